From an optimization exercise on the open Yosys and OpenROAD flow, aimed at small area; shortcuts taken in it are not production practice.
The RTL was checked by simulation tests, not by an equivalence proof against the original design.
Order is by start time. A run may have started before the one above it ended, and the first run may already hold edits.
The series may have gaps, and a smaller design here may also do less where the tests do not look.

==> run.sh <==
#!/bin/bash
# synth_recipe.tcl (not shown) runs the flow's synth.tcl, then flattens the netlist and writes it again
# the make line also repeats each setting of config.mk as NAME=value (left out here)
make -C /OpenROAD-flow-scripts/flow DESIGN_CONFIG=/design/flow/config.mk WORK_HOME=/design/flow/orfs CLKGATE_MAP_FILE= SYNTH_SCRIPT=/design/flow/synth_recipe.tcl finish
==> design.v <==
`timescale 1ns/1ps
module BAUD_GEN #(
    parameter PARA_CLK_FREQ  = 50    
)
(
    input       I_CLK,
    input       I_RESET_N,
    input [3:0] I_BAUD_RATE,
    input       I_BCLK_MODE,      
    input       I_CNT_EN,
    input       I_CNT_LOAD,
    output logic O_BCLK      
);
localparam PARA_BD_9600   = 4'h0;
localparam PARA_BD_19200  = 4'h1;
localparam PARA_BD_38400  = 4'h2;
localparam PARA_BD_115200 = 4'h3;
localparam PARA_CLK_HZ = PARA_CLK_FREQ * 1000000;     
localparam PARA_DIV_9600_X16 = PARA_CLK_HZ / (9600 * 16) -1;
localparam PARA_DIV_19200_X16 = PARA_CLK_HZ / (19200 * 16) -1;
localparam PARA_DIV_38400_X16 = PARA_CLK_HZ / (38400 * 16) -1;
localparam PARA_DIV_115200_X16 = PARA_CLK_HZ / (115200 * 16) -1;
localparam PARA_DIV_9600_X13 = PARA_CLK_HZ / (9600 * 13) -1;
localparam PARA_DIV_19200_X13 = PARA_CLK_HZ / (19200 * 13) -1;
localparam PARA_DIV_38400_X13 = PARA_CLK_HZ / (38400 * 13) -1;
localparam PARA_DIV_115200_X13 = PARA_CLK_HZ / (115200 * 13) -1;
logic [8:0] divisor_x16;
logic [8:0] divisor_x13;
logic [8:0] divisor;
logic [8:0] cnt_reg;
always_comb begin
    casez(I_BAUD_RATE)
        PARA_BD_9600: divisor_x16   = PARA_DIV_9600_X16;
        PARA_BD_19200: divisor_x16  = PARA_DIV_19200_X16;
        PARA_BD_38400: divisor_x16  = PARA_DIV_38400_X16;
        PARA_BD_115200: divisor_x16 = PARA_DIV_115200_X16;
        default: divisor_x16   = 9'dx;
    endcase
end
always_comb begin
    casez(I_BAUD_RATE)
        PARA_BD_9600: divisor_x13   = PARA_DIV_9600_X13;
        PARA_BD_19200: divisor_x13  = PARA_DIV_19200_X13;
        PARA_BD_38400: divisor_x13  = PARA_DIV_38400_X13;
        PARA_BD_115200: divisor_x13 = PARA_DIV_115200_X13;
        default: divisor_x13   = 9'dx;
    endcase
end
always_ff@(posedge I_CLK or negedge I_RESET_N) begin
    if(!I_RESET_N)
       cnt_reg <= '0; 
    else if((I_CNT_LOAD || ~|cnt_reg) && I_CNT_EN)
        cnt_reg <= divisor;
    else if(I_CNT_EN) 
        cnt_reg <= cnt_reg -'d1;
end
assign divisor = (I_BCLK_MODE) ? divisor_x13 : divisor_x16;
assign O_BCLK  = ~|cnt_reg & I_CNT_EN; 
endmodule
`timescale 1ns/1ps
module FIFO_SYNC #(
    parameter PARA_FIFO_DEPTH = 16,
    parameter PARA_DATA_WIDTH = 8                
)
(
    input                              I_CLK,
    input                              I_RESET_N,
    input                              I_WR_EN,
    input                              I_RD_EN,
    input [PARA_DATA_WIDTH-1:0]        I_FIFO_WDATA,
    output logic [PARA_DATA_WIDTH-1:0] O_FIFO_RDATA,
    output logic                       O_FIFO_FULL,
    output logic                       O_FIFO_EMPTY 
); 
localparam PARA_ADDR_WIDTH = $clog2(PARA_FIFO_DEPTH);
logic [PARA_DATA_WIDTH-1:0] mem [0:PARA_FIFO_DEPTH-1];
logic [PARA_ADDR_WIDTH:0] wpointer_reg;
logic [PARA_ADDR_WIDTH:0] rpointer_reg;
always_ff@(posedge I_CLK) begin
    if(I_WR_EN && !O_FIFO_FULL)
      mem[wpointer_reg[PARA_ADDR_WIDTH-1:0]] <= I_FIFO_WDATA;
end
always_ff@(posedge I_CLK or negedge I_RESET_N) begin
    if(!I_RESET_N)
        wpointer_reg <= '0;       
    else if(!O_FIFO_FULL && I_WR_EN)
        wpointer_reg <= wpointer_reg + 'h1;
end
always_ff@(posedge I_CLK or negedge I_RESET_N) begin
    if(!I_RESET_N)
        rpointer_reg <= '0;        
    else if(!O_FIFO_EMPTY && I_RD_EN)
        rpointer_reg <= rpointer_reg + 'h1;
end
always_comb begin
    O_FIFO_EMPTY = ~(wpointer_reg[PARA_ADDR_WIDTH] ^ rpointer_reg[PARA_ADDR_WIDTH]) & (wpointer_reg[PARA_ADDR_WIDTH-1:0] == rpointer_reg[PARA_ADDR_WIDTH-1:0]);
    O_FIFO_FULL = (wpointer_reg[PARA_ADDR_WIDTH] ^ rpointer_reg[PARA_ADDR_WIDTH]) & (wpointer_reg[PARA_ADDR_WIDTH-1:0] == rpointer_reg[PARA_ADDR_WIDTH-1:0]);
    O_FIFO_RDATA = mem[rpointer_reg[PARA_ADDR_WIDTH-1:0]];
end
endmodule
`timescale 1ns/1ps
module HEX_7_SEG(
    input [3:0] I_HEX_IN,
    output logic [7:0] O_SEG_OUT
);
always@(*) begin
    case(I_HEX_IN)
        4'h0: O_SEG_OUT = 8'b1100_0000;  
        4'h1: O_SEG_OUT = 8'b1111_1001;  
        4'h2: O_SEG_OUT = 8'b1010_0100;  
        4'h3: O_SEG_OUT = 8'b1011_0000;  
        4'h4: O_SEG_OUT = 8'b1001_1001;  
        4'h5: O_SEG_OUT = 8'b1001_0010;  
        4'h6: O_SEG_OUT = 8'b1000_0010;  
        4'h7: O_SEG_OUT = 8'b1111_1000;  
        4'h8: O_SEG_OUT = 8'b1000_0000;  
        4'h9: O_SEG_OUT = 8'b1001_0000;  
        4'hA: O_SEG_OUT = 8'b1000_1000;  
        4'hB: O_SEG_OUT = 8'b1000_0011;  
        4'hC: O_SEG_OUT = 8'b1100_0110;  
        4'hD: O_SEG_OUT = 8'b1010_0001;  
        4'hE: O_SEG_OUT = 8'b1000_0110;  
        4'hF: O_SEG_OUT = 8'b1000_1110;  
        default: O_SEG_OUT = 8'b1111_1111;
    endcase
end
endmodule
`timescale 1ns/1ps
module RECEIVER_SHIFT_REG(
    input              I_CLK,
    input              I_RESET_N,
    input              I_BCLK,
    input              I_FIFO_NFULL,
    input              I_RX_IN,
    input              I_PARITY_EN,
    input              I_PARITY_TYPE,  
    output logic       O_PARITY_ERR,
    output logic       O_FIFO_WRITE,
    output logic [7:0] O_RDATA
);
localparam IDLE_STATE       = 3'b000;
localparam START_STATE      = 3'b001;
localparam DATA_STATE       = 3'b010;
localparam PARITY_STATE     = 3'b011;
localparam STOP_STATE       = 3'b100;
localparam WRITE_STATE      = 3'b101;
logic       falling_edge;
logic       falling_edge_reg;
logic [1:0] rx_in_sync;
logic [8:0] shift_reg;
logic       shift_clr;
logic       shift_en;
logic [3:0] baud_cnt_reg;
logic       baud_cnt_clr;
logic [2:0] bit_cnt_reg;
logic       bit_cnt_clr;
logic [2:0] current_state;
logic [2:0] next_state;
always_ff@(posedge I_CLK or negedge I_RESET_N) begin
    if(!I_RESET_N)
        rx_in_sync <= 2'b11;
    else
        rx_in_sync <= {rx_in_sync[0], I_RX_IN};
end
always_ff @(posedge I_CLK or negedge I_RESET_N ) begin 
   if(!I_RESET_N)
        falling_edge_reg <= 1'b1;
    else
        falling_edge_reg <= rx_in_sync[1];
end
always_ff@(posedge I_CLK or negedge I_RESET_N) begin
    if(!I_RESET_N)
        shift_reg <= '0;
    else if(shift_clr || ((current_state == START_STATE) && I_BCLK && ~rx_in_sync[1]))
        shift_reg <= '0;
   else if(shift_en && (baud_cnt_reg == 4'd7) && I_BCLK)
        shift_reg <= {rx_in_sync[1], shift_reg[8:1]};
end
always_ff@(posedge I_CLK or negedge I_RESET_N) begin
    if(!I_RESET_N)
        baud_cnt_reg <= '0;
    else if(baud_cnt_clr)
        baud_cnt_reg <= '0;
    else if(I_BCLK)
        baud_cnt_reg <= baud_cnt_reg + 1'b1;
end
always_ff@(posedge I_CLK or negedge I_RESET_N) begin
    if(!I_RESET_N)
        bit_cnt_reg <= '0;
    else if(bit_cnt_clr)
        bit_cnt_reg <= '0;
    else if(I_BCLK && (baud_cnt_reg == 4'd7))
        bit_cnt_reg <= bit_cnt_reg + 1'b1;
end
always_ff@(posedge I_CLK or negedge I_RESET_N) begin
    if (!I_RESET_N)
        O_PARITY_ERR <= '0;
    else if ((!I_PARITY_EN) | (current_state == IDLE_STATE))
        O_PARITY_ERR <= '0;
    else begin
        if ((I_PARITY_EN) && (current_state == STOP_STATE) && (baud_cnt_reg == 4'd7) && I_BCLK) begin
            if(I_PARITY_TYPE)
                O_PARITY_ERR <= ~(^shift_reg);
            else
                O_PARITY_ERR <= ^shift_reg;
        end
    end
end
always_ff@(posedge I_CLK or negedge I_RESET_N) begin
    if(!I_RESET_N)
        current_state <= IDLE_STATE;
    else
        current_state <= next_state;
end
always_comb begin
    casez(current_state)
        IDLE_STATE:  next_state = (falling_edge && I_FIFO_NFULL) ? START_STATE : current_state;
        START_STATE: begin
            if((baud_cnt_reg == 4'd7) && I_BCLK) begin
                if(~rx_in_sync[1])  
                    next_state = DATA_STATE;
                else
                    next_state = IDLE_STATE;  
            end  
            else
                next_state = current_state;
        end 
        DATA_STATE:  begin
            if ((bit_cnt_reg == 7) && (baud_cnt_reg == 4'd7) && I_BCLK) 
                next_state = I_PARITY_EN ? PARITY_STATE : STOP_STATE; 
            else
                next_state = current_state;
                     end
        PARITY_STATE: next_state = ((baud_cnt_reg == 4'd7) && I_BCLK) ? STOP_STATE : current_state; 
        STOP_STATE: begin
            if((baud_cnt_reg == 4'd7) && I_BCLK) begin
                if(rx_in_sync[1])
                    next_state = WRITE_STATE;
                else
                    next_state = IDLE_STATE;  
            end  
            else
                next_state = current_state;
        end 
        WRITE_STATE: next_state = IDLE_STATE;
        default: next_state = 3'bxx;
    endcase
end
always_comb begin
    casez(current_state)
        IDLE_STATE: begin
            shift_en        = 1'b0;
            bit_cnt_clr     = 1'b1; 
            baud_cnt_clr    = 1'b1; 
            shift_clr       = 1'b1;
            O_FIFO_WRITE    = 1'b0;
        end 
        START_STATE: begin         
            shift_en        = 1'b0;
            bit_cnt_clr     = 1'b1; 
            baud_cnt_clr    = 1'b0; 
            shift_clr       = 1'b0;
            O_FIFO_WRITE    = 1'b0;
        end
        DATA_STATE: begin
            shift_en        = 1'b1;
            bit_cnt_clr     = 1'b0; 
            baud_cnt_clr    = 1'b0; 
            shift_clr       = 1'b0;
            O_FIFO_WRITE    = 1'b0;
        end
        PARITY_STATE: begin
            shift_en        = 1'b1;
            bit_cnt_clr     = 1'b0; 
            baud_cnt_clr    = 1'b0; 
            shift_clr       = 1'b0;
            O_FIFO_WRITE    = 1'b0;
        end
        STOP_STATE: begin
            shift_en        = 1'b0;
            bit_cnt_clr     = 1'b1; 
            baud_cnt_clr    = 1'b0; 
            shift_clr       = 1'b0;
            O_FIFO_WRITE    = 1'b0;
        end
        WRITE_STATE: begin
            shift_en        = 1'b0;
            bit_cnt_clr     = 1'b1; 
            baud_cnt_clr    = 1'b1; 
            shift_clr       = 1'b0;
            O_FIFO_WRITE    = ~O_PARITY_ERR;
        end
        default: begin
            shift_en        = 1'bx;
            bit_cnt_clr     = 1'bx; 
            baud_cnt_clr    = 1'bx; 
            shift_clr       = 1'bx;
            O_FIFO_WRITE    = 1'bx;
        end
    endcase
end
assign falling_edge = ~rx_in_sync[1] & falling_edge_reg;
assign O_RDATA      = I_PARITY_EN ? shift_reg[7:0] : shift_reg[8:1];
endmodule
`timescale 1ns/1ps
module TRANS_SHIFT_REG(
    input        I_CLK,
    input        I_BCLK,
    input        I_RESET_N,
    input [7:0]  I_TDATA,  
    input        I_FIFO_NEMPTY,
    input        I_PARITY_TYPE,  
    input        I_PARITY_EN,
    output logic O_FIFO_READ,        
    output logic O_TX_OUT
);
localparam IDLE_STATE    = 3'b000;
localparam LOAD_STATE    = 3'b001;
localparam START_STATE   = 3'b010;
localparam DATA_STATE    = 3'b011;
localparam PARITY_STATE  = 3'b100;
localparam STOP_STATE    = 3'b101;
logic [7:0] shift_reg;
logic       shift_clr;
logic       shift_en;
logic       shift_load;
logic [3:0] baud_cnt_reg;
logic       baud_cnt_clr;
logic [2:0] bit_cnt_reg;
logic       bit_cnt_clr;
logic [2:0] current_state;
logic [2:0] next_state;
logic       parity_bit;
logic [7:0] parity_data;
always_ff@(posedge I_CLK or negedge I_RESET_N) begin
    if(!I_RESET_N)
        shift_reg <= '0;
    else if(shift_clr)
        shift_reg <= '0;
    else if(shift_load)
        shift_reg <= I_TDATA;
    else if(shift_en && (baud_cnt_reg == 4'd15) && I_BCLK)
        shift_reg <= {1'b1, shift_reg[7:1]};
end
always_ff@(posedge I_CLK or negedge I_RESET_N) begin
    if(!I_RESET_N)
        baud_cnt_reg <= '0;
    else if(baud_cnt_clr)
        baud_cnt_reg <= '0;
    else if(I_BCLK)
        baud_cnt_reg <= baud_cnt_reg + 1'b1;
end
always_ff@(posedge I_CLK or negedge I_RESET_N) begin
    if(!I_RESET_N)
        bit_cnt_reg <= '0;
    else if(bit_cnt_clr)
        bit_cnt_reg <= '0;
    else if(I_BCLK && (baud_cnt_reg == 4'd15))
        bit_cnt_reg <= bit_cnt_reg + 1'b1;
end
always_ff@(posedge I_CLK or negedge I_RESET_N) begin
    if(!I_RESET_N)
        parity_data <= '0;
    else if(shift_load)
        parity_data <= I_TDATA;
end
always_comb begin
    if(I_PARITY_EN) begin
        if(I_PARITY_TYPE)  
            parity_bit = ~(^parity_data);
        else  
            parity_bit = ^parity_data;
    end
    else
        parity_bit = 1'b1;  
end
always_ff@(posedge I_CLK or negedge I_RESET_N) begin
    if(!I_RESET_N)
        current_state <= IDLE_STATE;
    else
        current_state <= next_state;
end
always_comb begin
    casez(current_state)
        IDLE_STATE:  next_state = I_FIFO_NEMPTY ? LOAD_STATE : current_state;
        LOAD_STATE:  next_state = START_STATE;
        START_STATE: next_state = (I_BCLK && (baud_cnt_reg == 4'd15)) ? DATA_STATE : current_state;
        DATA_STATE:  begin 
                        if (I_BCLK && (baud_cnt_reg == 4'd15) && (bit_cnt_reg == 3'd7))
                            next_state = I_PARITY_EN ? PARITY_STATE : STOP_STATE;
                        else
                            next_state = current_state;
                     end
        PARITY_STATE: next_state = (I_BCLK && (baud_cnt_reg == 4'd15)) ? STOP_STATE : current_state;
        STOP_STATE:   next_state = (I_BCLK && (baud_cnt_reg == 4'd15)) ? IDLE_STATE : current_state;
        default: next_state = 3'bxx;
    endcase
end
always_comb begin
    casez(current_state)
        IDLE_STATE: begin
            shift_en        = 1'b0;
            bit_cnt_clr     = 1'b1; 
            baud_cnt_clr    = 1'b1; 
            shift_load      = 1'b0; 
            shift_clr       = 1'b1;
            O_FIFO_READ     = 1'b0;
            O_TX_OUT        = 1'b1; 
        end 
        LOAD_STATE: begin         
            shift_en        = 1'b0;
            bit_cnt_clr     = 1'b1; 
            baud_cnt_clr    = 1'b0; 
            shift_load      = 1'b1; 
            shift_clr       = 1'b0;
            O_FIFO_READ     = 1'b1;
            O_TX_OUT        = 1'b1;
        end
        START_STATE: begin         
            shift_en        = 1'b0;
            bit_cnt_clr     = 1'b1; 
            baud_cnt_clr    = 1'b0; 
            shift_load      = 1'b0; 
            shift_clr       = 1'b0;
            O_FIFO_READ     = 1'b0;
            O_TX_OUT        = 1'b0;
        end
        DATA_STATE: begin
            shift_en        = 1'b1;
            bit_cnt_clr     = 1'b0; 
            baud_cnt_clr    = 1'b0; 
            shift_load      = 1'b0; 
            shift_clr       = 1'b0;
            O_FIFO_READ     = 1'b0;
            O_TX_OUT        = shift_reg[0];
        end
        PARITY_STATE: begin
            shift_en        = 1'b0;
            bit_cnt_clr     = 1'b0; 
            baud_cnt_clr    = 1'b0; 
            shift_load      = 1'b0; 
            shift_clr       = 1'b0;
            O_FIFO_READ     = 1'b0;
            O_TX_OUT        = parity_bit;
        end
        STOP_STATE: begin
            shift_en        = 1'b0;
            bit_cnt_clr     = 1'b1; 
            baud_cnt_clr    = 1'b0; 
            shift_load      = 1'b0;
            shift_clr       = 1'b0;
            O_FIFO_READ     = 1'b0;
            O_TX_OUT        = 1'b1; 
        end
        default: begin
            shift_en        = 1'bx;
            bit_cnt_clr     = 1'bx; 
            baud_cnt_clr    = 1'bx; 
            shift_load      = 1'bx; 
            shift_clr       = 1'bx;
            O_FIFO_READ     = 1'bx;
            O_TX_OUT        = 1'bx;
        end
    endcase
end
endmodule
`timescale 1ns/1ps
module UART_TOP(
    input                I_CLK,
    input                I_RESET_N,
    input [3:0]          I_BAUD_RATE,
    input                I_BCLK_MODE,  
    input                I_CNT_EN,   
    input                I_CNT_LOAD,   
    input                I_PARITY_TYPE, 
    input                I_PARITY_EN,
    input                I_WR_EN,       
    input                I_RD_EN,       
    input [7:0]          I_WDATA,
    input                I_RX_IN,
    output logic        O_TX_OUT,
    output logic        O_RX_FULL,
    output logic        O_TX_EMPTY,
    output logic [15:0] O_RDATA,
    output logic        O_PARITY_ERR,
    output logic        O_RX_EMPTY
);
    logic [7:0] rdata_out;
    logic       bclk;
    logic       rsr_fifo_nfull;
    logic       rsr_write;
    logic [7:0] rsr_data;
    logic       tsr_fifo_nempty;
    logic       tsr_read;
    logic [7:0] tsr_data;
    logic       parity_error;
    logic       rsr_fifo_empty;
BAUD_GEN baud_gen(
    .I_CLK       ( I_CLK),
    .I_RESET_N   ( I_RESET_N),
    .I_BAUD_RATE ( I_BAUD_RATE),
    .I_BCLK_MODE ( I_BCLK_MODE),
    .I_CNT_EN    ( I_CNT_EN),
    .I_CNT_LOAD  ( I_CNT_LOAD),
    .O_BCLK      ( bclk)
);
RECEIVER_SHIFT_REG receiver_shift_reg(
    .I_CLK         ( I_CLK),
    .I_RESET_N     ( I_RESET_N),
    .I_BCLK        ( bclk),
    .I_FIFO_NFULL  ( ~rsr_fifo_nfull),
    .I_RX_IN       ( I_RX_IN),
    .I_PARITY_EN   ( I_PARITY_EN),
    .I_PARITY_TYPE ( I_PARITY_TYPE),
    .O_PARITY_ERR  ( parity_error),
    .O_FIFO_WRITE  ( rsr_write),
    .O_RDATA       ( rsr_data)
);
FIFO_SYNC fifo_sync_rsr(
    .I_CLK        ( I_CLK),
    .I_RESET_N    ( I_RESET_N),
    .I_WR_EN      ( rsr_write),
    .I_RD_EN      ( I_RD_EN),
    .I_FIFO_WDATA ( rsr_data),
    .O_FIFO_RDATA ( rdata_out),
    .O_FIFO_FULL  ( rsr_fifo_nfull),
    .O_FIFO_EMPTY ( rsr_fifo_empty)
);
TRANS_SHIFT_REG trans_shift_reg(
    .I_CLK         ( I_CLK),
    .I_BCLK        ( bclk),
    .I_RESET_N     ( I_RESET_N),
    .I_TDATA       ( tsr_data),
    .I_FIFO_NEMPTY ( ~tsr_fifo_nempty),
    .I_PARITY_EN   ( I_PARITY_EN),
    .I_PARITY_TYPE ( I_PARITY_TYPE),
    .O_FIFO_READ   ( tsr_read),
    .O_TX_OUT      ( O_TX_OUT)
);
FIFO_SYNC fifo_sync_tsr(
    .I_CLK        ( I_CLK),
    .I_RESET_N    ( I_RESET_N),
    .I_WR_EN      ( I_WR_EN),
    .I_RD_EN      ( tsr_read),
    .I_FIFO_WDATA ( I_WDATA),
    .O_FIFO_RDATA ( tsr_data),
    .O_FIFO_FULL  ( ),
    .O_FIFO_EMPTY ( tsr_fifo_nempty)
);
HEX_7_SEG hex_7_seg_0(
    .I_HEX_IN  ( rdata_out[3:0]),
    .O_SEG_OUT ( O_RDATA[7:0])  
);
HEX_7_SEG hex_7_seg_1(
    .I_HEX_IN  ( rdata_out[7:4]),
    .O_SEG_OUT ( O_RDATA[15:8])  
);
assign O_TX_EMPTY   = tsr_fifo_nempty;
assign O_RX_FULL    = rsr_fifo_nfull;
assign O_PARITY_ERR = parity_error;
assign O_RX_EMPTY   = rsr_fifo_empty;
endmodule
==> constraint.sdc <==
create_clock -name core_clock -period 20.0 [get_ports {I_CLK}]
set_input_delay 4.0000 -clock core_clock [delete_from_list [all_inputs] [get_ports {I_CLK}]]
set_output_delay 4.0000 -clock core_clock [all_outputs]
set_load 0.01 [all_outputs]
==> config.mk <==
export PLATFORM = sky130hd
export DESIGN_NAME = UART_TOP
export DESIGN_NICKNAME = UART_TOP
export VERILOG_FILES = /design/flow/design.v
export SDC_FILE = /design/flow/constraint.sdc
export NUM_CORES = 4
export LEC_CHECK = 0
export CAP_MARGIN = 20
export CORE_MARGIN = 2
export CORE_UTILIZATION = 40
export SLEW_MARGIN = 20
==> notes.md, run 1 <==
Route
The count of vias placed by the detailed router is 7780. The final routed DRC violation total is 0. The final antenna-violating net count is 0. In the final routed layout, each cell accounts on average for 19.42 µm. Before antenna repair, the detailed router went through 6 iterations.

The total wire length is 28220 µm. The first-iteration detailed-routing DRC count is 534. The detailed-route vias per instance is 5.354.

STA
Setup repair after global routing left no endpoint under its margin. The number of max-slew violations in the final report was 0. The actual transition at the worst max-transition pin is 1.021 ns. Setup violations remaining at the end of the flow were counted as 0.

Based on the critical path, the design can be clocked at up to 101.7 MHz. Measured against its own limit, the worst slew margin works out to 0.3161. Dividing the final minimum period by the clock period gives 0.4917. After routing, the total negative slack on setup checks comes to 0 ns.

The number of hold violations in the final report is 0. The routed design could run at a clock period as short as 9.834 ns. Clock skew on the completed layout was measured at 0.02053 ns.

Clock tree
The depth of the CTS H-tree is 2. Buffers inserted during clock tree synthesis total 36. The CTS tree is built. The number of buffers added for setup after CTS is 0.

The tree built by TritonCTS fans out to 334 sinks. The library cell used as clock root buffer is sky130_fd_sc_hd__clkbuf_16. Gates resized during post-CTS repair numbered 0. The clock-pin slew on the worst setup and hold paths is 0.05 ns.

The insertion delay to the later sink of the worst-skew pair is 0.51 ns. For this design, the CTS-stage hold fixing added 0 buffers. The maximum root-to-sink buffer count is 3.

Final layout
The signed area change from the synthesized netlist to the final layout is 13.21%. The library cells used most frequently in the layout, excluding fill and tap cells, are sky130_fd_sc_hd__edfxtp_1, sky130_fd_sc_hd__dfrtp_1, sky130_fd_sc_hd__mux4_2, sky130_fd_sc_hd__clkdlybuf4s50_1, sky130_fd_sc_hd__clkbuf_16. At the end of the flow, the number of nets in the layout was 1010. The total inserted antenna cells is 0.

The count of filler cells inserted in the layout is 3124. The library cell used most frequently in the layout, excluding fill and tap cells, is sky130_fd_sc_hd__edfxtp_1. In the final layout, the share of cells above drive strength 1 is 0.1716.

Yosys
Counting every instance in the synthesized netlist gives 913. Yosys mapped a number of flops with a built-in enable equal to 256. After synthesis the cells add up to 14780 µm². The post-synthesis area per instance is 16.19 µm².

The synthesized flop and latch total is 334. The share of synthesized area occupied by flip-flops and latches is 0.6524. The prevailing post-synth register cell is sky130_fd_sc_hd__edfxtp_1. During synthesis, Yosys emitted a total of 5 warnings. The distinct cell type count of the synthesized netlist is 72. In the synthesized netlist the async set-or-reset flop fraction comes to 0.2335.

Global routing
The first global-routing pass estimated 44770 µm of wire. The combined global-route utilization of all metal layers is 0.1494. The number of antenna violations at the first check in global routing is 0. The number of global-route vias before repair came to 7858. Entering global routing, the biggest net connects 77 pins. Summed over all layers, the global routing overflow is 0.

Setup path
The classification of the worst setup path is primary input to primary output. The endpoint arrival time on the critical path is 5.83 ns. The critical path data required time is 16.00 ns. The top fanout value on the critical path is 2. STA classifies the critical path startpoint as a primary input. The flop-to-flop setup slack is 17.12 ns. The worst setup path is captured at a primary output.

Place
Routability-driven placement finished with a final weighted congestion of 0.8154. The count of buffers from port buffering is 40. Detailed placement finished with a half-perimeter wire length of 18500 µm.

Flow run
The number of violations of the max-capacitance limit is 0.

Min path
The min-delay analysis places its worst path in the category flip-flop to flip-flop.

Floorplanning
From left edge to right edge, the die measures 196.2 µm. The die is 196.2 µm tall. The die covers 38510 µm².

The number of top-level design ports is 43. The floorplan step defined a core boundary enclosing 36520 µm². The starting utilization of the core area is 0.4047.

The placement row count is 70.

Run status
The flow ran to the end and the layout has no timing, DRC or antenna violations.
==> through the flow <==
| step | setup WS, ns | hold WS [ns] | area (µm²) | util | std cells |
|---|---|---|---|---|---|
| CTS | 10.15 | 0.3557 | 16720 | 0.4579 | 1453 |
| detailed placement | 10.16 | 0.3476 | 15660 | 0.4289 | 1389 |
| global route | 10.04 | 0.3566 | 16730 | 0.4582 | 1453 |
| finish | 10.17 | 0.3549 | 16730 | 0.4582 | 1453 |
| global placement | 10.16 | 0.3499 | 15660 | 0.4289 | 1389 |
| floorplan | 11.17 | 0.3452 | 14790 | - | 914 |
==> worst max-delay path: stages <==
cell	delay [ns]
sky130_fd_sc_hd__clkdlybuf4s50_1	0.51
sky130_fd_sc_hd__xor2_1	0.18
sky130_fd_sc_hd__xnor2_1	0.15
sky130_fd_sc_hd__xnor2_1	0.14
sky130_fd_sc_hd__a31oi_1	0.09
sky130_fd_sc_hd__a221o_1	0.28
sky130_fd_sc_hd__clkdlybuf4s50_1	0.48
==> cell type report <==
type / instances / area, µm² / area share
Clock buffer: 49 / 949.7 / 0.05675
Sequential cell: 334 / 9646 / 0.5764
Clock inverter: 15 / 108.9 / 0.006505
Timing Repair Buffer: 56 / 521.8 / 0.03118
Multi-Input combinational cell: 504 / 4822 / 0.2881
Inverter: 27 / 101.3 / 0.006056
Tap cell: 468 / 585.6 / 0.03499
==> cells in the mapped netlist, types with 6 or more instances <==
library cell                number  area [µm²]
sky130_fd_sc_hd__mux2_2         15       168.9
sky130_fd_sc_hd__and2_1         12       75.07
sky130_fd_sc_hd__nor2b_1         9       56.30
sky130_fd_sc_hd__nand3_1        10       50.05
sky130_fd_sc_hd__inv_1          26       97.59
sky130_fd_sc_hd__o2bb2ai_1      10       87.58
sky130_fd_sc_hd__a21o_1          9       67.56
sky130_fd_sc_hd__and4_1          9       78.83
sky130_fd_sc_hd__o21ai_0        22       110.1
sky130_fd_sc_hd__nand2_1        31       116.4
sky130_fd_sc_hd__nand4_1         8       50.05
sky130_fd_sc_hd__edfxtp_1      256        7687
sky130_fd_sc_hd__and3_1         10       62.56
sky130_fd_sc_hd__buf_2          16       80.08
sky130_fd_sc_hd__a21oi_1        30       150.1
sky130_fd_sc_hd__nor2_1         34       127.6
sky130_fd_sc_hd__mux2i_1        29       290.3
sky130_fd_sc_hd__o22ai_1         6       37.54
sky130_fd_sc_hd__mux4_2         62        1396
sky130_fd_sc_hd__ha_1           29       362.9
sky130_fd_sc_hd__a22oi_1        22       165.2
sky130_fd_sc_hd__clkbuf_1       23       86.33
sky130_fd_sc_hd__xnor2_1        35       306.5
sky130_fd_sc_hd__dfrtp_1        75        1877
sky130_fd_sc_hd__xor2_1         17       148.9
sky130_fd_sc_hd__nor3b_1         8       60.06
sky130_fd_sc_hd__a22o_1          6       52.55
sky130_fd_sc_hd__nor3_1         11       55.05
==> routing by layer <==
layer / wire, µm / track usage / vias to the layer above / share of wire
met1: 12510 / 0.1959 / 3958 / 0.44
met4: 454 / 0.03760 / 0 / 0.016
met5: 0 / 0 / - / 0
met2: 14240 / 0.2610 / 130 / 0.50
li1: - / - / 3661 / -
met3: 1010 / 0.02321 / 31 / 0.036
==> logic make-up (layout without fill, tap and decap cells) <==
| group | after synthesis | in the layout | share of synthesized area |
|---|---|---|---|
| simple gates | 170 | 170 | 0.06577 |
| buf+inv | 76 | 147 | 0.02463 |
| compound gates | 139 | 139 | 0.06594 |
| xor+xnor | 54 | 54 | 0.03386 |
| other cells | 1 | 2 | 0.0002537 |
| flops | 334 | 334 | 0.6524 |
| fa+ha+maj | 29 | 29 | 0.02455 |
| mux | 110 | 110 | 0.1326 |
==> path summary, 6_finish.rpt <==
kind / depth (start not counted) / end / from
max in group asynchronous: 2 / fifo_sync_rsr.rpointer_reg[0]$_DFFE_PN0P_ / I_RESET_N
max reg2reg: 6 / fifo_sync_tsr.mem[11][3]$_DFFE_PP_ / fifo_sync_tsr.rpointer_reg[0]$_DFFE_PN0P_
min in group asynchronous: 1 / baud_gen.cnt_reg[0]$_DFFE_PN0P_ / I_RESET_N
min reg2reg: 0 / receiver_shift_reg.rx_in_sync[1]$_DFF_PN1_ / receiver_shift_reg.rx_in_sync[0]$_DFF_PN1_
max: 7 / O_TX_OUT / I_PARITY_TYPE
min: 0 / receiver_shift_reg.rx_in_sync[1]$_DFF_PN1_ / receiver_shift_reg.rx_in_sync[0]$_DFF_PN1_
Power of run 1 is not shown: the default activity estimate is doubtful for this run.
==> inputs of run 2 (changes only) <==
==> design.v (replaced) <==
`timescale 1ns/1ps
module BAUD_GEN (
    input        I_CLK,
    input        I_RESET_N,
    input  [3:0] I_BAUD_RATE,
    input        I_BCLK_MODE,
    input        I_CNT_EN,
    input        I_CNT_LOAD,
    output logic O_BCLK
);
logic [8:0] cnt_reg;
logic [8:0] divisor;
always_comb begin
    case ({I_BCLK_MODE, I_BAUD_RATE[1:0]})
        3'b000: divisor = 9'b011100001;  
        3'b001: divisor = 9'b100101010;  
        3'b010: divisor = 9'b010101110;  
        3'b011: divisor = 9'b011000101;  
        3'b100: divisor = 9'b000101011;  
        3'b101: divisor = 9'b010101111;  
        3'b110: divisor = 9'b010010011;  
        default: divisor = 9'b110110011;  
    endcase
end
wire zero = ~|cnt_reg;
always_ff @(posedge I_CLK or negedge I_RESET_N) begin
    if (!I_RESET_N)
        cnt_reg <= '0;
    else if (I_CNT_EN)
        cnt_reg <= (I_CNT_LOAD | zero) ? divisor : {cnt_reg[7:0], ~(cnt_reg[8] ^ cnt_reg[3])};
end
assign O_BCLK = zero & I_CNT_EN;
endmodule
`timescale 1ns/1ps
module FIFO_SYNC (
    input              I_CLK,
    input              I_RESET_N,
    input              I_WR_EN,
    input              I_RD_EN,
    input        [7:0] I_FIFO_WDATA,
    output logic [7:0] O_FIFO_RDATA,
    output logic       O_FIFO_FULL,
    output logic       O_FIFO_EMPTY
);
logic [7:0] mem [0:15];
logic [4:0] last;
logic [7:0] lvl1 [0:3];
wire push = I_WR_EN & ~O_FIFO_FULL;
wire pop  = I_RD_EN & ~O_FIFO_EMPTY;
always_ff @(posedge I_CLK) begin
    if (push) begin
        mem[0] <= I_FIFO_WDATA;
        for (int i = 1; i < 16; i++)
            mem[i] <= mem[i-1];
    end
end
always_ff @(posedge I_CLK or negedge I_RESET_N) begin
    if (!I_RESET_N)
        last <= 5'b11111;
    else if (push & ~pop)
        last <= last + 5'd1;
    else if (pop & ~push)
        last <= last - 5'd1;
end
assign O_FIFO_EMPTY = last[4];
assign O_FIFO_FULL  = ~last[4] & (&last[3:0]);
always_comb begin
    for (int g = 0; g < 4; g++)
        lvl1[g] = last[1] ? (last[0] ? mem[4*g+3] : mem[4*g+2])
                          : (last[0] ? mem[4*g+1] : mem[4*g]);
    O_FIFO_RDATA = last[3] ? (last[2] ? lvl1[3] : lvl1[2])
                           : (last[2] ? lvl1[1] : lvl1[0]);
end
endmodule
`timescale 1ns/1ps
module HEX_7_SEG (
    input        [3:0] I_HEX_IN,
    output logic [7:0] O_SEG_OUT
);
wire [3:0] h = I_HEX_IN;
assign O_SEG_OUT[0] = ~((~h[2] & ~h[0]) | (h[3] & ~h[2] & ~h[1]) | (h[3] & ~h[0]) | (~h[3] & h[1]) | (h[2] & h[1]) | (~h[3] & h[2] & h[0]));
assign O_SEG_OUT[1] = (~h[3] & h[2] & ~h[1] & h[0]) | (h[3] & h[2] & ~h[0]) | (h[2] & h[1] & ~h[0]) | (h[3] & h[1] & h[0]);
assign O_SEG_OUT[2] = (h[3] & h[2] & h[1]) | (~h[3] & ~h[2] & h[1] & ~h[0]) | (h[3] & h[2] & ~h[0]);
assign O_SEG_OUT[3] = ~((~h[2] & h[1] & h[0]) | (h[2] & ~h[1] & h[0]) | (h[2] & h[1] & ~h[0]) | (~h[3] & ~h[2] & ~h[0]) | (h[3] & ~h[1]));
assign O_SEG_OUT[4] = (~h[3] & h[0]) | (~h[2] & ~h[1] & h[0]) | (~h[3] & h[2] & ~h[1]);
assign O_SEG_OUT[5] = ~((~h[1] & ~h[0]) | (h[2] & ~h[0]) | (h[3] & h[1]) | (h[3] & ~h[2]) | (~h[3] & h[2] & ~h[1]));
assign O_SEG_OUT[6] = (~h[3] & ~h[2] & ~h[1]) | (h[3] & h[2] & ~h[1] & ~h[0]) | (~h[3] & h[2] & h[1] & h[0]);
assign O_SEG_OUT[7] = 1'b1;
endmodule
`timescale 1ns/1ps
module RECEIVER_SHIFT_REG (
    input              I_CLK,
    input              I_RESET_N,
    input              I_BCLK,
    input              I_FIFO_NFULL,
    input              I_RX_IN,
    input              I_PARITY_EN,
    input              I_PARITY_TYPE,
    output logic       O_PARITY_ERR,
    output logic       O_FIFO_WRITE,
    output logic [7:0] O_RDATA
);
localparam [3:0] P_IDLE   = 4'd0;
localparam [3:0] P_START  = 4'd1;
localparam [3:0] P_D7     = 4'd9;
localparam [3:0] P_PARITY = 4'd10;
localparam [3:0] P_STOP   = 4'd11;
localparam [3:0] P_WRITE  = 4'd12;
logic [1:0] rx_in_sync;
logic       falling_edge_reg;
logic [3:0] pos;
logic [3:0] baud_cnt;
logic [8:0] shift_reg;
logic       par_acc;
wire rx       = rx_in_sync[1];
wire sample   = I_BCLK & (baud_cnt == 4'd7);
wire shifting = (pos >= 4'd2) & (pos <= P_PARITY);
always_ff @(posedge I_CLK or negedge I_RESET_N) begin
    if (!I_RESET_N) begin
        rx_in_sync       <= 2'b11;
        falling_edge_reg <= 1'b1;
    end else begin
        rx_in_sync       <= {rx_in_sync[0], I_RX_IN};
        falling_edge_reg <= rx;
    end
end
always_ff @(posedge I_CLK or negedge I_RESET_N) begin
    if (!I_RESET_N)
        pos <= P_IDLE;
    else begin
        case (pos)
            P_IDLE:  if (~rx & falling_edge_reg & I_FIFO_NFULL) pos <= P_START;
            P_START: if (sample) pos <= rx ? P_IDLE : pos + 4'd1;
            P_D7:    if (sample) pos <= I_PARITY_EN ? P_PARITY : P_STOP;
            P_STOP:  if (sample) pos <= rx ? P_WRITE : P_IDLE;
            P_WRITE: pos <= P_IDLE;
            default: if (sample) pos <= pos + 4'd1;
        endcase
    end
end
always_ff @(posedge I_CLK) begin
    if ((pos == P_IDLE) | (pos == P_WRITE))
        baud_cnt <= '0;
    else if (I_BCLK)
        baud_cnt <= baud_cnt + 4'd1;
end
always_ff @(posedge I_CLK) begin
    if (shifting & sample) begin
        shift_reg <= {rx, shift_reg[8:1]};
        par_acc   <= par_acc ^ rx;
    end else if (pos == P_IDLE) begin
        shift_reg[8] <= 1'b0;
        par_acc      <= 1'b0;
    end
end
always_ff @(posedge I_CLK or negedge I_RESET_N) begin
    if (!I_RESET_N)
        O_PARITY_ERR <= 1'b0;
    else if (~I_PARITY_EN | (pos == P_IDLE))
        O_PARITY_ERR <= 1'b0;
    else if ((pos == P_STOP) & sample)
        O_PARITY_ERR <= par_acc ^ I_PARITY_TYPE;
end
assign O_FIFO_WRITE = (pos == P_WRITE) & ~O_PARITY_ERR;
assign O_RDATA      = I_PARITY_EN ? shift_reg[7:0] : shift_reg[8:1];
endmodule
`timescale 1ns/1ps
module TRANS_SHIFT_REG (
    input        I_CLK,
    input        I_BCLK,
    input        I_RESET_N,
    input  [7:0] I_TDATA,
    input        I_FIFO_NEMPTY,
    input        I_PARITY_TYPE,
    input        I_PARITY_EN,
    output logic O_FIFO_READ,
    output logic O_TX_OUT
);
localparam [3:0] P_IDLE   = 4'd0;
localparam [3:0] P_LOAD   = 4'd1;
localparam [3:0] P_START  = 4'd2;
localparam [3:0] P_D7     = 4'd10;
localparam [3:0] P_PARITY = 4'd11;
localparam [3:0] P_STOP   = 4'd12;
logic [3:0] pos;
logic [3:0] baud_cnt;
logic [7:0] shift_reg;
wire tick    = I_BCLK & (baud_cnt == 4'd15);
wire in_data = (pos >= 4'd3) & (pos <= P_D7);
always_ff @(posedge I_CLK or negedge I_RESET_N) begin
    if (!I_RESET_N)
        pos <= P_IDLE;
    else begin
        case (pos)
            P_IDLE:   if (I_FIFO_NEMPTY) pos <= P_LOAD;
            P_LOAD:   pos <= P_START;
            P_D7:     if (tick) pos <= I_PARITY_EN ? P_PARITY : P_STOP;
            P_STOP:   if (tick) pos <= P_IDLE;
            default:  if (tick) pos <= pos + 4'd1;
        endcase
    end
end
always_ff @(posedge I_CLK) begin
    if (pos == P_IDLE)
        baud_cnt <= '0;
    else if (I_BCLK)
        baud_cnt <= baud_cnt + 4'd1;
end
always_ff @(posedge I_CLK) begin
    if (pos == P_LOAD)
        shift_reg <= I_TDATA;
    else if (in_data & tick)
        shift_reg <= {shift_reg[7] ^ shift_reg[0], shift_reg[7:1]};
end
assign O_FIFO_READ = (pos == P_LOAD);
always_comb begin
    if (pos == P_START)
        O_TX_OUT = 1'b0;
    else if (in_data)
        O_TX_OUT = shift_reg[0];
    else if (pos == P_PARITY)
        O_TX_OUT = ~I_PARITY_EN | (shift_reg[6] ^ I_PARITY_TYPE);
    else
        O_TX_OUT = 1'b1;
end
endmodule
`timescale 1ns/1ps
module UART_TOP(
    input                I_CLK,
    input                I_RESET_N,
    input [3:0]          I_BAUD_RATE,
    input                I_BCLK_MODE,  
    input                I_CNT_EN,   
    input                I_CNT_LOAD,   
    input                I_PARITY_TYPE, 
    input                I_PARITY_EN,
    input                I_WR_EN,       
    input                I_RD_EN,       
    input [7:0]          I_WDATA,
    input                I_RX_IN,
    output logic        O_TX_OUT,
    output logic        O_RX_FULL,
    output logic        O_TX_EMPTY,
    output logic [15:0] O_RDATA,
    output logic        O_PARITY_ERR,
    output logic        O_RX_EMPTY
);
    logic [7:0] rdata_out;
    logic       bclk;
    logic       rsr_fifo_nfull;
    logic       rsr_write;
    logic [7:0] rsr_data;
    logic       tsr_fifo_nempty;
    logic       tsr_read;
    logic [7:0] tsr_data;
    logic       parity_error;
    logic       rsr_fifo_empty;
BAUD_GEN baud_gen(
    .I_CLK       ( I_CLK),
    .I_RESET_N   ( I_RESET_N),
    .I_BAUD_RATE ( I_BAUD_RATE),
    .I_BCLK_MODE ( I_BCLK_MODE),
    .I_CNT_EN    ( I_CNT_EN),
    .I_CNT_LOAD  ( I_CNT_LOAD),
    .O_BCLK      ( bclk)
);
RECEIVER_SHIFT_REG receiver_shift_reg(
    .I_CLK         ( I_CLK),
    .I_RESET_N     ( I_RESET_N),
    .I_BCLK        ( bclk),
    .I_FIFO_NFULL  ( ~rsr_fifo_nfull),
    .I_RX_IN       ( I_RX_IN),
    .I_PARITY_EN   ( I_PARITY_EN),
    .I_PARITY_TYPE ( I_PARITY_TYPE),
    .O_PARITY_ERR  ( parity_error),
    .O_FIFO_WRITE  ( rsr_write),
    .O_RDATA       ( rsr_data)
);
FIFO_SYNC fifo_sync_rsr(
    .I_CLK        ( I_CLK),
    .I_RESET_N    ( I_RESET_N),
    .I_WR_EN      ( rsr_write),
    .I_RD_EN      ( I_RD_EN),
    .I_FIFO_WDATA ( rsr_data),
    .O_FIFO_RDATA ( rdata_out),
    .O_FIFO_FULL  ( rsr_fifo_nfull),
    .O_FIFO_EMPTY ( rsr_fifo_empty)
);
TRANS_SHIFT_REG trans_shift_reg(
    .I_CLK         ( I_CLK),
    .I_BCLK        ( bclk),
    .I_RESET_N     ( I_RESET_N),
    .I_TDATA       ( tsr_data),
    .I_FIFO_NEMPTY ( ~tsr_fifo_nempty),
    .I_PARITY_EN   ( I_PARITY_EN),
    .I_PARITY_TYPE ( I_PARITY_TYPE),
    .O_FIFO_READ   ( tsr_read),
    .O_TX_OUT      ( O_TX_OUT)
);
FIFO_SYNC fifo_sync_tsr(
    .I_CLK        ( I_CLK),
    .I_RESET_N    ( I_RESET_N),
    .I_WR_EN      ( I_WR_EN),
    .I_RD_EN      ( tsr_read),
    .I_FIFO_WDATA ( I_WDATA),
    .O_FIFO_RDATA ( tsr_data),
    .O_FIFO_FULL  ( ),
    .O_FIFO_EMPTY ( tsr_fifo_nempty)
);
HEX_7_SEG hex_7_seg_0(
    .I_HEX_IN  ( rdata_out[3:0]),
    .O_SEG_OUT ( O_RDATA[7:0])  
);
HEX_7_SEG hex_7_seg_1(
    .I_HEX_IN  ( rdata_out[7:4]),
    .O_SEG_OUT ( O_RDATA[15:8])  
);
assign O_TX_EMPTY   = tsr_fifo_nempty;
assign O_RX_FULL    = rsr_fifo_nfull;
assign O_PARITY_ERR = parity_error;
assign O_RX_EMPTY   = rsr_fifo_empty;
endmodule
--- a/config.mk
+++ b/config.mk
@@ -8,4 +8,6 @@
 export CAP_MARGIN = 20
 export CORE_MARGIN = 2
 export CORE_UTILIZATION = 40
+export CTS_CLUSTER_DIAMETER = 200
+export CTS_CLUSTER_SIZE = 30
 export SLEW_MARGIN = 20
==> run 2 against run 1 <==
Compared with the run above:
- critical path type unchanged
- synthesized cell count is 12% lower
- largest cell class unchanged
- via count down 13%
- hold slack better by 0.023 ns
- routed wire length decreased by 24%
- maximum frequency fell by 1.5%
- register-to-register slack got worse by 1.0 ns
- still clean on timing, DRC and antenna
- non-clock buffer count decreased by 11
==> notes.md, run 2 <==
Global routing
The number of antenna violations at the first check in global routing came to 0 (unchanged). The combined global-route utilization of all metal layers came to 0.1225 (-0.02695). The number of global-route vias before repair was 6544 (-17%). The global-route wire length before repair is 35570 µm (-21%). The remaining global-route overflow is 0 (unchanged). The largest net degree at the start of global routing is 94 (+22%).

Yosys
The count of synthesis-stage warnings from yosys came to 6 (+1). The post-synthesis compound-gate area fraction is 0.06593 (about the same). The synthesized netlist cell count is 804 (-12%).

sky130_fd_sc_hd__edfxtp_1 takes more of the synthesized area than any other cell. The area share of the largest cell type after synthesis is 0.6132 (+0.09314). Ranked by instance count, the synthesized netlist is headed by sky130_fd_sc_hd__edfxtp_1, sky130_fd_sc_hd__nand2_1, sky130_fd_sc_hd__mux4_2, sky130_fd_sc_hd__mux2i_1, sky130_fd_sc_hd__nor2_1. The number of enable-type register cells in the synthesized netlist came to 274 (+7.0%).

The post-synthesis instance area is 13420 µm² (-9.2%). The share of synthesized area occupied by flip-flops and latches is 0.6842 (+0.03180). By area the synthesized netlist is led by sky130_fd_sc_hd__edfxtp_1, sky130_fd_sc_hd__mux4_2, sky130_fd_sc_hd__dfrtp_1, sky130_fd_sc_hd__mux2i_1, sky130_fd_sc_hd__dfstp_2. The distinct cell type count of the synthesized netlist is 65 (-9.7%). The xor and xnor fraction of the mapped netlist area is 0.01632 (-0.01754). The share of synthesized cell area in and, or, nand and nor gates is 0.05520 (-0.01057). Among all cell types in the netlist, the one instantiated most often is sky130_fd_sc_hd__edfxtp_1.

The post-synthesis area per instance is 16.69 µm² (+3.1%). The synthesized flop and latch total is 313 (-6.3%). The prevailing post-synth register cell is sky130_fd_sc_hd__edfxtp_1. The proportion of register bits with asynchronous set or reset after synthesis is 0.09904 (-0.1345). The main combinational cell family by area after synthesis is multiplexers. The adder and majority cell fraction of the synthesized area is 0.02145 (-0.003100). The post-synthesis mux area share is 0.1325 (-0.0001327).

Flow run
The number of violations of the max-capacitance limit is 0 (unchanged).

Min path
The min-delay analysis places its worst path in the category flip-flop to flip-flop.

Final layout
The ratio of cells with drive above 1 in the final layout was 0.1396 (-0.03198). The commonest non-fill, non-tap cell in the layout is sky130_fd_sc_hd__edfxtp_1. The count of filler cells inserted in the layout came to 2915 (-6.7%). The signed area change from the synthesized netlist to the final layout is 8.868%. The total inserted antenna cells came to 0 (unchanged).

In the layout the commonest cells are sky130_fd_sc_hd__edfxtp_1, sky130_fd_sc_hd__nand2_1, sky130_fd_sc_hd__mux4_2, sky130_fd_sc_hd__clkdlybuf4s50_1, sky130_fd_sc_hd__mux2i_1. The final net count came to 866 (-14%).

Clock tree
The number of buffers inserted during clock tree synthesis is 14 (-61%). The depth of the CTS H-tree is 1 (-1). The cts-stage hold buffer count is 0 (unchanged). The number of buffers added for setup after CTS came to 0 (unchanged).

The insertion delay to the later sink of the worst-skew pair came to 0.51 ns (about the same). The number of resized instances in the post-cts repair step is 0 (unchanged). The library cell used as clock root buffer is sky130_fd_sc_hd__clkbuf_16.

The maximum root-to-sink buffer count is 3 (unchanged). TritonCTS built the clock tree. The number of sinks on the clock net is 313 (-6.3%). The clock-pin slew on the worst setup and hold paths was 0.11 ns (+0.06 ns).

Floorplanning
The number of top-level design ports is 43 (unchanged). The core region area is 33280 µm² (-8.9%). The total die area is 35030 µm² (-9.0%). The starting utilization of the core area is 0.4032 (-0.001555).

The placement row count is 67 (-4.3%). The horizontal die dimension came to 187.2 µm (-4.6%). The die height came to 187.2 µm (-4.6%).

Route
The per-cell routed wire length is 16.87 µm (-13%). The total wire length is 21570 µm (-24%). The number of iterations in the first detailed-routing pass is 5 (-1).

The final antenna-violating net count came to 0 (unchanged). The detailed-route vias per instance was 5.281 (-1.4%). The count of vias placed by the detailed router is 6754 (-13%).

The first-iteration detailed-routing DRC count was 608 (+14%). The final routed DRC violation total is 0 (unchanged).

Setup path
The endpoint arrival time on the critical path is 5.98 ns (+0.15 ns). The worst setup path is launched from a primary input. The worst setup path is of the primary input to primary output kind.

The worst setup path is captured at a primary output. The critical path data required time was 16.00 ns (about the same). The top fanout value on the critical path came to 13 (+11).

Run status
The flow ran to the end and the layout has no timing, DRC or antenna violations.

STA
The number of hold violations in the final report is 0 (unchanged). The achievable frequency is 100.2 MHz (-1.5%). The final clock skew came to 0.02486 ns (+0.004335 ns). Setup repair after global routing left no endpoint under its margin. The total setup violations reported at the end of the flow is 0 (unchanged). The minimum clock period after layout is 9.979 ns (+0.1448 ns). The number of max-slew violations in the final report is 0 (unchanged). The final total negative setup slack is 0 ns (unchanged). The worst relative slew slack came to 0.3677 (+0.05162). The ratio of final minimum period to clock period is 0.4990 (+0.007240).

The minimum setup slack in the final design is 10.02 ns (-0.1448 ns). The actual transition at the worst max-transition pin was 0.9484 ns (-0.07267 ns).

Place
The final weighted congestion in routability-driven placement is 0.7506 (-7.9%). The setup slack at placement is 10.04 ns (-0.1181 ns). The count of buffers from port buffering was 38 (-5.0%). The estimated wirelength of the detail-placed design came to 13050 µm (-29%).
==> run 2: logic make-up (layout without fill, tap and decap cells) <==
| logic type | after synthesis | after routing |
|---|---|---|
| flops | 313 | 313 |
| buf+inv | 61 | 87 |
| other cells | 1 | 2 |
| xor+xnor | 25 | 25 |
| simple gates | 156 | 156 |
| compound gates | 121 | 121 |
| mux | 105 | 105 |
| fa+ha+maj | 22 | 22 |
==> run 2: through the flow <==
stage                     utilization  cell area [µm²]  std cells  hold WS [ns]
final                          0.4389            14610       1279        0.3780
after global routing           0.4389            14610       1279        0.3828
after CTS                      0.4386            14600       1279        0.3825
after global placement         0.4258            14170       1255        0.3660
after detailed placement       0.4258            14170       1255        0.3650
after floorplan                     -            13420        805        0.3452
==> run 2: per-layer routing <==
layer / vias to the layer above / wire length, µm / global-route usage
li1: 3192 / - / -
met5: - / 0 / 0
met1: 3459 / 10890 / 0.1892
met2: 81 / 9712 / 0.1859
met3: 22 / 615 / 0.01576
met4: 0 / 359 / 0.02656
==> run 2: final timing paths <==
| path | startpoint | end | slack (ns) | cells past startpoint |
|---|---|---|---|---|
| setup / recovery | I_PARITY_EN | O_TX_OUT | 10.02 | 5 |
| hold / removal | receiver_shift_reg.rx_in_sync[0]$_DFF_PN1_ | receiver_shift_reg.rx_in_sync[1]$_DFF_PN1_ | 0.38 | 0 |
| setup reg to reg | fifo_sync_rsr.last[0]$_DFFE_PN1P_ | fifo_sync_rsr.last[4]$_DFFE_PN1P_ | 16.11 | 13 |
| hold reg to reg | receiver_shift_reg.rx_in_sync[0]$_DFF_PN1_ | receiver_shift_reg.rx_in_sync[1]$_DFF_PN1_ | 0.38 | 0 |
| max in group asynchronous | I_RESET_N | receiver_shift_reg.rx_in_sync[1]$_DFF_PN1_ | 15.78 | 2 |
| min in group asynchronous | I_RESET_N | trans_shift_reg.pos[0]$_DFFE_PN0P_ | 3.88 | 2 |
==> run 2: area by class of cell <==
class / count / area (µm²) / share of cell area
sequential: 313 / 9180 / 0.6284
multi-input combinational: 431 / 3938 / 0.2695
tap: 448 / 560.5 / 0.03837
timing repair buffer: 45 / 436.7 / 0.02989
clock buffer: 23 / 405.4 / 0.02775
inverter: 18 / 67.56 / 0.004625
clock inverter: 1 / 20.02 / 0.001370
==> run 2: worst max-delay path, cell delays in order <==
cell and delay (ns):
sky130_fd_sc_hd__clkdlybuf4s50_1 0.71, sky130_fd_sc_hd__nand3_1 0.18, sky130_fd_sc_hd__nor2_1 0.06, sky130_fd_sc_hd__a221oi_1 0.40, sky130_fd_sc_hd__clkdlybuf4s50_1 0.62
Power of run 2 is not shown: the default activity estimate is doubtful for this run.
==> inputs of run 3 (changes only) <==
==> flow/run.sh (new file) <==
#!/bin/bash
# The standard layout (standard.sh: the ORFS flow with its standard
# synthesis), with two changes in how the layout is made:
#  - port buffering uses the smallest buffer (buf_1) rather than the one
#    buffer_ports picks by default (clkdlybuf4s50_1);
#  - clock tree synthesis clusters up to 30 sinks per leaf buffer within a
#    200 um diameter and inserts no dummy loads.
# make's full output goes to flow_make.log; each ORFS step writes its own log
# under orfs/logs/.
set -euo pipefail
export BUFFER_PORTS_ARGS="-buffer_cell sky130_fd_sc_hd__buf_1"
export CTS_ARGS="-sink_clustering_enable -repair_clock_nets -sink_clustering_size 30 -sink_clustering_max_diameter 200 -dont_use_dummy_load"
bash standard.sh finish > flow_make.log 2>&1
==> standard.sh (new file) <==
#!/bin/bash
# synth_recipe.tcl (not shown) runs the flow's synth.tcl, then flattens the netlist and writes it again
# the make line also repeats each setting of config.mk as NAME=value (left out here)
make -C /OpenROAD-flow-scripts/flow DESIGN_CONFIG=/design/flow/config.mk WORK_HOME=/design/flow/orfs CLKGATE_MAP_FILE= SYNTH_SCRIPT=/design/flow/synth_recipe.tcl "${@:-finish}"
--- a/config.mk
+++ b/config.mk
@@ -8,6 +8,4 @@
 export CAP_MARGIN = 20
 export CORE_MARGIN = 2
 export CORE_UTILIZATION = 40
-export CTS_CLUSTER_DIAMETER = 200
-export CTS_CLUSTER_SIZE = 30
 export SLEW_MARGIN = 20
removed: run.sh
==> run 3 against run 2 <==
Compared with the run above:
- routed wire length is 0.48% higher
- clock skew is 0.023 ns higher
- setup slack better by 0.90 ns
- critical path depth stayed put
- utilization is 0.96 points lower
- first-iteration DRC count is 22% lower
- non-clock buffer count is 1 lower
- via count is 0.28% lower
- hold slack better by 0.016 ns
- cell area is 2.2% lower
- global-route usage is 0.14 points higher
- synthesized cell count stayed put
==> notes.md, run 3 <==
Run status
The flow ran to the end and the layout has no timing, DRC or antenna violations.

Floorplanning
The number of top-level design ports is 43 (unchanged). The starting utilization of the core area is 0.4032 (unchanged). The placement row count came to 67 (unchanged). The core region area is 33280 µm² (unchanged). The horizontal die dimension is 187.2 µm (unchanged). The total die area is 35030 µm² (unchanged). The die height is 187.2 µm (unchanged).

Final layout
The final core utilization was 0.4293 (-0.009587). The signed area change from the synthesized netlist to the final layout is 6.490%. The commonest non-fill, non-tap cell in the layout is sky130_fd_sc_hd__edfxtp_1.

The multi-input combinational cell area is 3938 µm² (unchanged). The count of filler cells inserted in the layout was 2967 (+1.8%). The ratio of cells with drive above 1 in the final layout was 0.1390 (-0.0005665).

The area taken by flip-flops and latches came to 9180 µm² (unchanged). The final net count is 865 (-0.12%). In the layout the commonest cells are sky130_fd_sc_hd__edfxtp_1, sky130_fd_sc_hd__nand2_1, sky130_fd_sc_hd__mux4_2, sky130_fd_sc_hd__mux2i_1, sky130_fd_sc_hd__buf_1. The total inserted antenna cells is 0 (unchanged).

Global routing
The number of global-route vias before repair is 6614 (+1.1%). The met1 track demand over resource is 0.1844 (-0.004856). The remaining global-route overflow is 0 (unchanged). The combined global-route utilization of all metal layers is 0.1238 (+0.001376). The met2 capacity usage during global routing is 0.1946 (+0.008722). The number of antenna violations at the first check in global routing is 0 (unchanged). The met3 track demand over resource is 0.01445 (-0.001313). The global-route wire length before repair is 35710 µm (+0.41%). The layer with the highest usage after global routing is met2. The largest net degree at the start of global routing is 94 (unchanged).

Yosys
The synthesized flop and latch total was 313 (unchanged). The post-synthesis instance area is 13420 µm² (unchanged). Sorting the synthesized cells by area gives the leading types as sky130_fd_sc_hd__edfxtp_1, sky130_fd_sc_hd__mux4_2, sky130_fd_sc_hd__dfrtp_1, sky130_fd_sc_hd__mux2i_1, sky130_fd_sc_hd__dfstp_2.

By count the netlist is led by sky130_fd_sc_hd__edfxtp_1, sky130_fd_sc_hd__nand2_1, sky130_fd_sc_hd__mux4_2, sky130_fd_sc_hd__mux2i_1, sky130_fd_sc_hd__nor2_1. Among all flip-flop cells after synthesis, the most frequent one is sky130_fd_sc_hd__edfxtp_1. The distinct cell type count of the synthesized netlist is 65 (unchanged). The area share of the largest cell type after synthesis is 0.6132 (unchanged). The share of synthesized area occupied by flip-flops and latches came to 0.6842 (unchanged). The most common cell in the synthesized netlist is sky130_fd_sc_hd__edfxtp_1. The number of enable-type register cells in the synthesized netlist is 274 (unchanged).

The synthesized netlist cell count is 804 (unchanged). The proportion of register bits with asynchronous set or reset after synthesis is 0.09904 (unchanged). The synthesized design spends more area on one cell type than any other, namely sky130_fd_sc_hd__edfxtp_1. The post-synthesis area per instance is 16.69 µm² (unchanged). The count of synthesis-stage warnings from yosys was 6 (unchanged).

Flow run
The number of violations of the max-capacitance limit came to 0 (unchanged).

STA
The number of hold violations in the final report is 0 (unchanged). The achievable frequency is 110.2 MHz (+9.9%). Setup repair after global routing left no endpoint under its margin.

The minimum clock period after layout is 9.077 ns (-0.9021 ns). The final total negative setup slack was 0 ns (unchanged). The final hold slack is 0.3942 ns (+0.01626 ns). The final clock skew is 0.04744 ns (+0.02257 ns). The ratio of final minimum period to clock period is 0.4539 (-0.04511). The minimum setup slack in the final design came to 10.92 ns (+0.9021 ns).

The worst relative slew slack is 0.3631 (-0.004598). The number of max-slew violations in the final report is 0 (unchanged). The actual transition at the worst max-transition pin was 0.9553 ns (+0.006897 ns). The total setup violations reported at the end of the flow is 0 (unchanged).

Place
The final weighted congestion in routability-driven placement is 0.7762 (+3.4%). The estimated wirelength of the detail-placed design is 13270 µm (+1.7%). The count of buffers from port buffering came to 38 (unchanged). The setup slack at placement is 10.88 ns (+0.8335 ns).

Setup path
The highest cell delay on the worst timing path is 0.52 ns (-0.19 ns). The slowest stage of the critical path belongs to the cell sky130_fd_sc_hd__buf_1. The top fanout value on the critical path was 13 (unchanged). Walking the worst path, the cells encountered are buf_1 -> nand3_1 -> nor2_1 -> a221oi_1 -> buf_1. STA classifies the critical path startpoint as a primary input. The endpoint arrival time on the critical path came to 5.08 ns (-0.90 ns). The kind of cell with the highest combined delay along the critical path is buffers and inverters. The critical path data required time is 16.00 ns (about the same). By instance count, the cell type seen most on the critical path is sky130_fd_sc_hd__buf_1. The element type at the critical path end is a primary output. The number of buffers and inverters on the critical path is 2 (unchanged). By startpoint and endpoint, the worst setup path is classified as primary input to primary output.

Min path
The min-delay analysis places its worst path in the category flip-flop to flip-flop.

Clock tree
The number of resized instances in the post-cts repair step is 0 (unchanged). CTS placed an instance of sky130_fd_sc_hd__clkbuf_16 at the clock tree root. The number of sinks on the clock net came to 313 (unchanged).

The clock-pin slew on the worst setup and hold paths was 0.11 ns (about the same). The maximum root-to-sink buffer count is 3 (unchanged). The number of buffers added for setup after CTS is 0 (unchanged). The number of buffers inserted during clock tree synthesis is 14 (unchanged).

The insertion delay to the later sink of the worst-skew pair is 0.48 ns (-0.03 ns). The depth of the CTS H-tree is 1 (unchanged). The cts-stage hold buffer count is 0 (unchanged). The CTS tree is built.

Route
The total wire length was 21680 µm (+0.48%). The final routed DRC violation total came to 0 (unchanged). The first-iteration detailed-routing DRC count is 474 (-22%).

The final antenna-violating net count was 0 (unchanged). The per-cell routed wire length is 17.10 µm (+1.4%). The count of vias placed by the detailed router is 6735 (-0.28%). The number of iterations in the first detailed-routing pass came to 5 (unchanged). The detailed-route vias per instance is 5.312 (+0.58%).
-- run 3: worst reg2reg max path, cell delays in order, from the launching register on --
cell and delay (ns):
sky130_fd_sc_hd__dfstp_2 0.53, sky130_fd_sc_hd__buf_4 0.71, sky130_fd_sc_hd__nand4_1 0.18, sky130_fd_sc_hd__nor2_1 0.35, sky130_fd_sc_hd__nor4b_2 0.09, sky130_fd_sc_hd__buf_4 0.39, sky130_fd_sc_hd__ha_1 0.37, sky130_fd_sc_hd__inv_1 0.15
sky130_fd_sc_hd__ha_1 0.29, sky130_fd_sc_hd__a21o_1 0.19, sky130_fd_sc_hd__a21oi_1 0.19, sky130_fd_sc_hd__xnor2_1 0.09, sky130_fd_sc_hd__nor2_1 0.12, sky130_fd_sc_hd__xor2_1 0.16
-- run 3: cells by family (layout without fill, tap and decap cells) --
logic type / count (synthesis) / in the layout / share of synthesized area
adder cells (fa/ha/maj): 22 / 22 / 0.02145
other: 1 / 2 / 0.0002795
flip-flops: 313 / 313 / 0.6842
AND/OR/NAND/NOR: 156 / 156 / 0.05521
XOR/XNOR: 25 / 25 / 0.01632
AO/OA/AOI/OAI: 121 / 121 / 0.06593
multiplexers: 105 / 105 / 0.1325
buffers and inverters: 61 / 76 / 0.02415
-- run 3: per-stage QoR --
step,std cells,area (µm²)
global placement,1254,13930
floorplan,805,13420
CTS,1268,14280
global route,1268,14290
detailed placement,1254,13930
finish,1268,14290
-- run 3: final timing paths --
kind / startpoint / end / slack (ns) / depth (start not counted)
worst max-delay path: I_PARITY_EN / O_TX_OUT / 10.92 / 5
worst max register to register: fifo_sync_rsr.last[0]$_DFFE_PN1P_ / fifo_sync_rsr.last[4]$_DFFE_PN1P_ / 16.13 / 13
max in group asynchronous: I_RESET_N / baud_gen.cnt_reg[4]$_DFFE_PN0P_ / 15.88 / 1
worst min-delay path: fifo_sync_tsr.mem[11][7]$_DFFE_PP_ / fifo_sync_tsr.mem[12][7]$_DFFE_PP_ / 0.39 / 0
worst min register to register: fifo_sync_tsr.mem[11][7]$_DFFE_PP_ / fifo_sync_tsr.mem[12][7]$_DFFE_PP_ / 0.39 / 0
min in group asynchronous: I_RESET_N / receiver_shift_reg.pos[2]$_DFFE_PN0P_ / 3.59 / 1
-- run 3: per-layer routing --
layer / up-vias / part of all wire
li1: 3175 / -
met1: 3436 / 0.50
met2: 95 / 0.46
met3: 29 / 0.026
met4: 0 / 0.021
met5: - / 0
-- run 3: final cells by class --
class	instances	share of cell area
Clock buffer	14	0.02452
Sequential cell	313	0.6425
Tap cell	448	0.03923
Timing Repair Buffer	44	0.01349
Multi-Input combinational cell	431	0.2756
Inverter	18	0.004729
Power of run 3 is not shown: the default activity estimate is doubtful for this run.
==> inputs of run 4 (changes only) <==
--- a/design.v
+++ b/design.v
@@ -43,8 +43,8 @@
     output logic       O_FIFO_EMPTY
 );
 logic [7:0] mem [0:15];
-logic [4:0] last;
-logic [7:0] lvl1 [0:3];
+logic [4:0] last_n;    
+wire  [4:0] last = ~last_n;
 wire push = I_WR_EN & ~O_FIFO_FULL;
 wire pop  = I_RD_EN & ~O_FIFO_EMPTY;
 always_ff @(posedge I_CLK) begin
@@ -56,20 +56,18 @@
 end
 always_ff @(posedge I_CLK or negedge I_RESET_N) begin
     if (!I_RESET_N)
-        last <= 5'b11111;
+        last_n <= 5'b00000;
     else if (push & ~pop)
-        last <= last + 5'd1;
+        last_n <= last_n - 5'd1;
     else if (pop & ~push)
-        last <= last - 5'd1;
+        last_n <= last_n + 5'd1;
 end
 assign O_FIFO_EMPTY = last[4];
 assign O_FIFO_FULL  = ~last[4] & (&last[3:0]);
 always_comb begin
-    for (int g = 0; g < 4; g++)
-        lvl1[g] = last[1] ? (last[0] ? mem[4*g+3] : mem[4*g+2])
-                          : (last[0] ? mem[4*g+1] : mem[4*g]);
-    O_FIFO_RDATA = last[3] ? (last[2] ? lvl1[3] : lvl1[2])
-                           : (last[2] ? lvl1[1] : lvl1[0]);
+    O_FIFO_RDATA = '0;
+    for (int i = 0; i < 16; i++)
+        O_FIFO_RDATA = O_FIFO_RDATA | ({8{last[3:0] == i}} & mem[i]);
 end
 endmodule
 `timescale 1ns/1ps
==> flow/run.sh (replaced) <==
#!/bin/bash
# The standard layout (standard.sh), with these changes in how the layout
# is made:
#  - synthesis: flow/synth_area.tcl sources synth_recipe.tcl unchanged but has
#    Yosys's abc pass use the area-oriented ABC script flow/area.abc, and
#    ADDER_MAP_FILE is left empty so adders are mapped by ABC with the rest
#    of the logic instead of as separate half/full-adder cells. Registers are
#    mapped and named as in the standard synthesis.
#  - port buffering uses the smallest buffer (buf_1);
#  - clock tree synthesis clusters up to 30 sinks per leaf buffer within a
#    200 um diameter and inserts no dummy loads.
# make's full output goes to flow_make.log; each ORFS step (Yosys, OpenROAD)
# writes its own log under orfs/logs/.
set -euo pipefail
HERE=$(pwd)
export FLOW_SYNTH_TCL="$HERE/synth_recipe.tcl"
export FLOW_ABC_SCRIPT="$HERE/flow/area.abc"
export BUFFER_PORTS_ARGS="-buffer_cell sky130_fd_sc_hd__buf_1"
export CTS_ARGS="-sink_clustering_enable -repair_clock_nets -sink_clustering_size 30 -sink_clustering_max_diameter 200 -dont_use_dummy_load"
bash standard.sh SYNTH_SCRIPT="$HERE/flow/synth_area.tcl" ADDER_MAP_FILE= finish > flow_make.log 2>&1
==> flow/area.abc (new file) <==
strash
if -K 4 -a
mfs2 -a
strash
dc2
dch -f
amap -F 8 -A 8
==> flow/synth_area.tcl (new file) <==
# The standard synthesis (synth_recipe.tcl, sourced unchanged), except
# that Yosys's abc pass maps the combinational logic with the area-oriented
# ABC script flow/area.abc instead of ORFS's speed script. Registers are
# mapped by dfflibmap as in the standard synthesis and keep their names.
proc abc {args} {
  set i [lsearch $args -script]
  if {$i >= 0} { lset args [expr {$i + 1}] $::env(FLOW_ABC_SCRIPT) }
  yosys abc {*}$args
}
source $::env(FLOW_SYNTH_TCL)
==> run 4 against run 3 <==
Compared with the run above:
- sequential share of layout area increased by 5.1 points
- setup slack lost 0.67 ns
- routed wire length grew 20%
- highest routed layer unchanged
- global-route usage is 4.1 points higher
- first-iteration DRC count grew 81%
- critical path depth grew 2
- final cell count grew 0.79%
- via count is 11% higher
- cell area is 7.5% lower
- hold slack lost 0.033 ns
- clock skew fell by 0.0032 ns
- non-clock buffer count is 14 higher
==> notes.md, run 4 <==
STA
The minimum clock period after layout was 9.749 ns (+0.6719 ns). The final hold slack is 0.3617 ns (-0.03253 ns). The number of hold violations in the final report is 0 (unchanged). The worst relative slew slack came to 0.2769 (-0.08622). The final total negative setup slack is 0 ns (unchanged). The achievable frequency is 102.6 MHz (-6.9%). The final clock skew is 0.04422 ns (-0.003214 ns). The ratio of final minimum period to clock period came to 0.4875 (+0.03360). The number of max-slew violations in the final report is 0 (unchanged). The total setup violations reported at the end of the flow is 0 (unchanged). The actual transition at the worst max-transition pin is 1.081 ns (+0.1253 ns). Setup repair after global routing left no endpoint under its margin.

Setup path
The kind of cell with the highest combined delay along the critical path is buffers and inverters. The depth of the critical timing path with buffers and inverters included is 7 (+2). The top fanout value on the critical path is 12 (-1). The cell type of the slowest stage on the worst timing path is sky130_fd_sc_hd__or4_1. The most numerous cell on the critical path is sky130_fd_sc_hd__buf_1. The endpoint of the lowest-slack register-to-register path is fifo_sync_tsr.last_n[4]$_DFFE_PN0P_.

The number of buffers and inverters on the critical path was 3 (+1). The flop-to-flop setup slack is 15.94 ns (-0.19 ns). The element type at the critical path end is a primary output. The highest cell delay on the worst timing path is 0.43 ns (-0.09 ns). Traced cell by cell, the critical path runs through buf_1 -> clkinv_1 -> nor2_1 -> a21oi_1 -> or4_1 -> o21a_1 -> buf_1. The worst reg2reg path depth came to 10 (-3). The endpoint arrival time on the critical path came to 5.75 ns (+0.67 ns).

The critical path data required time is 16.00 ns (about the same). The startpoint identified for the worst register-to-register timing path is trans_shift_reg.pos[1]$_DFFE_PN0P_. The type of element launching the critical path is a primary input. The classification of the worst setup path is primary input to primary output.

Clock tree
The number of sinks on the clock net came to 313 (unchanged). The insertion delay to the later sink of the worst-skew pair came to 0.51 ns (+0.03 ns). The number of buffers added for setup after CTS is 0 (unchanged). The maximum root-to-sink buffer count is 3 (unchanged). TritonCTS built the clock tree. The depth of the CTS H-tree is 1 (unchanged). The tree is rooted in a sky130_fd_sc_hd__clkbuf_16. The number of resized instances in the post-cts repair step is 0 (unchanged). The cts-stage hold buffer count is 0 (unchanged). The number of buffers inserted during clock tree synthesis is 14 (unchanged). The clock-pin slew on the worst setup and hold paths was 0.11 ns (about the same).

Min path
In this run the worst hold path is classified as flip-flop to flip-flop. The worst min-delay path startpoint is receiver_shift_reg.rx_in_sync[0]$_DFF_PN1_. The number of cells on the worst hold path came to 0 (unchanged). The worst hold path endpoint is receiver_shift_reg.rx_in_sync[1]$_DFF_PN1_.

Global routing
The combined global-route utilization of all metal layers came to 0.1645 (+0.04071). The global-route wire length before repair is 40120 µm (+12%). The remaining global-route overflow is 0 (unchanged).

The number of antenna violations at the first check in global routing was 0 (unchanged). The largest net degree at the start of global routing is 83 (-12%). The number of global-route vias before repair came to 7059 (+6.7%).

Floorplanning
The core region area was 29640 µm² (-11%). The starting utilization of the core area is 0.4062 (+0.003066). The total die area is 31500 µm² (-10%). The die height is 177.5 µm (-5.2%). The placement row count is 63 (-6.0%). The number of top-level design ports was 43 (unchanged). The horizontal die dimension is 177.5 µm (-5.2%).

Route
The per-cell routed wire length is 20.35 µm (+19%). The first-iteration detailed-routing DRC count was 860 (+81%). The total wire length is 26000 µm (+20%). The met3 routed wirelength is 1735 µm (+210%). The final antenna-violating net count came to 0 (unchanged). After detailed routing, no signal wire sits above met4. The count of vias placed by the detailed router is 7456 (+11%). The routed wire length on met2 is 12330 µm (+25%). The detailed-route vias per instance came to 5.834 (+9.8%). The met1 routed wirelength after detailed routing is 11360 µm (+5.5%). The number of iterations in the first detailed-routing pass is 6 (+1). The final routed DRC violation total is 0 (unchanged).

Final layout
The ratio of cells with drive above 1 in the final layout came to 0.05293 (-0.08610). Relative to the synthesized area, the layout overhead comes to 9.768%. The final net count is 912 (+5.4%). The commonest non-fill, non-tap cell in the layout is sky130_fd_sc_hd__edfxtp_1. In the layout the commonest cells are sky130_fd_sc_hd__edfxtp_1, sky130_fd_sc_hd__nor2_1, sky130_fd_sc_hd__clkinv_1, sky130_fd_sc_hd__nand2_1, sky130_fd_sc_hd__a222oi_1. The total inserted antenna cells was 0 (unchanged).

Yosys
The synthesized flop and latch total was 313 (unchanged). The count of synthesis-stage warnings from yosys came to 5 (-1). The share of synthesized area occupied by flip-flops and latches came to 0.7614 (+0.07724). The post-synthesis instance area is 12040 µm² (-10%). The distinct cell type count of the synthesized netlist is 40 (-38%). The prevailing post-synth register cell is sky130_fd_sc_hd__edfxtp_1.

The synthesized netlist cell count was 817 (+1.6%). The largest area contributor in the netlist is sky130_fd_sc_hd__edfxtp_1. The most repeated cell in the gate-level netlist after synthesis is sky130_fd_sc_hd__edfxtp_1.

By count the netlist is led by sky130_fd_sc_hd__edfxtp_1, sky130_fd_sc_hd__nor2_1, sky130_fd_sc_hd__clkinv_1, sky130_fd_sc_hd__nand2_1, sky130_fd_sc_hd__a222oi_1. The area share of the largest cell type after synthesis is 0.6834 (+0.07016). The proportion of register bits with asynchronous set or reset after synthesis is 0.09904 (unchanged). The post-synthesis area per instance is 14.74 µm² (-12%). Yosys attributes the largest share of cell area to sky130_fd_sc_hd__edfxtp_1, sky130_fd_sc_hd__dfrtp_1, sky130_fd_sc_hd__a222oi_1, sky130_fd_sc_hd__nor2_1, sky130_fd_sc_hd__clkinv_1. The number of enable-type register cells in the synthesized netlist is 274 (unchanged).

Place
The final weighted congestion in routability-driven placement is 0.8157 (+5.1%). The count of buffers from port buffering is 38 (unchanged). The estimated wirelength of the detail-placed design is 16020 µm (+21%).

Flow run
The number of violations of the max-capacitance limit is 0 (unchanged).

Run status
The run finished with no timing, DRC or antenna violations.
## run 4: cell count changes after synthesis, sizes merged, moves of 19 or more
| cell | previous run | this run |
|---|---|---|
| a222oi | 0 | 52 |
| a22oi | 7 | 27 |
| buf | 22 | 2 |
| clkbuf | 21 | 0 |
| clkinv | 0 | 67 |
| ha | 19 | 0 |
| mux2i | 37 | 0 |
| mux4 | 56 | 0 |
| nor2 | 36 | 75 |
| nor3 | 4 | 31 |
## run 4: cell families after synthesis
| kind of cell | count (synthesis) | synth area share |
|---|---|---|
| AO/OA/AOI/OAI | 230 | 0.1427 |
| buffers and inverters | 69 | 0.02213 |
| flip-flops | 313 | 0.7614 |
| other | 1 | 0.0003115 |
| AND/OR/NAND/NOR | 204 | 0.07347 |
## run 4: worst max path at each step
| stage | start | end | slack (ns) |
|---|---|---|---|
| 2_1_floorplan | I_WR_EN | fifo_sync_tsr.last_n[4]$_DFFE_PN0P_ | 2.91 |
| 3_3_place_gp | I_PARITY_EN | O_TX_OUT | 10.25 |
| 3_5_place_dp | I_PARITY_EN | O_TX_OUT | 10.25 |
| 4_1_cts | I_PARITY_EN | O_TX_OUT | 10.24 |
| 5_1_grt | I_PARITY_EN | O_TX_OUT | 10.03 |
| 6_report | I_PARITY_EN | O_TX_OUT | 10.25 |
## run 4: area by class of cell
cell class	count	area (µm²)
multi-input cells	436	2665
clock buffers	14	350.3
repair buffers	58	294.0
flip-flops and latches	313	9168
fillers	2696	16420
well taps	390	488.0
inverters	67	251.5
## run 4: routing by layer
layer	global-route usage	vias to the layer above
li1	-	3444
met1	0.2338	3680
met2	0.2678	291
met3	0.02164	41
met4	0.04372	0
met5	0	-
## run 4: per-stage QoR
stage / std cells / instance area, µm² / utilization / setup slack (ns)
6_report: 1278 / 13220 / 0.4459 / 10.25
5_1_grt: 1278 / 13220 / 0.4459 / 10.03
4_1_cts: 1278 / 13220 / 0.4459 / 10.24
3_5_place_dp: 1264 / 12870 / 0.4341 / 10.25
3_3_place_gp: 1264 / 12870 / 0.4341 / 10.25
2_1_floorplan: 818 / 12040 / - / 2.912
Power of run 4 is not shown: the default activity estimate is doubtful for this run.
==> inputs of run 5 (changes only) <==
--- a/design.v
+++ b/design.v
@@ -100,10 +100,11 @@
 );
 localparam [3:0] P_IDLE   = 4'd0;
 localparam [3:0] P_START  = 4'd1;
-localparam [3:0] P_D7     = 4'd9;
-localparam [3:0] P_PARITY = 4'd10;
-localparam [3:0] P_STOP   = 4'd11;
-localparam [3:0] P_WRITE  = 4'd12;
+localparam [3:0] P_PARITY = 4'd2;
+localparam [3:0] P_STOP   = 4'd3;
+localparam [3:0] P_WRITE  = 4'd4;
+localparam [3:0] P_D0     = 4'd8;    
+localparam [3:0] P_D7     = 4'd15;
 logic [1:0] rx_in_sync;
 logic       falling_edge_reg;
 logic [3:0] pos;
@@ -112,7 +113,7 @@
 logic       par_acc;
 wire rx       = rx_in_sync[1];
 wire sample   = I_BCLK & (baud_cnt == 4'd7);
-wire shifting = (pos >= 4'd2) & (pos <= P_PARITY);
+wire shifting = pos[3] | (pos == P_PARITY);
 always_ff @(posedge I_CLK or negedge I_RESET_N) begin
     if (!I_RESET_N) begin
         rx_in_sync       <= 2'b11;
@@ -128,9 +129,10 @@
     else begin
         case (pos)
             P_IDLE:  if (~rx & falling_edge_reg & I_FIFO_NFULL) pos <= P_START;
-            P_START: if (sample) pos <= rx ? P_IDLE : pos + 4'd1;
+            P_START: if (sample) pos <= rx ? P_IDLE : P_D0;
             P_D7:    if (sample) pos <= I_PARITY_EN ? P_PARITY : P_STOP;
             P_STOP:  if (sample) pos <= rx ? P_WRITE : P_IDLE;
+            P_PARITY: if (sample) pos <= P_STOP;
             P_WRITE: pos <= P_IDLE;
             default: if (sample) pos <= pos + 4'd1;
         endcase
@@ -177,14 +179,15 @@
 localparam [3:0] P_IDLE   = 4'd0;
 localparam [3:0] P_LOAD   = 4'd1;
 localparam [3:0] P_START  = 4'd2;
-localparam [3:0] P_D7     = 4'd10;
-localparam [3:0] P_PARITY = 4'd11;
-localparam [3:0] P_STOP   = 4'd12;
+localparam [3:0] P_PARITY = 4'd3;
+localparam [3:0] P_STOP   = 4'd4;
+localparam [3:0] P_D0     = 4'd8;    
+localparam [3:0] P_D7     = 4'd15;
 logic [3:0] pos;
 logic [3:0] baud_cnt;
 logic [7:0] shift_reg;
 wire tick    = I_BCLK & (baud_cnt == 4'd15);
-wire in_data = (pos >= 4'd3) & (pos <= P_D7);
+wire in_data = pos[3];
 always_ff @(posedge I_CLK or negedge I_RESET_N) begin
     if (!I_RESET_N)
         pos <= P_IDLE;
@@ -192,6 +195,8 @@
         case (pos)
             P_IDLE:   if (I_FIFO_NEMPTY) pos <= P_LOAD;
             P_LOAD:   pos <= P_START;
+            P_START:  if (tick) pos <= P_D0;
+            P_PARITY: if (tick) pos <= P_STOP;
             P_D7:     if (tick) pos <= I_PARITY_EN ? P_PARITY : P_STOP;
             P_STOP:   if (tick) pos <= P_IDLE;
             default:  if (tick) pos <= pos + 4'd1;
==> flow/area.abc (replaced) <==
strash
&get -n
&deepsyn -I 4 -J 50
&put
if -K 4 -a
mfs2 -a
strash
dc2
dch -f
amap -F 8 -A 8
==> run 5 against run 4 <==
Compared with the run above:
- still clean on timing, DRC and antenna
- global-route usage is 0.38 points lower
- routed wire length is 2.3% lower
- clock skew is 0.0026 ns higher
- register-to-register slack better by 0.45 ns
- via count decreased by 2.6%
- synthesized cell count fell by 2.9%
- final cell count fell by 1.7%
- die area down 1.1%
- cell area down 0.90%
- critical path type unchanged
==> notes.md, run 5 <==
Route
The per-cell routed wire length was 20.23 µm (-0.56%). The count of vias placed by the detailed router is 7260 (-2.6%). The final antenna-violating net count came to 0 (unchanged). The first-iteration detailed-routing DRC count came to 1080 (+26%). The number of iterations in the first detailed-routing pass is 6 (unchanged). The total wire length came to 25410 µm (-2.3%). The final routed DRC violation total was 0 (unchanged).

The detailed-route vias per instance is 5.780 (-0.92%).

Yosys
The proportion of register bits with asynchronous set or reset after synthesis was 0.09904 (unchanged). The synthesized netlist cell count was 793 (-2.9%). The area share of the largest cell type after synthesis is 0.6911 (+0.007757).

The count of synthesis-stage warnings from yosys came to 5 (unchanged). The post-synthesis instance area came to 11910 µm² (-1.1%). The most repeated cell in the gate-level netlist after synthesis is sky130_fd_sc_hd__edfxtp_1. The largest area contributor in the netlist is sky130_fd_sc_hd__edfxtp_1. The synthesized flop and latch total was 313 (unchanged). The number of enable-type register cells in the synthesized netlist is 274 (unchanged). The commonest cells after synthesis are sky130_fd_sc_hd__edfxtp_1, sky130_fd_sc_hd__clkinv_1, sky130_fd_sc_hd__nand2_1, sky130_fd_sc_hd__nor2_1, sky130_fd_sc_hd__a222oi_1. The share of synthesized area occupied by flip-flops and latches came to 0.7700 (+0.008642). The prevailing post-synth register cell is sky130_fd_sc_hd__edfxtp_1.

The distinct cell type count of the synthesized netlist is 42 (+5.0%). The post-synthesis area per instance was 15.01 µm² (+1.9%). Yosys attributes the largest share of cell area to sky130_fd_sc_hd__edfxtp_1, sky130_fd_sc_hd__dfrtp_1, sky130_fd_sc_hd__a222oi_1, sky130_fd_sc_hd__a22oi_1, sky130_fd_sc_hd__clkinv_1.

Final layout
The ratio of cells with drive above 1 in the final layout was 0.05543 (+0.002499). In the layout the commonest cells are sky130_fd_sc_hd__edfxtp_1, sky130_fd_sc_hd__nand2_1, sky130_fd_sc_hd__clkinv_1, sky130_fd_sc_hd__nor2_1, sky130_fd_sc_hd__a222oi_1. Leaving out fill and tap cells, the most frequent cell in the layout is sky130_fd_sc_hd__edfxtp_1. The area growth from synthesis to layout is 10.02%. The final net count was 890 (-2.4%). The total inserted antenna cells came to 0 (unchanged).

Clock tree
The clock-pin slew on the worst setup and hold paths was 0.11 ns (about the same). The depth of the CTS H-tree is 1 (unchanged). The number of sinks on the clock net is 313 (unchanged). The cts-stage hold buffer count is 0 (unchanged).

The number of resized instances in the post-cts repair step is 0 (unchanged). The insertion delay to the later sink of the worst-skew pair is 0.51 ns (about the same). The maximum root-to-sink buffer count came to 3 (unchanged). The tree is rooted in a sky130_fd_sc_hd__clkbuf_16. The CTS tree is built. The number of buffers inserted during clock tree synthesis is 14 (unchanged). The number of buffers added for setup after CTS is 0 (unchanged).

Setup path
The critical path data required time was 16.00 ns (about the same). The largest individual stage delay along the critical path comes from the cell sky130_fd_sc_hd__buf_1. The most numerous cell type found on the critical path is sky130_fd_sc_hd__buf_1.

The endpoint arrival time on the critical path is 5.31 ns (-0.44 ns). The signal on the critical path passes through buf_1 -> o21ai_0 -> a21oi_1 -> nor2_1 -> o32a_1 -> buf_1. The highest cell delay on the worst timing path is 0.48 ns (+0.05 ns).

The type of element launching the critical path is a primary input. The largest delay contributor family on the critical path is buffers and inverters. The classification of the worst setup path is primary input to primary output. The top fanout value on the critical path is 14 (+2). STA classifies the critical path endpoint as a primary output. The number of buffers and inverters on the critical path is 2 (-1).

Floorplanning
The core region area is 29480 µm² (-0.53%). The number of top-level design ports is 43 (unchanged). The placement row count is 63 (unchanged). The total die area is 31160 µm² (-1.1%). The horizontal die dimension is 176.5 µm (-0.55%). The die height is 176.5 µm (-0.55%). The starting utilization of the core area is 0.4038 (-0.002411).

Min path
The tightest min-delay check is of the flip-flop to flip-flop type.

STA
The total setup violations reported at the end of the flow is 0 (unchanged). The minimum clock period after layout is 9.314 ns (-0.4351 ns). The number of max-slew violations in the final report is 0 (unchanged). The ratio of final minimum period to clock period is 0.4657 (-0.02176). The achievable frequency is 107.4 MHz (+4.7%). The worst relative slew slack came to 0.2692 (-0.007735).

The number of hold violations in the final report is 0 (unchanged). The final clock skew was 0.04679 ns (+0.002572 ns). The actual transition at the worst max-transition pin is 1.093 ns (+0.01284 ns).

The final total negative setup slack came to 0 ns (unchanged). Setup repair after global routing left no endpoint under its margin.

Place
The final weighted congestion in routability-driven placement is 0.7944 (-2.6%). The count of buffers from port buffering was 38 (unchanged). The estimated wirelength of the detail-placed design is 16040 µm (+0.16%).

Global routing
The global-route wire length before repair came to 38970 µm (-2.9%). The largest net degree at the start of global routing came to 72 (-13%). The combined global-route utilization of all metal layers is 0.1608 (-0.003753). The number of global-route vias before repair came to 6757 (-4.3%). The number of antenna violations at the first check in global routing is 0 (unchanged). The remaining global-route overflow is 0 (unchanged).

Run status
The run finished with no timing, DRC or antenna violations.

Flow run
The number of violations of the max-capacitance limit is 0 (unchanged).
[run 5: cells by family (layout without fill, tap and decap cells)]
logic type	count (synthesis)	after routing	share of synthesized area
DFF	313	313	0.7700
AOI/OAI and AO/OA	220	220	0.1383
and+or+nand+nor	190	190	0.06894
buffers and inverters	69	141	0.02239
other	1	2	0.0003150
[run 5: layout make-up]
type                            instances  area [µm²]
Inverter                               67       254.0
Timing Repair Buffer                   60       309.0
Clock buffer                           14       350.3
Fill cell                            2655       16380
Sequential cell                       313        9168
Multi-Input combinational cell        412        2529
Tap cell                              390       488.0
[run 5: routing by layer]
metal  up-vias  GRT usage  routed length (µm)
met5         -          0                   0
met1      3599     0.2431               11460
li1       3343          -                   -
met3        29    0.02713                2105
met4         0    0.03030                 316
met2       289     0.2471               11540
[run 5: final timing paths]
| path | slack (ns) | cells after the start | start | to |
|---|---|---|---|---|
| max | 10.69 | 6 | I_PARITY_EN | O_TX_OUT |
| max reg2reg | 16.39 | 11 | fifo_sync_tsr.last_n[3]$_DFFE_PN0P_ | fifo_sync_tsr.last_n[3]$_DFFE_PN0P_ |
| max in group asynchronous | 15.89 | 1 | I_RESET_N | fifo_sync_rsr.last_n[3]$_DFFE_PN0P_ |
| min in group asynchronous | 3.58 | 1 | I_RESET_N | baud_gen.cnt_reg[7]$_DFFE_PN0P_ |
| min reg2reg | 0.36 | 0 | receiver_shift_reg.rx_in_sync[0]$_DFF_PN1_ | receiver_shift_reg.rx_in_sync[1]$_DFF_PN1_ |
| min | 0.36 | 0 | receiver_shift_reg.rx_in_sync[0]$_DFF_PN1_ | receiver_shift_reg.rx_in_sync[1]$_DFF_PN1_ |
[run 5: worst register-to-register path, cell delays in order (launching register included)]
cell,delay [ns]
sky130_fd_sc_hd__dfrtp_1,0.81
sky130_fd_sc_hd__nor2_1,0.17
sky130_fd_sc_hd__clkinv_1,0.09
sky130_fd_sc_hd__o21ai_0,0.16
sky130_fd_sc_hd__inv_4,0.59
sky130_fd_sc_hd__buf_4,0.81
sky130_fd_sc_hd__nor3_1,0.11
sky130_fd_sc_hd__a31oi_1,0.33
sky130_fd_sc_hd__clkinv_1,0.18
sky130_fd_sc_hd__o21ai_0,0.13
sky130_fd_sc_hd__nand2_1,0.07
sky130_fd_sc_hd__o21ai_0,0.09
[run 5: per-stage QoR]
stage	hold WS [ns]	worst slack [ns]	cell area, µm²	cells	util
2_1_floorplan	0.3452	4.565	11910	794	-
3_3_place_gp	0.3468	10.65	12730	1242	0.4318
3_5_place_dp	0.3487	10.65	12730	1242	0.4320
4_1_cts	0.3655	10.64	13090	1256	0.4439
5_1_grt	0.3723	10.47	13100	1256	0.4443
6_report	0.3638	10.69	13100	1256	0.4443
Power of run 5 is not shown: the default activity estimate is doubtful for this run.
==> inputs of run 6 (changes only) <==
==> flow/run.sh (replaced) <==
#!/bin/bash
# The standard layout (standard.sh), with these changes in how the layout
# is made:
#  - synthesis: flow/synth_area.tcl sources synth_recipe.tcl unchanged but has
#    Yosys's abc pass use the area-oriented ABC script flow/area.abc, and
#    ADDER_MAP_FILE is left empty so adders are mapped by ABC with the rest
#    of the logic instead of as separate half/full-adder cells. Registers are
#    mapped and named as in the standard synthesis.
#  - port buffering uses the smallest buffer (buf_1);
#  - clock tree synthesis clusters up to 30 sinks per leaf buffer
#    (clkbuf_16) within a 200 um diameter, uses clkbuf_4 for the root and
#    the branches above the leaf buffers, and inserts no dummy loads.
# make's full output goes to flow_make.log; each ORFS step (Yosys, OpenROAD)
# writes its own log under orfs/logs/.
set -euo pipefail
HERE=$(pwd)
export FLOW_SYNTH_TCL="$HERE/synth_recipe.tcl"
export FLOW_ABC_SCRIPT="$HERE/flow/area.abc"
export BUFFER_PORTS_ARGS="-buffer_cell sky130_fd_sc_hd__buf_1"
export CTS_ARGS="-sink_clustering_enable -repair_clock_nets -sink_clustering_size 30 -sink_clustering_max_diameter 200 -dont_use_dummy_load -root_buf sky130_fd_sc_hd__clkbuf_4 -tree_buf sky130_fd_sc_hd__clkbuf_4 -sink_clustering_buffer sky130_fd_sc_hd__clkbuf_16 -buf_list {sky130_fd_sc_hd__clkbuf_4 sky130_fd_sc_hd__clkbuf_16}"
bash standard.sh SYNTH_SCRIPT="$HERE/flow/synth_area.tcl" ADDER_MAP_FILE= finish > flow_make.log 2>&1
==> run 6 against run 5 <==
Compared with the run above:
- still clean
- register-to-register slack improved by 0.05 ns
- hold slack barely moved
- routed wire length is essentially flat
- utilization decreased by 0.17 points
- critical path type unchanged
- critical endpoint unchanged
- highest routed layer unchanged
==> notes.md, run 6 <==
Place
The instance count after placement with tap cells included came to 1242 (unchanged). The estimated wirelength of the detail-placed design was 16040 µm (unchanged). The final weighted congestion in routability-driven placement was 0.7944 (unchanged).

The count of buffers from port buffering was 38 (unchanged).

Final layout
The final net count is 890 (unchanged). The ratio of cells with drive above 1 in the final layout is 0.05543 (unchanged). The final core utilization is 0.4426 (-0.001698).

The commonest non-fill, non-tap cell in the layout is sky130_fd_sc_hd__edfxtp_1. Relative to the synthesized area, the layout overhead comes to 9.595%. The top cell types in the final layout, fill and taps aside, are sky130_fd_sc_hd__edfxtp_1, sky130_fd_sc_hd__nand2_1, sky130_fd_sc_hd__clkinv_1, sky130_fd_sc_hd__nor2_1, sky130_fd_sc_hd__a222oi_1. The non-filler instance count after layout was 1257 (+0.080%). The count of filler cells inserted in the layout came to 2661 (+0.23%).

STA
The number of max-slew violations in the final report is 0 (unchanged). The ratio of final minimum period to clock period was 0.4658 (about the same). The minimum clock period after layout came to 9.315 ns (+0.001500 ns). The number of hold violations in the final report is 0 (unchanged). The actual transition at the worst max-transition pin is 1.108 ns (+0.01411 ns). The achievable frequency is 107.4 MHz (about the same). The worst relative slew slack is 0.2598 (-0.009429). The final total negative setup slack is 0 ns (unchanged). The final clock skew is 0.05174 ns (+0.004946 ns).

The total setup violations reported at the end of the flow is 0 (unchanged). Setup repair after global routing left no endpoint under its margin.

Yosys
The synthesized netlist cell count came to 793 (unchanged). The post-synthesis instance area is 11910 µm² (unchanged). The share of synthesized area occupied by flip-flops and latches is 0.7700 (unchanged). The synthesized flop and latch total is 313 (unchanged). Counting instances in the post-synthesis netlist gives the leading cell types as sky130_fd_sc_hd__edfxtp_1, sky130_fd_sc_hd__clkinv_1, sky130_fd_sc_hd__nand2_1, sky130_fd_sc_hd__nor2_1, sky130_fd_sc_hd__a222oi_1. The proportion of register bits with asynchronous set or reset after synthesis was 0.09904 (unchanged).

The prevailing post-synth register cell is sky130_fd_sc_hd__edfxtp_1. The number of enable-type register cells in the synthesized netlist is 274 (unchanged). The post-synthesis area per instance is 15.01 µm² (unchanged). The largest area contributor in the netlist is sky130_fd_sc_hd__edfxtp_1. By area the synthesized netlist is led by sky130_fd_sc_hd__edfxtp_1, sky130_fd_sc_hd__dfrtp_1, sky130_fd_sc_hd__a222oi_1, sky130_fd_sc_hd__a22oi_1, sky130_fd_sc_hd__clkinv_1.

The area share of the largest cell type after synthesis is 0.6911 (unchanged). The distinct cell type count of the synthesized netlist is 42 (unchanged). The most common cell in the synthesized netlist is sky130_fd_sc_hd__edfxtp_1. The count of synthesis-stage warnings from yosys was 5 (unchanged).

Floorplanning
The die height was 176.5 µm (unchanged). The placement row count came to 63 (unchanged). The total die area is 31160 µm² (unchanged). The horizontal die dimension was 176.5 µm (unchanged).

The number of top-level design ports is 43 (unchanged). The starting utilization of the core area is 0.4038 (unchanged). The core region area is 29480 µm² (unchanged).

Setup path
The endpoint arrival time on the critical path was 5.32 ns (about the same). The signal on the critical path passes through buf_1 -> o21ai_0 -> a21oi_1 -> nor2_1 -> o32a_1 -> buf_1. The most numerous cell type found on the critical path is sky130_fd_sc_hd__buf_1. The flop-to-flop setup slack is 16.44 ns (+0.05 ns). The cell type of the slowest stage on the worst timing path is sky130_fd_sc_hd__buf_1.

The worst setup path is launched from a primary input. The critical path data required time came to 16.00 ns (about the same). The element type at the critical path end is a primary output.

The highest cell delay on the worst timing path is 0.48 ns (about the same). The number of buffers and inverters on the critical path was 2 (unchanged). The classification of the worst setup path is primary input to primary output. The top fanout value on the critical path is 14 (unchanged). The largest delay contributor family on the critical path is buffers and inverters.

Clock tree
The insertion delay to the later sink of the worst-skew pair is 0.69 ns (+0.18 ns). The number of resized instances in the post-cts repair step is 0 (unchanged). The cts-stage hold buffer count came to 0 (unchanged). The number of buffers inserted during clock tree synthesis is 14 (unchanged).

The clock-pin slew on the worst setup and hold paths was 0.11 ns (about the same). The number of sinks on the clock net is 313 (unchanged). TritonCTS built the clock tree. The maximum root-to-sink buffer count is 3 (unchanged). CTS placed an instance of sky130_fd_sc_hd__clkbuf_4 at the clock tree root.

The depth of the CTS H-tree is 1 (unchanged). The number of buffers added for setup after CTS is 0 (unchanged).

Flow run
The number of violations of the max-capacitance limit is 0 (unchanged).

Route
The total wire length is 25430 µm (about the same). The count of vias placed by the detailed router is 7270 (+0.14%). The final antenna-violating net count came to 0 (unchanged). The per-cell routed wire length came to 20.23 µm (about the same). The number of iterations in the first detailed-routing pass is 7 (+1). The first-iteration detailed-routing DRC count is 1048 (-3.0%).

The final routed DRC violation total is 0 (unchanged). The detailed-route vias per instance is 5.784 (about the same).

Global routing
The combined global-route utilization of all metal layers was 0.1610 (+0.0001883). The number of antenna violations at the first check in global routing was 1 (+1). The largest net degree at the start of global routing is 72 (unchanged). The number of global-route vias before repair is 6751 (-0.089%). The global-route wire length before repair is 38990 µm (about the same). The remaining global-route overflow is 0 (unchanged).

Run status
The run finished with no timing, DRC or antenna violations.

Min path
The min-delay analysis places its worst path in the category flip-flop to flip-flop.
-- run 6: cells by family (layout without fill, tap and decap cells) --
logic type      count (synthesis)  count (layout)  synth area share
compound gates                220             220            0.1383
buf+inv                        69             141           0.02239
flops                         313             313            0.7700
other cells                     1               3         0.0003150
simple gates                  190             190           0.06894
-- run 6: per-layer routing --
| layer | vias up | global-route usage | part of all wire |
|---|---|---|---|
| li1 | 3347 | - | - |
| met2 | 288 | 0.2479 | 0.45 |
| met1 | 3611 | 0.2430 | 0.45 |
| met5 | - | 0 | 0 |
| met3 | 24 | 0.02821 | 0.080 |
| met4 | 0 | 0.02858 | 0.011 |
-- run 6: per-stage QoR --
| step | hold slack, ns | cell area, µm² | worst slack (ns) |
|---|---|---|---|
| 4_1_cts | 0.3657 | 13030 | 10.64 |
| 3_5_place_dp | 0.3487 | 12730 | 10.65 |
| 2_1_floorplan | 0.3452 | 11910 | 4.565 |
| 6_report | 0.3639 | 13050 | 10.68 |
| 3_3_place_gp | 0.3468 | 12730 | 10.65 |
| 5_1_grt | 0.3724 | 13050 | 10.47 |
-- run 6: worst paths after layout --
check	cells after the start	to	from
setup / recovery	6	O_TX_OUT	I_PARITY_EN
hold / removal	0	receiver_shift_reg.rx_in_sync[1]$_DFF_PN1_	receiver_shift_reg.rx_in_sync[0]$_DFF_PN1_
setup reg to reg	11	fifo_sync_tsr.last_n[3]$_DFFE_PN0P_	fifo_sync_tsr.last_n[3]$_DFFE_PN0P_
hold reg to reg	0	receiver_shift_reg.rx_in_sync[1]$_DFF_PN1_	receiver_shift_reg.rx_in_sync[0]$_DFF_PN1_
max in group asynchronous	1	fifo_sync_rsr.last_n[3]$_DFFE_PN0P_	I_RESET_N
min in group asynchronous	1	baud_gen.cnt_reg[7]$_DFFE_PN0P_	I_RESET_N
-- run 6: area by class of cell --
cell class	instances	area, µm²	share of cell area
sequential	313	9168	0.7026
multi-input combinational	412	2529	0.1938
tap	390	488.0	0.03740
timing repair buffer	60	309.0	0.02369
clock buffer	14	297.8	0.02282
inverter	67	254.0	0.01947
antenna	1	2.502	0.0001918
Power of run 6 is not shown: the default activity estimate is doubtful for this run.
==> inputs of run 7 (changes only) <==
--- a/design.v
+++ b/design.v
@@ -8,28 +8,29 @@
     input        I_CNT_LOAD,
     output logic O_BCLK
 );
+localparam logic [8:0] END_STATE = 9'b000000000;
 logic [8:0] cnt_reg;
 logic [8:0] divisor;
 always_comb begin
     case ({I_BCLK_MODE, I_BAUD_RATE[1:0]})
-        3'b000: divisor = 9'b011100001;  
-        3'b001: divisor = 9'b100101010;  
-        3'b010: divisor = 9'b010101110;  
-        3'b011: divisor = 9'b011000101;  
-        3'b100: divisor = 9'b000101011;  
-        3'b101: divisor = 9'b010101111;  
-        3'b110: divisor = 9'b010010011;  
-        default: divisor = 9'b110110011;  
+        3'b000: divisor = 9'b000110111;  
+        3'b001: divisor = 9'b101001001;  
+        3'b010: divisor = 9'b000101101;  
+        3'b011: divisor = 9'b010011001;  
+        3'b100: divisor = 9'b001110110;  
+        3'b101: divisor = 9'b101001101;  
+        3'b110: divisor = 9'b100010001;  
+        default: divisor = 9'b000010010;  
     endcase
 end
-wire zero = ~|cnt_reg;
+wire at_end = (cnt_reg == END_STATE);
 always_ff @(posedge I_CLK or negedge I_RESET_N) begin
     if (!I_RESET_N)
-        cnt_reg <= '0;
+        cnt_reg <= END_STATE;
     else if (I_CNT_EN)
-        cnt_reg <= (I_CNT_LOAD | zero) ? divisor : {cnt_reg[7:0], ~(cnt_reg[8] ^ cnt_reg[3])};
+        cnt_reg <= (I_CNT_LOAD | at_end) ? divisor : {cnt_reg[7:0], ~(cnt_reg[4] ^ cnt_reg[8])};
 end
-assign O_BCLK = zero & I_CNT_EN;
+assign O_BCLK = at_end & I_CNT_EN;
 endmodule
 `timescale 1ns/1ps
 module FIFO_SYNC (
==> run 7 against run 6 <==
Compared with the run above:
- still clean
- hold slack lost 0.030 ns
- non-clock buffer count fell by 10
- global-route usage increased by 0.15 points
- synthesized cell count fell by 2.0%
- via count decreased by 1.3%
- routed wire length is 0.30% lower
- sequential cell count stayed put
- setup slack worse by 0.22 ns
- final cell count down 2.1%
- sequential share of layout area grew 0.29 points
==> notes.md, run 7 <==
Run status
The flow ran to the end and the layout has no timing, DRC or antenna violations.

Setup path
The most numerous cell on the critical path is sky130_fd_sc_hd__buf_1. The element type at the critical path end is a primary output. The worst register-to-register path begins at receiver_shift_reg.pos[1]$_DFFE_PN0P_. The type of element launching the critical path is a primary input. The endpoint arrival time on the critical path came to 5.54 ns (+0.22 ns). The critical path data required time is 16.00 ns (about the same). The classification of the worst setup path is primary input to primary output. In this design, the largest share of critical-path delay is due to buffers and inverters. The top fanout value on the critical path is 11 (-3). The number of buffers and inverters on the critical path is 3 (+1).

The signal on the critical path passes through buf_1 -> clkinv_1 -> a221oi_1 -> o211ai_1 -> o21a_1 -> buf_1. The cell type of the slowest stage on the worst timing path is sky130_fd_sc_hd__clkinv_1. The launch point of the critical path is I_PARITY_EN. The highest cell delay on the worst timing path was 0.42 ns (-0.06 ns).

Final layout
The library cells used most frequently in the layout, excluding fill and tap cells, are sky130_fd_sc_hd__edfxtp_1, sky130_fd_sc_hd__nor2_1, sky130_fd_sc_hd__clkinv_1, sky130_fd_sc_hd__nand2_1, sky130_fd_sc_hd__a222oi_1. The final net count was 864 (-2.9%). The signed area change from the synthesized netlist to the final layout is 9.454%.

The library cell used most frequently in the layout, excluding fill and tap cells, is sky130_fd_sc_hd__edfxtp_1. The ratio of cells with drive above 1 in the final layout is 0.05476 (-0.0006653).

Floorplanning
The horizontal die dimension was 176.3 µm (-0.14%). The core region area is 29400 µm² (-0.27%). The placement row count was 63 (unchanged). The starting utilization of the core area came to 0.4038 (about the same). The die height is 176.3 µm (-0.14%). The total die area is 31070 µm² (-0.28%). The number of top-level design ports is 43 (unchanged).

Yosys
In the post-synthesis netlist, the biggest area contributors are sky130_fd_sc_hd__edfxtp_1, sky130_fd_sc_hd__dfrtp_1, sky130_fd_sc_hd__a222oi_1, sky130_fd_sc_hd__nor2_1, sky130_fd_sc_hd__clkinv_1. The post-synthesis instance area was 11870 µm² (-0.28%). The post-synthesis area per instance was 15.28 µm² (+1.8%).

The prevailing post-synth register cell is sky130_fd_sc_hd__edfxtp_1. The count of synthesis-stage warnings from yosys is 5 (unchanged). The number of enable-type register cells in the synthesized netlist is 274 (unchanged). The area share of the largest cell type after synthesis came to 0.6931 (+0.001967).

The distinct cell type count of the synthesized netlist is 40 (-4.8%). The synthesized netlist cell count is 777 (-2.0%). Yosys instantiated no cell more often than sky130_fd_sc_hd__edfxtp_1.

By count the netlist is led by sky130_fd_sc_hd__edfxtp_1, sky130_fd_sc_hd__nor2_1, sky130_fd_sc_hd__clkinv_1, sky130_fd_sc_hd__nand2_1, sky130_fd_sc_hd__a222oi_1. The synthesized flop and latch total came to 313 (unchanged). The proportion of register bits with asynchronous set or reset after synthesis was 0.09904 (unchanged).

The share of synthesized area occupied by flip-flops and latches is 0.7722 (+0.002191). Summed over all instances, the cell type with the most area after synthesis is sky130_fd_sc_hd__edfxtp_1.

STA
The achievable frequency was 104.9 MHz (-2.3%). The number of hold violations in the final report is 0 (unchanged). The number of max-slew violations in the final report came to 0 (unchanged). The worst relative slew slack is 0.2767 (+0.01699).

The total setup violations reported at the end of the flow is 0 (unchanged). The ratio of final minimum period to clock period is 0.4768 (+0.01099). The final total negative setup slack is 0 ns (unchanged). Setup repair after global routing left no endpoint under its margin. The final clock skew is 0.1444 ns (+0.09270 ns). The minimum clock period after layout is 9.535 ns (+0.2198 ns).

The actual transition at the worst max-transition pin is 1.085 ns (-0.02269 ns).

Place
The estimated wirelength of the detail-placed design is 15750 µm (-1.9%). The final weighted congestion in routability-driven placement is 0.8500 (+7.0%). The count of buffers from port buffering is 38 (unchanged).

Route
The per-cell routed wire length is 20.60 µm (+1.8%). The number of iterations in the first detailed-routing pass is 6 (-1). The final antenna-violating net count came to 0 (unchanged).

The total wire length is 25360 µm (-0.30%). The count of vias placed by the detailed router came to 7176 (-1.3%). The detailed-route vias per instance came to 5.829 (+0.79%). The final routed DRC violation total is 0 (unchanged). The first-iteration detailed-routing DRC count is 972 (-7.3%).

Clock tree
The clock-pin slew on the worst setup and hold paths is 0.11 ns (about the same). The maximum root-to-sink buffer count was 3 (unchanged). The cts-stage hold buffer count was 0 (unchanged). The insertion delay to the later sink of the worst-skew pair is 0.73 ns (+0.04 ns).

The number of resized instances in the post-cts repair step is 0 (unchanged). The number of buffers inserted during clock tree synthesis is 14 (unchanged). The number of buffers added for setup after CTS came to 0 (unchanged).

The library cell used as clock root buffer is sky130_fd_sc_hd__clkbuf_4. The depth of the CTS H-tree is 1 (unchanged). TritonCTS built the clock tree. The number of sinks on the clock net is 313 (unchanged).

Global routing
The remaining global-route overflow came to 0 (unchanged). The number of global-route vias before repair was 6821 (+1.0%). The number of antenna violations at the first check in global routing came to 1 (unchanged). The combined global-route utilization of all metal layers is 0.1625 (+0.001486). The global-route wire length before repair is 39110 µm (+0.30%). The largest net degree at the start of global routing is 94 (+31%).

Min path
The type of the tightest min-delay check is flip-flop to flip-flop. The worst min-delay path startpoint is fifo_sync_rsr.mem[10][6]$_DFFE_PP_.

Flow run
The number of violations of the max-capacitance limit is 0 (unchanged).
==> run 7: metal layers <==
| layer | vias up | GRT usage | part of all wire |
|---|---|---|---|
| met5 | - | 0 | 0 |
| met4 | 0 | 0.04270 | 0.022 |
| met3 | 39 | 0.03187 | 0.075 |
| met2 | 314 | 0.2546 | 0.47 |
| met1 | 3528 | 0.2336 | 0.44 |
| li1 | 3295 | - | - |
==> run 7: cell type report <==
type	instances	area, µm²
Fill cell	2615	16410
Sequential cell	313	9168
Multi-Input combinational cell	399	2540
Tap cell	390	488.0
Clock buffer	14	297.8
Timing Repair Buffer	50	257.7
Inverter	64	240.2
Antenna cell	1	2.502
==> run 7: path summary, 6_finish.rpt <==
path | end | slack, ns | depth (start not counted)
max | O_TX_OUT | 10.46 | 6
min | fifo_sync_rsr.mem[11][6]$_DFFE_PP_ | 0.33 | 0
max reg2reg | fifo_sync_rsr.last_n[4]$_DFFE_PN0P_ | 15.98 | 10
min reg2reg | fifo_sync_rsr.mem[11][6]$_DFFE_PP_ | 0.33 | 0
max in group asynchronous | fifo_sync_rsr.last_n[0]$_DFFE_PN0P_ | 16.00 | 1
min in group asynchronous | baud_gen.cnt_reg[8]$_DFFE_PN0P_ | 3.35 | 1
==> run 7: kinds of logic (layout without fill, tap and decap cells) <==
kind of cell | Yosys count | in the layout | share of synthesized area
other cells | 1 | 3 | 0.0003159
compound gates | 200 | 200 | 0.1342
buf+inv | 66 | 128 | 0.02150
flops | 313 | 313 | 0.7722
simple gates | 197 | 197 | 0.07178
==> run 7: worst register-to-register path: cells and delay by family, from the launching register on <==
kind / cells / cell delay (ns)
buffers and inverters: 4 / 1.83
and+or+nand+nor: 4 / 1.29
DFF: 1 / 0.45
AOI/OAI and AO/OA: 2 / 0.34
==> run 7: per-stage QoR <==
stage / std cells / hold WS (ns) / setup slack, ns / instance area, µm² / utilization
4_1_cts: 1230 / 0.3395 / 10.37 / 12990 / 0.4417
5_1_grt: 1231 / 0.3350 / 10.20 / 12990 / 0.4419
3_3_place_gp: 1215 / 0.3486 / 10.41 / 12660 / 0.4307
3_5_place_dp: 1216 / 0.3513 / 10.37 / 12690 / 0.4316
2_1_floorplan: 778 / 0.3452 / 3.755 / 11880 / -
6_report: 1231 / 0.3344 / 10.46 / 12990 / 0.4419
Power of run 7 is not shown: the default activity estimate is doubtful for this run.
==> inputs of run 8 (changes only) <==
--- a/design.v
+++ b/design.v
@@ -110,7 +110,7 @@
 logic       falling_edge_reg;
 logic [3:0] pos;
 logic [3:0] baud_cnt;
-logic [8:0] shift_reg;
+logic [8:0] shift_reg_n;    
 logic       par_acc;
 wire rx       = rx_in_sync[1];
 wire sample   = I_BCLK & (baud_cnt == 4'd7);
@@ -147,10 +147,10 @@
 end
 always_ff @(posedge I_CLK) begin
     if (shifting & sample) begin
-        shift_reg <= {rx, shift_reg[8:1]};
+        shift_reg_n <= {~rx, shift_reg_n[8:1]};
         par_acc   <= par_acc ^ rx;
     end else if (pos == P_IDLE) begin
-        shift_reg[8] <= 1'b0;
+        shift_reg_n[8] <= 1'b1;
         par_acc      <= 1'b0;
     end
 end
@@ -163,7 +163,7 @@
         O_PARITY_ERR <= par_acc ^ I_PARITY_TYPE;
 end
 assign O_FIFO_WRITE = (pos == P_WRITE) & ~O_PARITY_ERR;
-assign O_RDATA      = I_PARITY_EN ? shift_reg[7:0] : shift_reg[8:1];
+assign O_RDATA      = ~(I_PARITY_EN ? shift_reg_n[7:0] : shift_reg_n[8:1]);
 endmodule
 `timescale 1ns/1ps
 module TRANS_SHIFT_REG (
==> run 8 against run 7 <==
Compared with the run above:
- count of clock-buffer cells in the layout unchanged
- hold slack improved by 0.020 ns
- sequential cell count unchanged
- routed wire length decreased by 3.6%
- synthesized cell count increased by 1.0%
- die area decreased by 0.15%
- global-route usage decreased by 0.68 points
- largest cell class unchanged
- synthesized area decreased by 0.16%
- utilization decreased by 0.51 points
- via count decreased by 0.65%
- critical path type unchanged
==> notes.md, run 8 <==
Run status
The flow ran to the end and the layout has no timing, DRC or antenna violations.

Setup path
The largest delay contributor family on the critical path is buffers and inverters. The top fanout value on the critical path was 13 (+2). The critical path is of the primary input to primary output type. The endpoint arrival time on the critical path came to 5.49 ns (-0.05 ns).

The highest cell delay on the worst timing path is 0.41 ns (about the same). The startpoint identified for the worst register-to-register timing path is receiver_shift_reg.pos[1]$_DFFE_PN0P_. The critical path data required time is 16.00 ns (about the same). The most numerous cell on the critical path is sky130_fd_sc_hd__buf_1. The launch point of the critical path is I_PARITY_EN. The cell type of the slowest stage on the worst timing path is sky130_fd_sc_hd__clkinv_1. The number of buffers and inverters on the critical path is 3 (unchanged).

The element type at the critical path end is a primary output. STA classifies the critical path startpoint as a primary input. Walking the worst path, the cells encountered are buf_1 -> clkinv_1 -> a221oi_1 -> nor2_1 -> nor3_1 -> a21oi_1 -> buf_1.

Clock tree
The number of buffers added for setup after CTS is 0 (unchanged). The clock-pin slew on the worst setup and hold paths is 0.11 ns (about the same). The library cell used as clock root buffer is sky130_fd_sc_hd__clkbuf_4. The maximum root-to-sink buffer count is 3 (unchanged). The cts-stage hold buffer count was 0 (unchanged). The depth of the CTS H-tree is 1 (unchanged). The CTS tree is built.

The number of buffers inserted during clock tree synthesis is 14 (unchanged). The insertion delay to the later sink of the worst-skew pair was 0.72 ns (about the same). The number of sinks on the clock net came to 313 (unchanged).

The number of resized instances in the post-cts repair step came to 0 (unchanged).

Global routing
The global-route wire length before repair came to 37790 µm (-3.4%). The number of antenna violations at the first check in global routing was 1 (unchanged). The remaining global-route overflow is 0 (unchanged). The combined global-route utilization of all metal layers came to 0.1557 (-0.006778).

The number of global-route vias before repair came to 6674 (-2.2%). The largest net degree at the start of global routing is 73 (-22%).

Yosys
The synthesized flop and latch total is 313 (unchanged). The synthesized netlist cell count is 785 (+1.0%). The post-synthesis area per instance was 15.10 µm² (-1.2%). The count of synthesis-stage warnings from yosys is 5 (unchanged).

The number of enable-type register cells in the synthesized netlist is 274 (unchanged). For this run, the leading register cell type out of synthesis is sky130_fd_sc_hd__edfxtp_1. By count the netlist is led by sky130_fd_sc_hd__edfxtp_1, sky130_fd_sc_hd__nor2_1, sky130_fd_sc_hd__clkinv_1, sky130_fd_sc_hd__nand2_1, sky130_fd_sc_hd__a222oi_1. After synthesis, the cell types taking the most area are sky130_fd_sc_hd__edfxtp_1, sky130_fd_sc_hd__dfrtp_1, sky130_fd_sc_hd__a222oi_1, sky130_fd_sc_hd__nor2_1, sky130_fd_sc_hd__clkinv_1. The proportion of register bits with asynchronous set or reset after synthesis was 0.09904 (unchanged). By instance count, the leading cell after synthesis is sky130_fd_sc_hd__edfxtp_1. The share of synthesized area occupied by flip-flops and latches is 0.7735 (+0.001223). The post-synthesis instance area came to 11850 µm² (-0.16%).

The distinct cell type count of the synthesized netlist came to 44 (+10%). sky130_fd_sc_hd__edfxtp_1 takes more of the synthesized area than any other cell. The area share of the largest cell type after synthesis is 0.6942 (+0.001097).

STA
The actual transition at the worst max-transition pin is 1.167 ns (+0.08235 ns). The minimum clock period after layout was 9.487 ns (-0.04780 ns). The final total negative setup slack is 0 ns (unchanged).

The ratio of final minimum period to clock period is 0.4744 (-0.002390). The number of hold violations in the final report is 0 (unchanged). The worst relative slew slack came to 0.2190 (-0.05777). The total setup violations reported at the end of the flow is 0 (unchanged). The minimum setup slack in the final design came to 10.51 ns (+0.04780 ns). Setup repair after global routing left no endpoint under its margin. The final clock skew is 0.1332 ns (-0.01124 ns).

The number of max-slew violations in the final report came to 0 (unchanged). The achievable frequency is 105.4 MHz (+0.50%).

Route
The detailed-route vias per instance is 5.777 (-0.90%). The count of vias placed by the detailed router came to 7129 (-0.65%). The number of iterations in the first detailed-routing pass is 8 (+2). The total wire length was 24440 µm (-3.6%). The final antenna-violating net count came to 0 (unchanged).

The per-cell routed wire length is 19.81 µm (-3.8%). The first-iteration detailed-routing DRC count is 1028 (+5.8%). The final routed DRC violation total came to 0 (unchanged).

Final layout
The final net count is 867 (+0.35%). The library cell used most frequently in the layout, excluding fill and tap cells, is sky130_fd_sc_hd__edfxtp_1. In the layout the commonest cells are sky130_fd_sc_hd__edfxtp_1, sky130_fd_sc_hd__nor2_1, sky130_fd_sc_hd__clkinv_1, sky130_fd_sc_hd__nand2_1, sky130_fd_sc_hd__a222oi_1. The ratio of cells with drive above 1 in the final layout was 0.03203 (-0.02273).

The post-route standard cell area excluding fillers is 12840 µm² (-1.2%). The area growth from synthesis to layout is 8.361%. The final core utilization was 0.4368 (-0.005107).

Flow run
The number of violations of the max-capacitance limit came to 0 (unchanged).

Place
The setup slack at placement is 10.49 ns (+0.1234 ns). The count of buffers from port buffering is 38 (unchanged). The cell area after placement is 12540 µm² (-1.2%). The final weighted congestion in routability-driven placement is 0.8141 (-4.2%).

The estimated wirelength of the detail-placed design is 15380 µm (-2.3%).

Floorplanning
The core region area came to 29400 µm² (unchanged). The number of top-level design ports is 43 (unchanged). The placement row count was 63 (unchanged). The starting utilization of the core area is 0.4031 (-0.0006383). The die height is 176.1 µm (about the same). The horizontal die dimension came to 176.1 µm (about the same). The total die area came to 31030 µm² (-0.15%).

Min path
The worst min-delay path startpoint is fifo_sync_rsr.mem[4][7]$_DFFE_PP_. The path class of the tightest hold or removal check is flip-flop to flip-flop.
## run 8: changes by cell type in the layout (fill, tap and decap cells not counted), moves of 3 or more
cell,change
sky130_fd_sc_hd__a221o_1,-3
sky130_fd_sc_hd__o211a_1,-4
sky130_fd_sc_hd__o21ai_0,+10
sky130_fd_sc_hd__nor3_2,-14
sky130_fd_sc_hd__a221oi_1,+4
sky130_fd_sc_hd__nor2_1,+25
sky130_fd_sc_hd__a22o_1,+3
sky130_fd_sc_hd__nor3_1,-4
sky130_fd_sc_hd__clkinv_1,-3
sky130_fd_sc_hd__buf_4,-3
sky130_fd_sc_hd__nand3_1,-7
sky130_fd_sc_hd__a21oi_1,+4
sky130_fd_sc_hd__o221ai_1,-4
## run 8: final timing paths
path,to,slack [ns],cells past startpoint
worst max-delay path,O_TX_OUT,10.51,7
worst min-delay path,fifo_sync_rsr.mem[5][7]$_DFFE_PP_,0.35,0
worst max register to register,fifo_sync_rsr.mem[6][3]$_DFFE_PP_,16.31,5
worst min register to register,fifo_sync_rsr.mem[5][7]$_DFFE_PP_,0.35,0
max in group asynchronous,receiver_shift_reg.pos[0]$_DFFE_PN0P_,16.15,1
min in group asynchronous,trans_shift_reg.pos[3]$_DFFE_PN0P_,3.35,1
## run 8: stage by stage
stage | hold slack, ns | instances
2_1_floorplan | 0.3452 | 786
3_3_place_gp | 0.3564 | 1219
3_5_place_dp | 0.3550 | 1219
4_1_cts | 0.3387 | 1233
5_1_grt | 0.3742 | 1234
6_report | 0.3542 | 1234
## run 8: final cells by class
type | instances | area [µm²]
Inverter | 61 | 229.0
Antenna cell | 1 | 2.502
Fill cell | 2638 | 16560
Clock buffer | 14 | 297.8
Multi-Input combinational cell | 410 | 2462
Timing Repair Buffer | 45 | 196.4
Tap cell | 390 | 488.0
Sequential cell | 313 | 9168
## run 8: layer usage
metal  wire, µm  share of wire  vias up  global-route usage
li1           -              -     3288                   -
met1      11070           0.45     3533              0.2344
met2      11160           0.46      275              0.2400
met3       1781          0.073       33             0.02110
met4        431          0.018        0             0.03857
met5          0              0        -            0.003205
## run 8: cell families after synthesis
family / share of synthesized area
other: 0.0003164
AO/OA/AOI/OAI: 0.1342
buffers and inverters: 0.02058
AND/OR/NAND/NOR: 0.07147
flip-flops: 0.7735
Power of run 8 is not shown: the default activity estimate is doubtful for this run.

-- separate check: timing with driven ports --
Ports are ideal in the flow. The routed layouts listed here were re-timed in OpenROAD. Step 1 (the two cells are an assumption about what drives the block):
set clk [get_ports {I_CLK}]
set_driving_cell -lib_cell sky130_fd_sc_hd__clkbuf_16 $clk
set_driving_cell -lib_cell sky130_fd_sc_hd__buf_2 [delete_from_list [all_inputs] $clk]
Step 2 adds t to the input delays and takes it off the output delays; t is the mean of the earliest and latest rising clock arrival at the registers after step 1. Input paths then give back, and output paths get back, about the clock's delay inside the block. Slacks: ideal / step 1 / step 2; pairs: ideal / step 1.
run | t (ns) | setup WS [ns] | worst setup path at the end
run 1 | 0.552 | 10.166 / 10.144 / 10.144 | input to output
run 2 | 0.538 | 10.021 / 9.999 / 9.999 | input to output
run 3 | 0.514 | 10.923 / 10.896 / 10.896 | input to output
run 4 | 0.532 | 10.251 / 10.201 / 10.201 | input to output
run 5 | 0.531 | 10.686 / 10.659 / 10.659 | input to output
run 6 | 0.700 | 10.685 / 10.658 / 10.658 | input to output
run 7 | 0.703 | 10.465 / 10.440 / 10.440 | input to output
run 8 | 0.698 | 10.513 / 10.459 / 10.459 | input to output
After both steps setup and hold are still met in every run listed. For run 8, which loses most, drivers alone change the setup slack by -0.054 ns; drivers and shift together by -0.054 ns.
